Context: an optimization exercise on an open-source flow, tuned for small area, a short achievable clock period and few clock cycles per item. The choices shown serve that exercise and are no tape-out recipe. At most, simulation tests tie the RTL to the original design; equivalence was not proved. Order is by start time. A run may have started before the one above it ended, and the first run may already hold edits. The series may have gaps, and a smaller design here may also do less where the tests do not look. The RTL of runs 1 and 3 was laid out without a check of its function. No activity file was given, so power comes from the tool's default toggle rates.

[design/flow/run.sh]
#!/bin/bash
# synth_recipe.tcl (not shown) runs the flow's synth.tcl, then flattens the netlist and writes it again
# the make line also repeats each setting of config.mk as NAME=value (left out here)
make -C /OpenROAD-flow-scripts/flow DESIGN_CONFIG=/design/flow/config.mk WORK_HOME=/design/flow/orfs CLKGATE_MAP_FILE= SYNTH_SCRIPT=/design/flow/synth_recipe.tcl finish
[design/flow/config.mk]
export PLATFORM = sky130hd
export DESIGN_NAME = redmule_mx_encoder
export DESIGN_NICKNAME = redmule_mx_encoder
export VERILOG_FILES = /design/flow/design.v
export SDC_FILE = /design/flow/constraint.sdc
export NUM_CORES = 4
export LEC_CHECK = 0
export CAP_MARGIN = 20
export CORE_MARGIN = 2
export CORE_UTILIZATION = 40
export PLACE_DENSITY = 0.6
export SLEW_MARGIN = 20
[design/flow/constraint.sdc]
create_clock -name core_clock -period 66.0 [get_ports {clk_i}]
set_input_delay 13.2000 -clock core_clock [delete_from_list [all_inputs] [get_ports {clk_i}]]
set_output_delay 13.2000 -clock core_clock [all_outputs]
set_load 0.01 [all_outputs]
[design/flow/design.v]
package redmule_pkg;
  typedef enum logic [2:0] {
    MX_FMT_E4M3 = 3'b000,
    MX_FMT_E5M2 = 3'b001,
    MX_FMT_E3M2 = 3'b010,
    MX_FMT_E2M3 = 3'b011,
    MX_FMT_E2M1 = 3'b100
  } mx_format_e;
endpackage
import redmule_pkg::*;
module redmule_mx_encoder
#(
    parameter int unsigned DATA_W = 256,
    parameter int unsigned BITW = 16,
    parameter int unsigned NUM_LANES = 32
)(
    input logic                    clk_i,
    input logic                   rst_ni,
    input logic [2:0]              mx_format_i,
    input logic                  fp16_valid_i,
    output logic                 fp16_ready_o,
    input logic [NUM_LANES*BITW-1:0]       fp16_data_i,
    output logic                         mx_val_valid_o,
    input  logic                         mx_val_ready_i,
    output logic [DATA_W-1:0]            mx_val_data_o,
    output logic                         mx_exp_valid_o,
    input  logic                         mx_exp_ready_i,
    output logic [7:0]                   mx_exp_data_o
);
localparam int unsigned ELEM_WIDTH = 8;
localparam int unsigned NUM_ELEMS = DATA_W / ELEM_WIDTH;
localparam int unsigned NUM_GROUPS = NUM_ELEMS / NUM_LANES;
localparam int BIAS_FP8_E4M3 = 7;
localparam int BIAS_FP8_E5M2 = 15;
localparam int BIAS_FP16     = 15;
logic [BITW-1:0]  fp16_lane [NUM_LANES];
logic [4:0]       e16_lane  [NUM_LANES];
genvar lane;
generate
  for (lane = 0; lane < NUM_LANES; lane++) begin : gen_lanes
    assign fp16_lane[lane] = fp16_data_i[BITW*lane +: BITW];
    assign e16_lane[lane]  = fp16_lane[lane][14:10];
  end
endgenerate
function automatic logic [7:0] compute_shared_exp(input logic [4:0] max_e16, input logic [2:0] fmt);
  int signed eM_unbiased;
  int signed scale_needed;
  int signed e8m0;
  int signed max_unbiased_e8;
  begin
    if (max_e16 == 5'd0) begin
      compute_shared_exp = 8'd127;
    end else begin
      case (fmt)
        MX_FMT_E5M2:  max_unbiased_e8 = 15;
        MX_FMT_E3M2:  max_unbiased_e8 = 3;
        MX_FMT_E2M3:  max_unbiased_e8 = 2;
        MX_FMT_E2M1:  max_unbiased_e8 = 2;
        default:       max_unbiased_e8 = 7;
      endcase
      eM_unbiased  = int'(max_e16) - BIAS_FP16;
      scale_needed = eM_unbiased - max_unbiased_e8;
      e8m0 = scale_needed + 127;
      if (e8m0 < 0)        compute_shared_exp = 8'd0;
      else if (e8m0 > 255) compute_shared_exp = 8'd255;
      else                 compute_shared_exp = e8m0[7:0];
    end
  end
endfunction
function automatic logic rne_round_up(
    input logic lsb, input logic round_bit, input logic sticky_bit
);
  logic [1:0] rs;
  begin
    rs = {round_bit, sticky_bit};
    unique case (rs)
      2'b00, 2'b01: rne_round_up = 1'b0;
      2'b10:        rne_round_up = lsb;
      2'b11:        rne_round_up = 1'b1;
      default:      rne_round_up = 1'b0;
    endcase
  end
endfunction
function automatic logic [ELEM_WIDTH-1:0] mx_max_finite(input logic s, input logic [2:0] fmt);
  case (fmt)
    MX_FMT_E5M2: mx_max_finite = {s, 5'b11110, 2'b11};
    MX_FMT_E3M2: mx_max_finite = {2'b0, s, 3'b110, 2'b11};
    MX_FMT_E2M3: mx_max_finite = {2'b0, s, 2'b11, 3'b111};
    MX_FMT_E2M1: mx_max_finite = {4'b0, s, 2'b11, 1'b1};
    default:      mx_max_finite = {s, 4'hE, 3'b111};
  endcase
endfunction
function automatic logic [ELEM_WIDTH-1:0] mx_inf(input logic s, input logic [2:0] fmt);
  case (fmt)
    MX_FMT_E5M2: mx_inf = {s, 5'b11111, 2'b00};
    MX_FMT_E3M2: mx_inf = {2'b0, s, 3'b111, 2'b00};
    MX_FMT_E2M3: mx_inf = {2'b0, s, 2'b11, 3'b111};
    MX_FMT_E2M1: mx_inf = {4'b0, s, 2'b11, 1'b1};
    default:      mx_inf = {s, 4'hF, 3'b000};
  endcase
endfunction
function automatic logic [ELEM_WIDTH-1:0] mx_nan(input logic s, input logic [2:0] fmt);
  case (fmt)
    MX_FMT_E5M2: mx_nan = {s, 5'b11111, 2'b01};
    MX_FMT_E3M2: mx_nan = {2'b0, s, 3'b111, 2'b01};
    MX_FMT_E2M3: mx_nan = {2'b0, s, 2'b11, 3'b111};
    MX_FMT_E2M1: mx_nan = {4'b0, s, 2'b11, 1'b1};
    default:      mx_nan = {s, 4'hF, 3'b001};
  endcase
endfunction
function automatic logic [ELEM_WIDTH-1:0] mx_normal_pack(
    input logic s,
    input logic signed [5:0] e8_biased,
    input logic [9:0] m16,
    input logic [2:0] fmt
);
  logic rbit, sbit, round_up;
  logic [4:0] e5_out; logic [1:0] m2_trunc, m2_round; logic c5;
  logic [2:0] e3_out; logic [1:0] m32_trunc, m32_round; logic c3;
  logic [1:0] e23_out; logic [2:0] m23_trunc, m23_round; logic c23;
  logic [1:0] e21_out; logic m21_trunc, m21_round; logic c21;
  logic [3:0] e4_out; logic [2:0] m43_trunc, m43_round; logic c4;
  begin
    mx_normal_pack = '0;
    rbit = 1'b0; sbit = 1'b0; round_up = 1'b0;
    case (fmt)
      MX_FMT_E5M2: begin
        e5_out = e8_biased[4:0]; m2_trunc = m16[9:8];
        rbit = m16[7]; sbit = |m16[6:0];
        round_up = rne_round_up(m2_trunc[0], rbit, sbit);
        {c5, m2_round} = {1'b0, m2_trunc} + round_up;
        if (c5) begin
          if (e5_out >= 5'b11110) begin e5_out = 5'b11110; m2_round = 2'b11; end
          else                    e5_out = e5_out + 5'd1;
        end
        mx_normal_pack = {s, e5_out, m2_round};
      end
      MX_FMT_E3M2: begin
        e3_out = e8_biased[2:0]; m32_trunc = m16[9:8];
        rbit = m16[7]; sbit = |m16[6:0];
        round_up = rne_round_up(m32_trunc[0], rbit, sbit);
        {c3, m32_round} = {1'b0, m32_trunc} + round_up;
        if (c3) begin
          if (e3_out >= 3'b110) begin e3_out = 3'b110; m32_round = 2'b11; end
          else                   e3_out = e3_out + 3'd1;
        end
        mx_normal_pack = {2'b0, s, e3_out, m32_round};
      end
      MX_FMT_E2M3: begin
        e23_out = e8_biased[1:0]; m23_trunc = m16[9:7];
        rbit = m16[6]; sbit = |m16[5:0];
        round_up = rne_round_up(m23_trunc[0], rbit, sbit);
        {c23, m23_round} = {1'b0, m23_trunc} + round_up;
        if (c23) begin
          if (e23_out >= 2'b11) begin e23_out = 2'b11; m23_round = 3'b111; end
          else                   e23_out = e23_out + 2'd1;
        end
        mx_normal_pack = {2'b0, s, e23_out, m23_round};
      end
      MX_FMT_E2M1: begin
        e21_out = e8_biased[1:0]; m21_trunc = m16[9];
        rbit = m16[8]; sbit = |m16[7:0];
        round_up = rne_round_up(m21_trunc, rbit, sbit);
        {c21, m21_round} = {1'b0, m21_trunc} + round_up;
        if (c21) begin
          if (e21_out >= 2'b11) begin e21_out = 2'b11; m21_round = 1'b1; end
          else                   e21_out = e21_out + 2'd1;
        end
        mx_normal_pack = {4'b0, s, e21_out, m21_round};
      end
      default: begin  
        e4_out = e8_biased[3:0]; m43_trunc = m16[9:7];
        rbit = m16[6]; sbit = |m16[5:0];
        round_up = rne_round_up(m43_trunc[0], rbit, sbit);
        {c4, m43_round} = {1'b0, m43_trunc} + round_up;
        if (c4) begin
          if (e4_out >= 4'hE) begin e4_out = 4'hE; m43_round = 3'b111; end
          else                 e4_out = e4_out + 4'd1;
        end
        mx_normal_pack = {s, e4_out, m43_round};
      end
    endcase
  end
endfunction
logic                   s1_v_q;
logic [BITW-1:0]        s1_buf_q   [NUM_LANES];
logic [4:0]             s1_e16_max_q;
logic                   s2_v_q;
logic [BITW-1:0]        s2_buf_q   [NUM_LANES];
logic [7:0]             s2_scale_q;
logic                   s3_v_q;
logic [7:0]             s3_scale_q;
logic                   s3_sign_q      [NUM_LANES];
logic [9:0]             s3_mant_q      [NUM_LANES];
logic [2:0]             s3_special_q   [NUM_LANES];
logic signed [5:0]      s3_e8_biased_q [NUM_LANES];
logic                   s4_v_q;
logic [DATA_W-1:0]      s4_val_q;
logic [7:0]             s4_scale_q;
logic [4:0] e16_max_in;
always_comb begin
  e16_max_in = 5'd0;
  for (int l = 0; l < NUM_LANES; l++) begin
    if (e16_lane[l] != 5'b0 && e16_lane[l] != 5'b11111)
      if (e16_lane[l] > e16_max_in)
        e16_max_in = e16_lane[l];
  end
end
logic [7:0] s2_scale_next;
assign s2_scale_next = compute_shared_exp(s1_e16_max_q, mx_format_i);
logic [2:0]             s3_special_next   [NUM_LANES];
logic signed [5:0]      s3_e8_biased_next [NUM_LANES];
logic                   s3_sign_next      [NUM_LANES];
logic [9:0]             s3_mant_next      [NUM_LANES];
always_comb begin
  for (int l = 0; l < NUM_LANES; l++) begin
    logic [BITW-1:0] fp16_val;
    logic        s_bit;
    logic [4:0]  e16;
    logic [9:0]  m16;
    int signed   delta, e8_unbiased, e8_biased_tmp;
    int signed   fp8_bias, max_unbiased;
    fp16_val = s2_buf_q[l];
    s_bit = fp16_val[15];
    e16   = fp16_val[14:10];
    m16   = fp16_val[9:0];
    case (mx_format_i)
      MX_FMT_E5M2: begin fp8_bias = BIAS_FP8_E5M2; max_unbiased = 15; end
      MX_FMT_E3M2: begin fp8_bias = 3;             max_unbiased = 3;  end
      MX_FMT_E2M3: begin fp8_bias = 1;             max_unbiased = 2;  end
      MX_FMT_E2M1: begin fp8_bias = 1;             max_unbiased = 2;  end
      default:      begin fp8_bias = BIAS_FP8_E4M3; max_unbiased = 7;  end
    endcase
    delta         = int'(s2_scale_q) - 127;
    e8_unbiased   = int'(e16) - BIAS_FP16 - delta;
    e8_biased_tmp = e8_unbiased + fp8_bias;
    s3_sign_next[l] = s_bit;
    s3_mant_next[l] = m16;
    if (e16 == 5'b0) begin
      s3_special_next[l]   = 3'd1;
      s3_e8_biased_next[l] = '0;
    end else if (e16 == 5'b11111) begin
      s3_special_next[l]   = (m16 == 0) ? 3'd2 : 3'd3;
      s3_e8_biased_next[l] = '0;
    end else if (e8_unbiased < -fp8_bias) begin
      s3_special_next[l]   = 3'd4;
      s3_e8_biased_next[l] = '0;
    end else if (e8_unbiased > max_unbiased) begin
      s3_special_next[l]   = 3'd5;
      s3_e8_biased_next[l] = '0;
    end else if (e8_biased_tmp <= 0) begin
      s3_special_next[l]   = 3'd4;
      s3_e8_biased_next[l] = '0;
    end else begin
      s3_special_next[l]   = 3'd0;
      s3_e8_biased_next[l] = 6'(e8_biased_tmp);
    end
  end
end
logic [DATA_W-1:0] s4_val_next;
always_comb begin
  s4_val_next = '0;
  for (int l = 0; l < NUM_LANES; l++) begin
    logic [ELEM_WIDTH-1:0] fp8_val;
    case (s3_special_q[l])
      3'd1:    fp8_val = {s3_sign_q[l], 7'b0};
      3'd2:    fp8_val = mx_inf(s3_sign_q[l], mx_format_i);
      3'd3:    fp8_val = mx_nan(s3_sign_q[l], mx_format_i);
      3'd4:    fp8_val = {s3_sign_q[l], 7'b0};
      3'd5:    fp8_val = mx_max_finite(s3_sign_q[l], mx_format_i);
      default: fp8_val = mx_normal_pack(s3_sign_q[l], s3_e8_biased_q[l], s3_mant_q[l], mx_format_i);
    endcase
    s4_val_next[ELEM_WIDTH*l +: ELEM_WIDTH] = fp8_val;
  end
end
logic out_handshake;
assign out_handshake = mx_val_valid_o && mx_val_ready_i && mx_exp_ready_i;
logic s4_ready, s3_ready, s2_ready, s1_ready;
assign s4_ready = !s4_v_q || out_handshake;
assign s3_ready = !s3_v_q || s4_ready;
assign s2_ready = !s2_v_q || s3_ready;
assign s1_ready = !s1_v_q || s2_ready;
assign fp16_ready_o = s1_ready;
logic s1_load, s2_advance, s3_advance, s4_advance;
assign s1_load    = fp16_valid_i && fp16_ready_o;
assign s2_advance = s1_v_q && s2_ready;
assign s3_advance = s2_v_q && s3_ready;
assign s4_advance = s3_v_q && s4_ready;
always_ff @(posedge clk_i or negedge rst_ni) begin
  if (!rst_ni) begin
    s1_v_q <= 1'b0;
    s2_v_q <= 1'b0;
    s3_v_q <= 1'b0;
    s4_v_q <= 1'b0;
    s1_e16_max_q <= 5'd0;
    s2_scale_q   <= 8'd0;
    s3_scale_q   <= 8'd0;
    s4_scale_q   <= 8'd0;
    s4_val_q     <= '0;
    for (int i = 0; i < NUM_LANES; i++) begin
      s1_buf_q[i]       <= '0;
      s2_buf_q[i]       <= '0;
      s3_sign_q[i]      <= 1'b0;
      s3_mant_q[i]      <= '0;
      s3_special_q[i]   <= '0;
      s3_e8_biased_q[i] <= '0;
    end
  end else begin
    if (s1_load) begin
      s1_v_q <= 1'b1;
      for (int l = 0; l < NUM_LANES; l++) s1_buf_q[l] <= fp16_lane[l];
      s1_e16_max_q <= e16_max_in;
    end else if (s2_advance) begin
      s1_v_q <= 1'b0;
    end
    if (s2_advance) begin
      s2_v_q <= 1'b1;
      for (int l = 0; l < NUM_LANES; l++) s2_buf_q[l] <= s1_buf_q[l];
      s2_scale_q <= s2_scale_next;
    end else if (s3_advance) begin
      s2_v_q <= 1'b0;
    end
    if (s3_advance) begin
      s3_v_q <= 1'b1;
      s3_scale_q <= s2_scale_q;
      for (int l = 0; l < NUM_LANES; l++) begin
        s3_sign_q[l]      <= s3_sign_next[l];
        s3_mant_q[l]      <= s3_mant_next[l];
        s3_special_q[l]   <= s3_special_next[l];
        s3_e8_biased_q[l] <= s3_e8_biased_next[l];
      end
    end else if (s4_advance) begin
      s3_v_q <= 1'b0;
    end
    if (s4_advance) begin
      s4_v_q <= 1'b1;
      s4_val_q   <= s4_val_next;
      s4_scale_q <= s3_scale_q;
    end else if (out_handshake) begin
      s4_v_q <= 1'b0;
    end
  end
end
assign mx_val_valid_o = s4_v_q;
assign mx_val_data_o  = s4_val_q;
assign mx_exp_valid_o = s4_v_q;
assign mx_exp_data_o  = s4_scale_q;
endmodule
==> impl_metrics.env, run 1 <==
export IMPL_status="no timing/DRC/antenna violations"
export IMPL_fin_nets=17400
export IMPL_setup_violations=0
export IMPL_slew_violations=0
export IMPL_crit_arrival_ns=63.16
export IMPL_synth_nets=16900
export IMPL_start_util_pct=40.3
export IMPL_die_area_sq_mm=0.313
export IMPL_wl_met3_mm=27.4
export IMPL_antenna_left=0
export IMPL_io_buffers=786
export IMPL_dp_cells=19700
export IMPL_clkSlewWorstSetupHoldPaths_ns=0.06
export IMPL_holdPathEnd="s3_mant_q[23][2]"
export IMPL_r2r_start="s2_scale_q[1]"
export IMPL_synthSimpleGateAreaFrac_pct=23.6
export IMPL_routed_wl_met2_mm=204
export IMPL_wire_per_inst_um=22.7
export IMPL_area_growth_pct=16.7
export IMPL_synth_compound_area_share_pct=17.5
export IMPL_finalNonFillerCells=20100
export IMPL_yosysSeqAreaShare_pct=38.9
export IMPL_drc_errors=0
export IMPL_cp_slowest_cell="clkdlybuf4s50_1"
export IMPL_synthFlopType="dfrtp_1"
export IMPL_min_path_cells=2
export IMPL_rrSetupSlack_ns=60.49
export IMPL_cts_sinks=1921
export IMPL_cp_required_ns=66.76
export IMPL_mostFrequentLayoutCell="nand2_1"
export IMPL_final_cell_mix="nand2_1 (4890), dfrtp_1 (1921), o21ai_0 (1020)"
export IMPL_path_common_cell="ha_1"
export IMPL_die_y_um=560
export IMPL_min_period_over_period_pct=94.5
export IMPL_avgSynthCellArea_sq_um=8.06
export IMPL_dpl_hpwl_mm=331
export IMPL_antenna_found_initial=52
export IMPL_rows=203
export IMPL_cp_max_fo=14
export IMPL_rr_worst_depth=17
export IMPL_routed_wl_mm=456
export IMPL_clock_latency_ns=0.93
export IMPL_num_vias=112000
export IMPL_ys_types=104
export IMPL_synth_top_family_by_area="simple AND/OR/NAND/NOR gates"
export IMPL_synth_edf_count=0
export IMPL_cap_violations=0
export IMPL_async_reset_ff_share_pct=100
export IMPL_coreArea_sq_mm=0.307
export IMPL_r2r_end="s3_e8_biased_q[11][1]"
export IMPL_gp_congestion=0.947
export IMPL_grt_use_total_pct=28.4
export IMPL_clk_path_buf_depth=4
export IMPL_max_clock_freq_ghz=0.0160
export IMPL_grt_remaining_overflow=0
export IMPL_period_needed_ns=62.40
export IMPL_grt_pass1_vias=107000
export IMPL_synth_cells=15300
export IMPL_min_from="s2_buf_q[23][2]"
export IMPL_htree_levels=4
export IMPL_ios=787
export IMPL_die_w_um=560
export IMPL_synth_seq_cells=1921
export IMPL_min_path_type="flop to flop"
export IMPL_wl_met1_mm=202
export IMPL_critPathKind="input pin to flop"
export IMPL_ys_warn_count=13
export IMPL_fill_cells=30400
export IMPL_via_per_inst=5.56
export IMPL_synth_xor_area_share_pct=3.61
export IMPL_cpPeakStageDelay_ns=0.49
export IMPL_worst_pin_slew_ns=1.38
export IMPL_fin_skew_ns=0.0758
export IMPL_first_iter_violations=10200
export IMPL_cts_tree="yes"
export IMPL_crit_path_start_kind="input pin"
export IMPL_syn_area_sq_mm=0.123
export IMPL_cts_inserted_buffers=226
export IMPL_multi_input_area_sq_mm=0.0707
export IMPL_drive_gt1_share_pct=4.99
export IMPL_final_hold_viol_count=0
export IMPL_synthMuxAreaShare_pct=1.25
export IMPL_critPathCaptureType="flop"
export IMPL_slew_headroom_pct=7.98
export IMPL_synth_fa_ha_area_share_pct=10.8
export IMPL_grt_max_degree=192
export IMPL_grt_pass1_wl_mm=688
export IMPL_routed_top_layer="met5"
export IMPL_cts_root_buf="clkbuf_16"
export IMPL_regArea_sq_mm=0.0481
export IMPL_first_pass_iters=7
## cell families (layout without fill, tap and decap cells)
kind of cell	Yosys count	after routing
compound gates	3375	3376
xor+xnor	509	509
fa+ha+maj	1030	1030
buf+inv	1408	2094
flops	1921	1921
mux	148	148
other cells	0	24
simple gates	6925	6925
## how the worst max path moves through the flow
stage / startpoint / endpoint / slack, ns / cells after the start
2_1_floorplan: fp16_data_i[14] / s1_e16_max_q[3] / 5.82 / 261
3_3_place_gp: fp16_data_i[11] / s1_e16_max_q[3] / -2.67 / 251
3_5_place_dp: fp16_data_i[11] / s1_e16_max_q[3] / -2.84 / 252
4_1_cts: fp16_data_i[11] / s1_e16_max_q[3] / 0.11 / 254
5_1_grt: fp16_data_i[11] / s1_e16_max_q[3] / -0.06 / 253
6_report: fp16_data_i[11] / s1_e16_max_q[3] / 3.60 / 252
## final cells by class
class / count / share of cell area [%]
multi-input cells: 12000 / 49.1
flip-flops and latches: 1921 / 33.4
repair buffers: 983 / 6.61
clock buffers: 294 / 4.37
well taps: 4100 / 3.56
inverters: 695 / 1.82
clock inverters: 122 / 1.15
diodes: 24 / 0.0417
## stage by stage
step	setup slack [ns]	area (sq um)	setup TNS (ns)	util, %	hold WS (ns)
2_1_floorplan	5.82	123000	0	-	0.437
3_3_place_gp	-2.67	136000	-12.76	44.2	0.447
3_5_place_dp	-2.84	136000	-13.73	44.2	0.448
4_1_cts	0.106	144000	0	46.8	0.436
5_1_grt	-0.0634	144000	-0.0634	47.0	0.466
6_report	3.60	144000	0	47.0	0.445
## registers in the layout, summed over array words and instances, names as in the netlist
| signal | count |
|---|---|
| s3_e8_biased_q | 160 |
| s4_scale_q | 8 |
| s2_buf_q | 512 |
| s1_e16_max_q | 5 |
| s2_scale_q | 8 |
| s4_val_q | 256 |
| s3_special_q | 96 |
| s2_v_q | 1 |
| s1_buf_q | 512 |
| s3_scale_q | 8 |
| s3_mant_q | 320 |
| s4_v_q | 1 |
| s3_sign_q | 32 |
| s1_v_q | 1 |
| s3_v_q | 1 |
## layer usage
layer,vias to the layer above,track usage (%)
li1,53700,-
met1,53700,38.6
met2,3677,44.8
met3,831,3.68
met4,8,13.4
met5,-,0
## what timing repair did
item / CTS / global route
hold buffers: 0 / 0
pin swaps: 4 / 12
resized for setup: 10 / 65
endpoints found under the setup margin: 5 / 5
buffers inserted: 7 / 15
gates cloned: 0 / 1
## synth_stat cells (all sizes together), types with 55 or more instances
library cell / count / area share, %
a211oi: 62 / 0.38
a21o: 129 / 0.78
a21oi: 792 / 3.2
a221oi: 89 / 0.63
a22o: 85 / 0.60
a311oi: 62 / 0.44
a31oi: 158 / 0.80
a32o: 75 / 0.61
a41oi: 75 / 0.53
and2: 96 / 0.49
and3: 106 / 0.54
clkbuf: 664 / 2.0
dfrtp: 1921 / 39
fa: 64 / 1.0
ha: 966 / 9.8
inv: 694 / 2.1
mux2i: 116 / 0.95
nand2: 4905 / 15
nand2b: 66 / 0.33
nand3: 239 / 0.97
nand4: 87 / 0.44
nor2: 729 / 2.2
nor2b: 138 / 0.70
nor3: 159 / 0.64
nor4: 100 / 0.51
o211ai: 61 / 0.39
o21a: 72 / 0.44
o21ai: 1062 / 4.3
o21bai: 101 / 0.61
o221ai: 57 / 0.41
o22ai: 97 / 0.49
or4: 55 / 0.33
xnor2: 321 / 2.3
xor2: 188 / 1.3
## critical path: cells and delay by family
kind	cells	cell delay, ns
AOI/OAI and AO/OA	131	25.01
buffers and inverters	17	3.00
muxes	6	1.55
and+or+nand+nor	67	11.38
adders and majority gates	31	8.92
Power of run 1 is left out: the tool's default activity adds up to more than one toggle a clock period on the data nets, which glitch-free logic cannot reach.
==> run 2: changes to the inputs <==
==> design/flow/design.v (replaced) <==
package redmule_pkg;
  typedef enum logic [2:0] {
    MX_FMT_E4M3 = 3'b000,
    MX_FMT_E5M2 = 3'b001,
    MX_FMT_E3M2 = 3'b010,
    MX_FMT_E2M3 = 3'b011,
    MX_FMT_E2M1 = 3'b100
  } mx_format_e;
endpackage
import redmule_pkg::*;
module redmule_mx_encoder
#(
    parameter int unsigned DATA_W = 256,
    parameter int unsigned BITW = 16,
    parameter int unsigned NUM_LANES = 32
)(
    input logic                    clk_i,
    input logic                   rst_ni,
    input logic [2:0]              mx_format_i,
    input logic                  fp16_valid_i,
    output logic                 fp16_ready_o,
    input logic [NUM_LANES*BITW-1:0]       fp16_data_i,
    output logic                         mx_val_valid_o,
    input  logic                         mx_val_ready_i,
    output logic [DATA_W-1:0]            mx_val_data_o,
    output logic                         mx_exp_valid_o,
    input  logic                         mx_exp_ready_i,
    output logic [7:0]                   mx_exp_data_o
);
localparam int unsigned ELEM_WIDTH = 8;
logic f_e5m2, f_e3m2, f_e2m3, f_e2m1, f_e4m3;
assign f_e5m2 = (mx_format_i == MX_FMT_E5M2);
assign f_e3m2 = (mx_format_i == MX_FMT_E3M2);
assign f_e2m3 = (mx_format_i == MX_FMT_E2M3);
assign f_e2m1 = (mx_format_i == MX_FMT_E2M1);
assign f_e4m3 = !(f_e5m2 || f_e3m2 || f_e2m3 || f_e2m1);
logic mb3, mb2, mb1;
assign mb3 = f_e4m3 | f_e2m3;
assign mb2 = f_e5m2 | f_e3m2;
assign mb1 = f_e2m1;
logic sp7, sp5, sp3;
assign sp7 = f_e4m3 | f_e5m2;
assign sp5 = f_e3m2 | f_e2m3;
assign sp3 = f_e2m1;
logic [4:0] elim;
logic [6:0] mc, ic, ovf;
always_comb begin
  unique case (1'b1)
    f_e5m2: begin elim = 5'd30; mc = 7'h7B; ic = 7'h7C; ovf = 7'h7C; end
    f_e3m2: begin elim = 5'd6;  mc = 7'h1B; ic = 7'h1C; ovf = 7'h1C; end
    f_e2m3: begin elim = 5'd3;  mc = 7'h1F; ic = 7'h1F; ovf = 7'h20; end
    f_e2m1: begin elim = 5'd3;  mc = 7'h07; ic = 7'h07; ovf = 7'h08; end
    default: begin elim = 5'd14; mc = 7'h77; ic = 7'h78; ovf = 7'h78; end
  endcase
end
logic [4:0] emax;
logic [NUM_LANES-1:0] cand [6];
always_comb begin
  for (int l = 0; l < NUM_LANES; l++)
    cand[5][l] = ~&fp16_data_i[BITW*l+10 +: 5];
  for (int b = 4; b >= 0; b--) begin
    logic [NUM_LANES-1:0] hit;
    for (int l = 0; l < NUM_LANES; l++)
      hit[l] = cand[b+1][l] & fp16_data_i[BITW*l+10+b];
    emax[b] = |hit;
    cand[b] = emax[b] ? hit : cand[b+1];
  end
end
logic [7:0] scale;
always_comb begin
  logic [7:0] off;
  unique case (1'b1)
    f_e5m2:         off = 8'd97;    
    f_e3m2:         off = 8'd109;   
    f_e2m3, f_e2m1: off = 8'd110;   
    default:        off = 8'd105;   
  endcase
  scale = (emax == 5'd0) ? 8'd127 : ({3'b0, emax} + off);
end
logic [6:0] kd, ks;
logic [4:0] thr;
assign kd  = {2'b0, elim} - {2'b0, emax};
assign ks  = mb3 ? {kd[3:0], 3'b0} : mb2 ? {kd[4:0], 2'b0} : {kd[5:0], 1'b0};
assign thr = (emax > elim) ? (emax - elim) : 5'd0;
logic [DATA_W-1:0] val_d;
always_comb begin
  for (int l = 0; l < NUM_LANES; l++) begin
    logic       s;
    logic [4:0] e;
    logic [9:0] m;
    logic [6:0] z, w, c;
    logic       rbit, sticky, ru, zero, big, sat;
    s = fp16_data_i[BITW*l+15];
    e = fp16_data_i[BITW*l+10 +: 5];
    m = fp16_data_i[BITW*l +: 10];
    unique case (1'b1)
      mb3:     begin z = {e[3:0], m[9:7]}; rbit = m[6]; sticky = |m[5:0]; end
      mb2:     begin z = {e, m[9:8]};      rbit = m[7]; sticky = |m[6:0]; end
      default: begin z = {1'b0, e, m[9]};  rbit = m[8]; sticky = |m[7:0]; end
    endcase
    ru = rbit & (sticky | z[0]);
    w  = z + ks + {6'b0, ru};
    big  = &e;
    zero = (e <= thr);
    sat  = ((w & ovf) == ovf);
    if (big)       c = ic | {6'b0, |m};
    else if (sat)  c = mc;
    else           c = w;
    if (zero && !big) val_d[ELEM_WIDTH*l +: ELEM_WIDTH] = {s, 7'b0};
    else val_d[ELEM_WIDTH*l +: ELEM_WIDTH] =
        {s & sp7, c[6], c[5] | (s & sp5), c[4], c[3] | (s & sp3), c[2:0]};
  end
end
logic              v_q;
logic [DATA_W-1:0] val_q;
logic [7:0]        scale_q;
logic              load;
assign fp16_ready_o = !v_q || (mx_val_ready_i && mx_exp_ready_i);
assign load         = fp16_valid_i && fp16_ready_o;
always_ff @(posedge clk_i or negedge rst_ni) begin
  if (!rst_ni) v_q <= 1'b0;
  else if (fp16_ready_o) v_q <= fp16_valid_i;
end
always_ff @(posedge clk_i) begin
  if (load) begin
    val_q   <= val_d;
    scale_q <= scale;
  end
end
assign mx_val_valid_o = v_q;
assign mx_exp_valid_o = v_q;
assign mx_val_data_o  = val_q;
assign mx_exp_data_o  = scale_q;
endmodule
--- a/design/flow/config.mk
+++ b/design/flow/config.mk
@@ -5,6 +5,7 @@
 export SDC_FILE = /design/flow/constraint.sdc
 export NUM_CORES = 4
 export LEC_CHECK = 0
+export ABC_AREA = 1
 export CAP_MARGIN = 20
 export CORE_MARGIN = 2
 export CORE_UTILIZATION = 40
==> run 2 against run 1 <==
Count of clock-buffer cells in the layout is 249 lower. Global-route usage up 5.2 points. First-iteration DRC count fell by 63%. Wire length decreased by 66%. Non-clock buffer count down 152. Utilization up 4.9 points. Still clean.
==> impl_metrics.env, run 2 <==
export IMPL_status="no timing/DRC/antenna violations"
export IMPL_synthMuxAreaShare_pct=0
export IMPL_io_buffers=786
export IMPL_synth_compound_area_share_pct=23.7
export IMPL_htree_levels=2
export IMPL_setup_violations=0
export IMPL_regArea_sq_mm=0.00795
export IMPL_wire_per_inst_um=22.6
export IMPL_power_density_mw_per_mm2=26.9
export IMPL_synthSimpleGateAreaFrac_pct=25.9
export IMPL_clk_path_buf_depth=3
export IMPL_cts_hold_buf=0
export IMPL_min_path_type="flop to flop"
export IMPL_synth_cells=5101
export IMPL_synth_fa_ha_area_share_pct=13.9
export IMPL_period_needed_ns=27.59
export IMPL_slew_headroom_pct=22.6
export IMPL_routed_wl_mm=157
export IMPL_grt_pass1_vias=36900
export IMPL_synth_edf_count=264
export IMPL_start_util_pct=40.2
export IMPL_yosys_top_cells_area="edfxtp_1 (23%), ha_1 (12%), a21oi_1 (10%), nand2_1 (10%), nand3_1 (7.1%)"
export IMPL_antenna_left=0
export IMPL_first_pass_iters=7
export IMPL_tns_ns=0
export IMPL_async_reset_ff_share_pct=0.377
export IMPL_crit_arrival_ns=14.39
export IMPL_mostFrequentLayoutCell="nand2_1"
export IMPL_ys_types=51
export IMPL_die_w_um=299
export IMPL_cts_root_buf="clkbuf_16"
export IMPL_rows=108
export IMPL_cap_violations=0
export IMPL_rr_worst_depth=3
export IMPL_synth_top_area_share_pct=22.8
export IMPL_ys_warn_count=2
export IMPL_drive_gt1_share_pct=3.79
export IMPL_r2r_end="val_q[144]"
export IMPL_synth_common_cells="nand2_1 (935), a21oi_1 (712), inv_1 (591), nand3_1 (495)"
export IMPL_synth_area_leader_cell="edfxtp_1"
export IMPL_via_per_inst=5.73
export IMPL_cp_required_ns=52.80
export IMPL_slew_violations=0
export IMPL_multi_input_area_sq_mm=0.0237
export IMPL_grt_max_degree=134
export IMPL_grt_remaining_overflow=0
export IMPL_top_regs="val_q (256), scale_q (8), v_q (1)"
export IMPL_cts_sinks=265
export IMPL_num_vias=39900
export IMPL_dpl_hpwl_mm=114
export IMPL_yosysSeqAreaShare_pct=22.9
export IMPL_clock_latency_ns=0.57
export IMPL_rsz0062_at_grt="no"
export IMPL_synth_nets=5988
export IMPL_max_clock_freq_ghz=0.0362
export IMPL_cts_tree="yes"
export IMPL_synth_xor_area_share_pct=4.23
export IMPL_rrSetupSlack_ns=63.40
export IMPL_fill_cells=8666
export IMPL_fin_nets=6645
export IMPL_area_growth_pct=29.1
export IMPL_max_flop_register="val_q"
export IMPL_grt_pass1_wl_mm=230
export IMPL_fin_skew_ns=0.0135
export IMPL_synth_top_family_by_area="simple AND/OR/NAND/NOR gates"
export IMPL_peakVddDrop_uv=17.5
export IMPL_first_iter_violations=3725
export IMPL_final_cell_mix="nand2_1 (930), clkdlybuf4s50_1 (786), a21oi_1 (711)"
export IMPL_worst_pin_slew_ns=1.16
export IMPL_ios=787
export IMPL_cts_resized=0
export IMPL_finalNonFillerCells=6972
export IMPL_final_hold_viol_count=0
export IMPL_cp_max_fo=2
export IMPL_gp_congestion=0.926
export IMPL_leakagePower_nw=20.6
export IMPL_min_from="v_q"
export IMPL_synthFlopType="edfxtp_1"
export IMPL_synth_seq_cells=265
export IMPL_yosysMostFrequentCell="nand2_1"
export IMPL_drc_errors=0
export IMPL_syn_area_sq_mm=0.0347
export IMPL_coreArea_sq_mm=0.0865
export IMPL_crit_path_start_kind="input pin"
export IMPL_dp_cells=6876
export IMPL_cts_inserted_buffers=35
export IMPL_antenna_found_initial=44
export IMPL_holdPathEnd="v_q"
export IMPL_critPathCaptureType="primary output"
export IMPL_grt_use_total_pct=33.6
export IMPL_avgSynthCellArea_sq_um=6.81
export IMPL_die_y_um=299
export IMPL_min_period_over_period_pct=41.8
export IMPL_critPathKind="input pin to primary output"
export IMPL_r2r_start="v_q"
export IMPL_largest_reg_flops=256
export IMPL_post_cts_buffers=0
export IMPL_die_area_sq_mm=0.0892
export IMPL_min_path_cells=2
export IMPL_clkSlewWorstSetupHoldPaths_ns=0.05
[run 2: cell count changes after synthesis, sizes merged, moves of 285 or more]
cell / previous run / this run
clkbuf: 664 / 135
nor2: 729 / 327
o21ai: 1062 / 388
ha: 966 / 334
xnor2: 321 / 36
nand2: 4905 / 987
dfrtp: 1921 / 1
[run 2: cells by family (layout without fill, tap and decap cells)]
| group | Yosys count | in the layout |
|---|---|---|
| simple gates | 2010 | 2010 |
| compound gates | 1476 | 1476 |
| buf+inv | 815 | 1492 |
| fa+ha+maj | 367 | 367 |
| flops | 265 | 265 |
| xor+xnor | 168 | 168 |
| other cells | 0 | 39 |
[run 2: worst max-delay path by stage]
stage	cells past startpoint	to	slack (ns)	start
after floorplan	2	scale_q[0]	39.11	mx_val_ready_i
after global placement	4	fp16_ready_o	38.43	mx_val_ready_i
after detailed placement	52	val_q[244]	38.27	fp16_data_i[268]
after CTS	4	fp16_ready_o	38.40	mx_val_ready_i
after global routing	52	val_q[244]	38.01	fp16_data_i[268]
final	4	fp16_ready_o	38.41	mx_val_ready_i
[run 2: final cells by class]
class	count	area share [%]
timing repair buffer	831	18.4
clock inverter	12	0.307
clock buffer	45	2.13
multi-input combinational	4021	52.9
tap	1155	3.22
sequential	265	17.7
antenna	39	0.218
inverter	604	5.10
[run 2: routing by layer]
| metal | vias to the layer above | global-route usage (%) | part of all wire (%) |
|---|---|---|---|
| met5 | - | 0 | 0.050 |
| met4 | 14 | 13.8 | 3.7 |
| met3 | 265 | 5.45 | 8.4 |
| met2 | 1892 | 55.9 | 47 |
| met1 | 18500 | 43.4 | 41 |
| li1 | 19200 | - | - |
[run 2: report_power, final]
part | internal, mW | switching, mW
combinational | 0.296 | 0.474
sequential | 0.234 | 0.00954
clock | 0.113 | 0.0804
[run 2: critical path, cell delays in order]
cell             delay (ns)
clkdlybuf4s50_1        0.45
nand2_1                0.09
nand2_1                0.10
clkdlybuf4s50_1        0.55
[run 2: per-stage QoR]
step | worst slack [ns] | area [sq um] | hold slack (ns) | utilization (%) | power [mW]
finish | 38.41 | 44800 | 0.623 | 51.9 | 1.21
CTS | 38.40 | 44700 | 0.634 | 51.7 | 1.20
floorplan | 39.11 | 34700 | 0.630 | - | 0.760
detailed placement | 38.27 | 43700 | 0.620 | 50.5 | 1.00
global placement | 38.43 | 43600 | 0.600 | 50.4 | 0.997
global route | 38.01 | 44800 | 0.666 | 51.8 | 1.31
Testbench counts for the RTL of run 2, summed over its fixed seeds: cycles 2,056, items 2,048.
==> run 3: changes to the inputs <==
--- a/design/flow/design.v
+++ b/design/flow/design.v
@@ -82,6 +82,14 @@
 assign kd  = {2'b0, elim} - {2'b0, emax};
 assign ks  = mb3 ? {kd[3:0], 3'b0} : mb2 ? {kd[4:0], 2'b0} : {kd[5:0], 1'b0};
 assign thr = (emax > elim) ? (emax - elim) : 5'd0;
+function automatic logic [6:0] add7(input logic [6:0] a, input logic [6:0] b, input logic cin);
+  logic c;
+  c = cin;
+  for (int i = 0; i < 7; i++) begin
+    add7[i] = a[i] ^ b[i] ^ c;
+    c = (a[i] & b[i]) | (c & (a[i] ^ b[i]));
+  end
+endfunction
 logic [DATA_W-1:0] val_d;
 always_comb begin
   for (int l = 0; l < NUM_LANES; l++) begin
@@ -99,7 +107,7 @@
       default: begin z = {1'b0, e, m[9]};  rbit = m[8]; sticky = |m[7:0]; end
     endcase
     ru = rbit & (sticky | z[0]);
-    w  = z + ks + {6'b0, ru};
+    w  = add7(z, ks, ru);
     big  = &e;
     zero = (e <= thr);
     sat  = ((w & ovf) == ovf);
==> design/flow/flow/run.sh (new file) <==
#!/bin/bash
# Own layout flow: the standard synthesis, then the combinational logic is
# re-mapped for area (flip-flops untouched), then the standard layout from
# that netlist. Each tool's output goes to a log file in this folder.
set -euo pipefail
HERE=$(pwd)
FLOWDIR=$HERE/flow
R=$HERE/orfs/results/$FLOW_PLATFORM/redmule_mx_encoder/base
P=$FLOW_HOME/platforms/$FLOW_PLATFORM
LIB=$P/lib/sky130_fd_sc_hd__tt_025C_1v80.lib

bash standard.sh synth > $HERE/log_1_standard_synth.log 2>&1

cp $R/1_2_yosys.v $HERE/standard_netlist.v
DONTUSE=$(grep -A60 "^export DONT_USE_CELLS" $P/config.mk | sed -n '1,/^$/p' | grep -o "sky130_fd_sc_hd__[a-z0-9_]*" | sed 's/^/-dont_use /' | tr '\n' ' ')
printf 'set_driving_cell sky130_fd_sc_hd__buf_1\nset_load 5\n' > $HERE/reopt.constr
sed -e "s#{LIB}#$LIB#g" -e "s#{IN}#$HERE/standard_netlist.v#" -e "s#{TOP}#$FLOW_TOP#g" \
    -e "s#{ABCSCRIPT}#$FLOWDIR/reopt.abc#" -e "s#{CONSTR}#$HERE/reopt.constr#" \
    -e "s#{DONTUSE}#$DONTUSE#" -e "s#{STAT}#$HERE/reopt_stat.txt#" -e "s#{OUT}#$HERE/reopt_netlist.v#" \
    $FLOWDIR/reopt.ys > $HERE/reopt_run.ys
yosys -s $HERE/reopt_run.ys > $HERE/log_2_reopt_yosys.log 2>&1
cp $HERE/reopt_netlist.v $R/1_2_yosys.v

bash standard.sh do-1_synth > $HERE/log_3_synth_odb.log 2>&1
export BUFFER_PORTS_ARGS="-buffer_cell sky130_fd_sc_hd__buf_1"
bash standard.sh finish > $HERE/log_4_layout.log 2>&1
==> design/flow/flow/reopt.abc (new file) <==
strash
dch -f
amap
strash
dch -f
amap
topo
==> design/flow/flow/reopt.ys (new file) <==
# Re-map the combinational logic of the standard synthesis for area.
# Flip-flops (and tie cells) stay the instances standard synthesis made,
# with their names and cell types; all other cells are flattened to their
# library functions and mapped again by ABC with an area-only script.
read_liberty -ignore_miss_func {LIB}
read_verilog {IN}
hierarchy -top {TOP}
setattr -mod -set keep_hierarchy 1 sky130_fd_sc_hd__*df* sky130_fd_sc_hd__conb*
flatten
opt -purge
select {TOP}
abc -script {ABCSCRIPT} -liberty {LIB} -constr {CONSTR} {DONTUSE}
opt_clean -purge
tee -o {STAT} stat -liberty {LIB}
write_verilog -noattr -noexpr -nohex -nodec -selected {OUT}
==> design/flow/standard.sh (new file) <==
#!/bin/bash
# synth_recipe.tcl (not shown) runs the flow's synth.tcl, then flattens the netlist and writes it again
# the make line also repeats each setting of config.mk as NAME=value (left out here)
make -C /OpenROAD-flow-scripts/flow DESIGN_CONFIG=/design/flow/config.mk WORK_HOME=/design/flow/orfs CLKGATE_MAP_FILE= SYNTH_SCRIPT=/design/flow/synth_recipe.tcl "${@:-finish}"
removed: design/flow/run.sh
==> run 3 against run 2 <==
Cell count fell by 19%. Hold slack improved by 0.027 ns. Setup slack got worse by 0.22 ns. Via count shrank 8.6%. Critical path depth increased by 44. Count of clock-buffer cells in the layout decreased by 4. Area after synthesis decreased by 23%. Die area decreased by 23%. Highest routed layer unchanged.
==> impl_metrics.env, run 3 <==
export IMPL_synth_cells=3818
export IMPL_antenna_left=0
export IMPL_grt_max_degree=126
export IMPL_die_w_um=262
export IMPL_crit_arrival_ns=28.09
export IMPL_cp_required_ns=66.28
export IMPL_use_met3_pct=9.34
export IMPL_peakVddDrop_uv=16.5
export IMPL_max_clock_freq_ghz=0.0360
export IMPL_grt_util_met1_pct=50.9
export IMPL_rsz0062_at_grt="no"
export IMPL_die_area_sq_mm=0.0687
export IMPL_dpl_hpwl_mm=104
export IMPL_gp_congestion=1.01
export IMPL_period_needed_ns=27.81
export IMPL_endpoint="val_q[171]"
export IMPL_mostFrequentLayoutCell="nor2_1"
export IMPL_place_area_sq_mm=0.0313
export IMPL_htree_levels=2
export IMPL_min_period_over_period_pct=42.1
export IMPL_dpl_worst_slack_ns=38.11
export IMPL_fin_util_pct=49.4
export IMPL_final_cell_mix="nor2_1 (877), buf_1 (786), o21ai_0 (444)"
export IMPL_rr_worst_depth=5
export IMPL_rows=94
export IMPL_top_regs="val_q (256), scale_q (8), v_q (1)"
export IMPL_cp_max_fo=40
export IMPL_slew_headroom_pct=21.0
export IMPL_syn_area_sq_mm=0.0267
export IMPL_cts_root_buf="clkbuf_16"
export IMPL_setup_slack_ns=38.19
export IMPL_tns_ns=0
export IMPL_largest_reg_flops=256
export IMPL_area_growth_pct=22.1
export IMPL_clock_latency_ns=0.58
export IMPL_first_pass_iters=10
export IMPL_crit_path_start_kind="input pin"
export IMPL_power_density_mw_per_mm2=27.2
export IMPL_top_usage_layer="met2"
export IMPL_worst_pin_slew_ns=1.18
export IMPL_crit_path_start="fp16_data_i[314]"
export IMPL_avgSynthCellArea_sq_um=6.98
export IMPL_grt_pass1_wl_mm=206
export IMPL_critPathCaptureType="flop"
export IMPL_grt_remaining_overflow=0
export IMPL_clkSlewWorstSetupHoldPaths_ns=0.06
export IMPL_cts_hold_buf=0
export IMPL_grt_pass1_vias=31800
export IMPL_antenna_found_initial=43
export IMPL_die_y_um=262
export IMPL_coreArea_sq_mm=0.0659
export IMPL_ys_warn_count=2
export IMPL_finalInstanceArea_sq_mm=0.0325
export IMPL_cp_slowest_cell="nor2_4"
export IMPL_drive_gt1_share_pct=2.82
export IMPL_first_iter_violations=5348
export IMPL_r2r_start="v_q"
export IMPL_finalNonFillerCells=5613
export IMPL_routed_wl_mm=146
export IMPL_use_met2_pct=63.4
export IMPL_drc_errors=0
export IMPL_cap_violations=0
export IMPL_ios=787
export IMPL_clk_path_buf_depth=3
export IMPL_wire_per_inst_um=26.1
export IMPL_grt_use_total_pct=40.2
export IMPL_start_util_pct=40.5
export IMPL_fin_skew_ns=0.0323
export IMPL_dp_cells=5518
export IMPL_rrSetupSlack_ns=62.91
export IMPL_max_flop_register="val_q"
export IMPL_critPathKind="input pin to flop"
export IMPL_via_per_inst=6.50
export IMPL_synth_nets=4338
export IMPL_slew_violations=0
export IMPL_hold_worst_slack_ns=0.650
export IMPL_cts_inserted_buffers=34
export IMPL_path_common_cell="nor2_1"
export IMPL_min_path_type="flop to flop"
export IMPL_final_hold_viol_count=0
export IMPL_cts_resized=0
export IMPL_leakagePower_nw=10.2
export IMPL_total_power_mw=0.885
export IMPL_io_buffers=786
export IMPL_cpPeakStageDelay_ns=0.82
export IMPL_setup_violations=0
export IMPL_status="no timing/DRC/antenna violations"
export IMPL_r2r_end="val_q[192]"
export IMPL_cts_tree="yes"
export IMPL_num_vias=36500
export IMPL_cts_sinks=265
export IMPL_post_cts_buffers=0
export IMPL_fin_nets=5210
run 3: critical path, delay by kind of cell:
kind / cells / cell delay [ns]
AO/OA/AOI/OAI: 19 / 5.57
buffers and inverters: 8 / 3.20
AND/OR/NAND/NOR: 21 / 5.98
run 3: layout make-up:
class	count	area, sq um
Sequential cell	265	7950
Fill cell	6804	33300
Antenna cell	35	87.6
Multi-Input combinational cell	3234	17700
Clock buffer	41	941
Tap cell	864	1080
Clock inverter	19	150
Timing Repair Buffer	837	3400
Inverter	318	1210
run 3: worst min path at each step:
stage / from / to / slack (ns) / cells after the start
floorplan: v_q / v_q / 0.76 / 3
global placement: v_q / v_q / 0.64 / 3
detailed placement: v_q / v_q / 0.64 / 3
CTS: v_q / v_q / 0.65 / 3
global route: v_q / v_q / 0.71 / 3
finish: v_q / v_q / 0.65 / 3
run 3: where the power goes:
group          total, mW  leakage, nW  switching, mW  internal, mW
clock network      0.191        0.530         0.0813         0.109
registers          0.226         2.52        0.00690         0.220
logic              0.468         7.19          0.321         0.147
run 3: layer usage:
metal,vias up,routed length [um]
met5,-,200
met1,16700,55300
met3,459,17100
met2,2500,65600
met4,30,8240
li1,16800,-
==> run 4: changes to the inputs <==
--- a/design/flow/design.v
+++ b/design/flow/design.v
@@ -77,46 +77,41 @@
   endcase
   scale = (emax == 5'd0) ? 8'd127 : ({3'b0, emax} + off);
 end
-logic [6:0] kd, ks;
-logic [4:0] thr;
-assign kd  = {2'b0, elim} - {2'b0, emax};
-assign ks  = mb3 ? {kd[3:0], 3'b0} : mb2 ? {kd[4:0], 2'b0} : {kd[5:0], 1'b0};
-assign thr = (emax > elim) ? (emax - elim) : 5'd0;
-function automatic logic [6:0] add7(input logic [6:0] a, input logic [6:0] b, input logic cin);
-  logic c;
-  c = cin;
-  for (int i = 0; i < 7; i++) begin
-    add7[i] = a[i] ^ b[i] ^ c;
-    c = (a[i] & b[i]) | (c & (a[i] ^ b[i]));
-  end
-endfunction
+logic [5:0] kd;
+assign kd = {1'b0, elim} - {1'b0, emax};
 logic [DATA_W-1:0] val_d;
 always_comb begin
   for (int l = 0; l < NUM_LANES; l++) begin
     logic       s;
     logic [4:0] e;
     logic [9:0] m;
-    logic [6:0] z, w, c;
-    logic       rbit, sticky, ru, zero, big, sat;
+    logic [2:0] mt, mo;
+    logic       rbit, sticky, ones, ru, cy, zero, big;
+    logic [5:0] ep;        
+    logic [6:0] c;         
     s = fp16_data_i[BITW*l+15];
     e = fp16_data_i[BITW*l+10 +: 5];
     m = fp16_data_i[BITW*l +: 10];
     unique case (1'b1)
-      mb3:     begin z = {e[3:0], m[9:7]}; rbit = m[6]; sticky = |m[5:0]; end
-      mb2:     begin z = {e, m[9:8]};      rbit = m[7]; sticky = |m[6:0]; end
-      default: begin z = {1'b0, e, m[9]};  rbit = m[8]; sticky = |m[7:0]; end
+      mb3:     begin mt = m[9:7];         rbit = m[6]; sticky = |m[5:0]; ones = &m[9:7]; end
+      mb2:     begin mt = {1'b0, m[9:8]}; rbit = m[7]; sticky = |m[6:0]; ones = &m[9:8]; end
+      default: begin mt = {2'b0, m[9]};   rbit = m[8]; sticky = |m[7:0]; ones = m[9];   end
     endcase
-    ru = rbit & (sticky | z[0]);
-    w  = add7(z, ks, ru);
+    ru = rbit & (sticky | mt[0]) & !(ones && cand[0][l]);
+    cy = ru & ones;
+    mo = mt + {2'b0, ru};
+    ep   = {1'b0, e} + kd + {5'b0, cy};
     big  = &e;
-    zero = (e <= thr);
-    sat  = ((w & ovf) == ovf);
-    if (big)       c = ic | {6'b0, |m};
-    else if (sat)  c = mc;
-    else           c = w;
+    zero = (e == 5'd0) || ep[5] || (ep[4:0] == 5'd0) || (cy && ep[4:0] == 5'd1);
+    unique case (1'b1)
+      mb3:     c = {ep[3:0], mo[2:0]};
+      mb2:     c = {ep[4:0], mo[1:0]};
+      default: c = {4'b0, ep[1:0], mo[0]};
+    endcase
+    if (big) c = ic | {6'b0, |m};
     if (zero && !big) val_d[ELEM_WIDTH*l +: ELEM_WIDTH] = {s, 7'b0};
     else val_d[ELEM_WIDTH*l +: ELEM_WIDTH] =
-        {s & sp7, c[6], c[5] | (s & sp5), c[4], c[3] | (s & sp3), c[2:0]};
+        {s & sp7, c[6] & sp7, c[5] | (s & sp5), c[4], c[3] | (s & sp3), c[2:0]};
   end
 end
 logic              v_q;
==> run 4 against run 3 <==
Utilization grew 0.21 points. First-iteration DRC count is 37% lower. Synthesized cell count is 5.2% lower. Critical endpoint is now val_q[72]. Largest cell class unchanged. Largest power group unchanged.
==> impl_metrics.env, run 4 <==
export IMPL_status="no timing/DRC/antenna violations"
export IMPL_routed_wl_mm=130
export IMPL_regArea_sq_mm=0.00795
export IMPL_cp_max_fo=36
export IMPL_setup_slack_ns=39.25
export IMPL_mostFrequentLayoutCell="buf_1"
export IMPL_critPathKind="input pin to flop"
export IMPL_wire_per_inst_um=24.2
export IMPL_cts_root_buf="clkbuf_16"
export IMPL_min_path_cells=3
export IMPL_leakagePower_nw=9.62
export IMPL_htree_levels=2
export IMPL_clock_latency_ns=0.56
export IMPL_slew_violations=0
export IMPL_start_util_pct=40.5
export IMPL_first_pass_iters=6
export IMPL_rrSetupSlack_ns=62.44
export IMPL_max_clock_freq_ghz=0.0374
export IMPL_cts_resized=0
export IMPL_final_cell_mix="buf_1 (786), nor2_1 (765), clkinv_1 (410)"
export IMPL_num_vias=33200
export IMPL_grt_remaining_overflow=0
export IMPL_syn_area_sq_mm=0.0250
export IMPL_rsz0062_at_grt="no"
export IMPL_min_period_over_period_pct=40.5
export IMPL_antenna_found_initial=41
export IMPL_grt_max_degree=76
export IMPL_rr_worst_depth=6
export IMPL_cp_slowest_cell="a2111oi_0"
export IMPL_grt_use_total_pct=38.2
export IMPL_r2r_start="v_q"
export IMPL_post_cts_buffers=0
export IMPL_die_area_sq_mm=0.0646
export IMPL_power_density_mw_per_mm2=25.1
export IMPL_multi_input_area_sq_mm=0.0157
export IMPL_grt_pass1_wl_mm=184
export IMPL_first_iter_violations=3359
export IMPL_cpPeakStageDelay_ns=0.80
export IMPL_holdPathEnd="v_q"
export IMPL_final_hold_viol_count=0
export IMPL_cap_violations=0
export IMPL_fill_cells=6501
export IMPL_largest_reg_flops=256
export IMPL_die_w_um=254
export IMPL_tns_ns=0
export IMPL_drive_gt1_share_pct=2.64
export IMPL_cts_hold_buf=0
export IMPL_cts_inserted_buffers=34
export IMPL_rows=91
export IMPL_avgSynthCellArea_sq_um=6.91
export IMPL_crit_arrival_ns=27.14
export IMPL_r2r_end="val_q[120]"
export IMPL_finalInstanceArea_sq_mm=0.0307
export IMPL_io_buffers=786
export IMPL_cp_required_ns=66.39
export IMPL_clkSlewWorstSetupHoldPaths_ns=0.06
export IMPL_crit_path_start_kind="input pin"
export IMPL_grt_pass1_vias=28800
export IMPL_area_growth_pct=22.6
export IMPL_gp_congestion=0.955
export IMPL_fin_util_pct=49.6
export IMPL_coreArea_sq_mm=0.0618
export IMPL_place_area_sq_mm=0.0295
export IMPL_top_regs="val_q (256), scale_q (8), v_q (1)"
export IMPL_max_flop_register="val_q"
export IMPL_ys_warn_count=2
export IMPL_cts_sinks=265
export IMPL_total_power_mw=0.770
export IMPL_worst_pin_slew_ns=1.17
export IMPL_antenna_left=0
export IMPL_drc_errors=0
export IMPL_setup_violations=0
export IMPL_fin_skew_ns=0.0146
export IMPL_synth_cells=3621
export IMPL_fin_nets=5007
export IMPL_min_path_type="flop to flop"
export IMPL_ios=787
export IMPL_dpl_hpwl_mm=94.4
export IMPL_slew_headroom_pct=21.2
export IMPL_synth_nets=4141
export IMPL_clk_path_buf_depth=3
export IMPL_min_from="v_q"
export IMPL_critPathCaptureType="flop"
export IMPL_period_needed_ns=26.75
export IMPL_peakVddDrop_uv=15.4
export IMPL_dpl_worst_slack_ns=38.83
export IMPL_cts_tree="yes"
export IMPL_via_per_inst=6.16
export IMPL_die_y_um=254
[run 4: worst max-delay path by stage]
stage | startpoint | end
floorplan | mx_format_i[0] | val_q[28]
global placement | fp16_data_i[317] | val_q[119]
detailed placement | fp16_data_i[317] | val_q[72]
CTS | mx_exp_ready_i | fp16_ready_o
global route | fp16_data_i[315] | val_q[112]
finish | fp16_data_i[317] | val_q[72]
[run 4: layout make-up]
type / instances / area share [%]
Multi-Input combinational cell: 2942 / 51.1
Clock buffer: 42 / 3.08
Sequential cell: 265 / 25.9
Antenna cell: 31 / 0.253
Tap cell: 837 / 3.41
Clock inverter: 19 / 0.408
Timing Repair Buffer: 831 / 10.7
Inverter: 413 / 5.10
[run 4: per-layer routing]
metal / track usage [%] / part of all wire [%] / wire length [um] / vias up
met5: 0 / 0.13 / 172 / -
met4: 20.0 / 5.3 / 6930 / 28
met3: 8.71 / 10 / 13600 / 350
met2: 60.7 / 45 / 58500 / 1892
met1: 48.4 / 39 / 50800 / 15200
li1: - / - / - / 15700
[run 4: report_power, final]
part | switching [mW] | internal [mW]
Clock | 0.0804 | 0.106
Combinational | 0.257 | 0.110
Sequential | 0.00606 | 0.211
Total | 0.343 | 0.427
[run 4: metrics by stage]
| step | hold WS, ns | std cells |
|---|---|---|
| finish | 0.650 | 5380 |
| floorplan | 0.764 | 3621 |
| global placement | 0.644 | 5287 |
| detailed placement | 0.641 | 5287 |
| global route | 0.731 | 5372 |
| CTS | 0.659 | 5348 |
[run 4: worst max-delay path, delay by kind of cell]
kind	cells	cell delay, ns
buffers and inverters	10	3.85
AND/OR/NAND/NOR	15	4.61
AO/OA/AOI/OAI	17	5.35
Testbench counts for the RTL of run 4, summed over its fixed seeds: cycles 2,056, items 2,048.
==> run 5: changes to the inputs <==
--- a/design/flow/design.v
+++ b/design/flow/design.v
@@ -54,18 +54,23 @@
   endcase
 end
 logic [4:0] emax;
-logic [NUM_LANES-1:0] cand [6];
+logic [NUM_LANES-1:0] cand0;
+logic [NUM_LANES-1:0] eb [5];
+logic [NUM_LANES-1:0] c0, c1, c2;
 always_comb begin
-  for (int l = 0; l < NUM_LANES; l++)
-    cand[5][l] = ~&fp16_data_i[BITW*l+10 +: 5];
-  for (int b = 4; b >= 0; b--) begin
-    logic [NUM_LANES-1:0] hit;
+  for (int b = 0; b < 5; b++)
     for (int l = 0; l < NUM_LANES; l++)
-      hit[l] = cand[b+1][l] & fp16_data_i[BITW*l+10+b];
-    emax[b] = |hit;
-    cand[b] = emax[b] ? hit : cand[b+1];
-  end
+      eb[b][l] = fp16_data_i[BITW*l+10+b];
 end
+assign c0 = ~(eb[4] & eb[3] & eb[2] & eb[1] & eb[0]);
+assign emax[4] = |(c0 & eb[4]);
+assign emax[3] = emax[4] ? |(c0 & eb[4] & eb[3]) : |(c0 & eb[3]);
+assign c1 = c0 & ~(eb[4] ^ {NUM_LANES{emax[4]}}) & ~(eb[3] ^ {NUM_LANES{emax[3]}});
+assign emax[2] = |(c1 & eb[2]);
+assign emax[1] = emax[2] ? |(c1 & eb[2] & eb[1]) : |(c1 & eb[1]);
+assign c2 = c1 & ~(eb[2] ^ {NUM_LANES{emax[2]}}) & ~(eb[1] ^ {NUM_LANES{emax[1]}});
+assign emax[0] = |(c2 & eb[0]);
+assign cand0   = emax[0] ? (c2 & eb[0]) : c2;
 logic [7:0] scale;
 always_comb begin
   logic [7:0] off;
@@ -97,7 +102,7 @@
       mb2:     begin mt = {1'b0, m[9:8]}; rbit = m[7]; sticky = |m[6:0]; ones = &m[9:8]; end
       default: begin mt = {2'b0, m[9]};   rbit = m[8]; sticky = |m[7:0]; ones = m[9];   end
     endcase
-    ru = rbit & (sticky | mt[0]) & !(ones && cand[0][l]);
+    ru = rbit & (sticky | mt[0]) & !(ones && cand0[l]);
     cy = ru & ones;
     mo = mt + {2'b0, ru};
     ep   = {1'b0, e} + kd + {5'b0, cy};
--- a/design/flow/flow/run.sh
+++ b/design/flow/flow/run.sh
@@ -1,6 +1,6 @@
 #!/bin/bash
 # Own layout flow: the standard synthesis, then the combinational logic is
-# re-mapped for area (flip-flops untouched), then the standard layout from
+# re-mapped for area by ABC (flow/reopt.abc; flip-flops untouched), then the standard layout from
 # that netlist. Each tool's output goes to a log file in this folder.
 set -euo pipefail
 HERE=$(pwd)
@@ -19,6 +19,10 @@
     -e "s#{DONTUSE}#$DONTUSE#" -e "s#{STAT}#$HERE/reopt_stat.txt#" -e "s#{OUT}#$HERE/reopt_netlist.v#" \
     $FLOWDIR/reopt.ys > $HERE/reopt_run.ys
 yosys -s $HERE/reopt_run.ys > $HERE/log_2_reopt_yosys.log 2>&1
+
+grep -oE "sky130_fd_sc_hd__[a-z0-9_]*df[a-z0-9_]* +[^ ]+" $HERE/standard_netlist.v | sort > $HERE/regs_standard.txt
+grep -oE "sky130_fd_sc_hd__[a-z0-9_]*df[a-z0-9_]* +[^ ]+" $HERE/reopt_netlist.v | sort > $HERE/regs_reopt.txt
+cmp $HERE/regs_standard.txt $HERE/regs_reopt.txt
 cp $HERE/reopt_netlist.v $R/1_2_yosys.v
 
 bash standard.sh do-1_synth > $HERE/log_3_synth_odb.log 2>&1
==> design/flow/flow/reopt.abc (replaced) <==
strash
&get -n
&deepsyn -T 240
&put
dch -f
amap
topo
--- a/design/flow/config.mk
+++ b/design/flow/config.mk
@@ -9,5 +9,7 @@
 export CAP_MARGIN = 20
 export CORE_MARGIN = 2
 export CORE_UTILIZATION = 40
+export CTS_CLUSTER_DIAMETER = 100
+export CTS_CLUSTER_SIZE = 20
 export PLACE_DENSITY = 0.6
 export SLEW_MARGIN = 20
==> run 5 against run 4 <==
Synthesized cell count down 6.0%. Setup slack got worse by 1.1 ns. Cell count shrank 5.3%. Register-to-register slack improved by 0.42 ns. Hold slack gained 0.037 ns. Final area is 3.1% lower. Global-route usage grew 3.3 points. Sequential power about the same. First-iteration DRC count increased by 21%. Still clean. Non-clock buffer count is 14 higher.
==> impl_metrics.env, run 5 <==
export IMPL_status="no timing/DRC/antenna violations"
export IMPL_worst_pin_slew_ns=1.09
export IMPL_dpl_hpwl_mm=106
export IMPL_cts_hold_buf=0
export IMPL_pwr_share_comb_pct=52.1
export IMPL_grt_pass1_vias=29900
export IMPL_cts_tree="yes"
export IMPL_finalInstanceArea_sq_mm=0.0297
export IMPL_period_needed_ns=27.90
export IMPL_switching_share_pct=46.1
export IMPL_start_util_pct=40.5
export IMPL_clk_path_buf_depth=3
export IMPL_cts_root_buf="clkbuf_16"
export IMPL_final_cell_mix="buf_1 (786), nor2_1 (531), clkinv_1 (423)"
export IMPL_wire_per_inst_um=27.1
export IMPL_antenna_left=0
export IMPL_grt_use_total_pct=41.5
export IMPL_first_pass_iters=6
export IMPL_crit_family="simple AND/OR/NAND/NOR gates"
export IMPL_cts_sinks=265
export IMPL_io_buffers=786
export IMPL_final_hold_viol_count=0
export IMPL_power_density_mw_per_mm2=23.8
export IMPL_coreArea_sq_mm=0.0605
export IMPL_fin_skew_ns=0.0306
export IMPL_antenna_found_initial=48
export IMPL_critPathCaptureType="flop"
export IMPL_min_period_over_period_pct=42.3
export IMPL_rows=90
export IMPL_mostFrequentLayoutCell="buf_1"
export IMPL_cap_violations=0
export IMPL_gp_congestion=1.03
export IMPL_max_flop_register="val_q"
export IMPL_ys_warn_count=2
export IMPL_rr_worst_depth=5
export IMPL_cp_required_ns=66.41
export IMPL_min_path_type="flop to flop"
export IMPL_tns_ns=0
export IMPL_post_cts_buffers=0
export IMPL_rsz0062_at_grt="no"
export IMPL_top_regs="val_q (256), scale_q (8), v_q (1)"
export IMPL_p_clk_share_pct=17.2
export IMPL_drc_errors=0
export IMPL_setup_slack_ns=38.10
export IMPL_ios=787
export IMPL_power_frac_seq_pct=30.8
export IMPL_synth_cells=3402
export IMPL_fill_cells=6393
export IMPL_crit_arrival_ns=28.32
export IMPL_die_y_um=252
export IMPL_cp_depth=51
export IMPL_grt_remaining_overflow=0
export IMPL_drive_gt1_share_pct=2.43
export IMPL_min_path_cells=3
export IMPL_syn_area_sq_mm=0.0245
export IMPL_power_internal_mw=0.382
export IMPL_grt_max_degree=91
export IMPL_switching_power_mw=0.327
export IMPL_clkSlewWorstSetupHoldPaths_ns=0.08
export IMPL_critPathKind="input pin to flop"
export IMPL_num_vias=32900
export IMPL_synth_nets=3922
export IMPL_slew_violations=0
export IMPL_die_area_sq_mm=0.0633
export IMPL_cts_resized=0
export IMPL_largest_reg_flops=256
export IMPL_max_clock_freq_ghz=0.0358
export IMPL_first_iter_violations=4070
export IMPL_cpPeakStageDelay_ns=0.93
export IMPL_regArea_sq_mm=0.00795
export IMPL_cp_slowest_cell="a221oi_1"
export IMPL_fin_nets=4786
export IMPL_place_area_sq_mm=0.0291
export IMPL_cp_max_fo=33
export IMPL_area_growth_pct=21.2
export IMPL_leakagePower_nw=9.41
export IMPL_via_per_inst=6.45
export IMPL_grt_pass1_wl_mm=196
export IMPL_slew_headroom_pct=25.3
export IMPL_path_common_cell="nor2_1"
export IMPL_htree_levels=1
export IMPL_die_w_um=252
export IMPL_setup_violations=0
export IMPL_avgSynthCellArea_sq_um=7.21
export IMPL_routed_wl_mm=138
export IMPL_clock_latency_ns=0.58
export IMPL_peakVddDrop_uv=14.9
export IMPL_dpl_worst_slack_ns=38.89
export IMPL_crit_path_start_kind="input pin"
export IMPL_multi_input_area_sq_mm=0.0151
export IMPL_path_buf_inv=14
export IMPL_cts_inserted_buffers=18
[run 5: cell types whose count changed in the layout (fill, tap and decap cells not counted), moves of 34 or more]
cell and delta:
nand3_1 +46, a22oi_1 +100, nor4_1 -34, o21a_1 +61, nand2_1 +148, nor2_1 -234, o21ai_0 -45, o221ai_1 +52
a21oi_1 -190, o22ai_1 -194
[run 5: cell type report]
type	count	area share [%]
Clock inverter	6	0.265
Sequential cell	265	26.8
Antenna cell	36	0.303
Tap cell	782	3.29
Inverter	427	5.41
Multi-Input combinational cell	2709	50.8
Clock buffer	24	1.62
Timing Repair Buffer	845	11.5
[run 5: worst reg2reg max path, stage by stage (launching register included)]
cell and delay [ns]:
dfrtp_1 0.40, nand2_1 0.10, clkinv_1 0.12, nor2b_4 0.44
buf_4 0.70, buf_4 0.91
[run 5: routing by layer]
metal,wire [um],vias to the layer above,GRT usage (%)
li1,-,14900,-
met1,52100,15300,52.3
met2,62300,2206,65.9
met3,16800,406,11.1
met4,6800,26,20.2
met5,172,-,0
[run 5: power by group through the flow]
stage                     Clock (mW)  Sequential [mW]  Combinational, mW
after floorplan                    0            0.233              0.220
after global placement             0            0.222              0.356
after detailed placement           0            0.222              0.356
after CTS                      0.123            0.218              0.358
after global routing           0.128            0.219              0.399
final                          0.122            0.218              0.369
[run 5: stage by stage]
stage	total power [mW]	util [%]	hold slack (ns)	instances
2_1_floorplan	0.452	-	0.764	3402
3_3_place_gp	0.578	48.0	0.655	5027
3_5_place_dp	0.578	48.1	0.659	5028
4_1_cts	0.699	49.0	0.681	5058
5_1_grt	0.746	49.1	0.778	5086
6_report	0.709	49.1	0.686	5094
[run 5: path summary, 6_finish.rpt]
path | slack [ns] | from | to
setup / recovery | 38.10 | fp16_data_i[43] | val_q[233]
hold / removal | 0.69 | v_q | v_q
setup reg to reg | 62.86 | v_q | val_q[230]
hold reg to reg | 0.69 | v_q | v_q
max in group asynchronous | 53.53 | rst_ni | v_q
min in group asynchronous | 12.37 | rst_ni | v_q
Testbench counts for the RTL of run 5, summed over its fixed seeds: cycles 2,056, items 2,048.
==> run 6: changes to the inputs <==
--- a/design/flow/design.v
+++ b/design/flow/design.v
@@ -54,23 +54,18 @@
   endcase
 end
 logic [4:0] emax;
-logic [NUM_LANES-1:0] cand0;
-logic [NUM_LANES-1:0] eb [5];
-logic [NUM_LANES-1:0] c0, c1, c2;
+logic [NUM_LANES-1:0] cand [6];
 always_comb begin
-  for (int b = 0; b < 5; b++)
+  for (int l = 0; l < NUM_LANES; l++)
+    cand[5][l] = ~&fp16_data_i[BITW*l+10 +: 5];
+  for (int b = 4; b >= 0; b--) begin
+    logic [NUM_LANES-1:0] hit;
     for (int l = 0; l < NUM_LANES; l++)
-      eb[b][l] = fp16_data_i[BITW*l+10+b];
+      hit[l] = cand[b+1][l] & fp16_data_i[BITW*l+10+b];
+    emax[b] = |hit;
+    cand[b] = emax[b] ? hit : cand[b+1];
+  end
 end
-assign c0 = ~(eb[4] & eb[3] & eb[2] & eb[1] & eb[0]);
-assign emax[4] = |(c0 & eb[4]);
-assign emax[3] = emax[4] ? |(c0 & eb[4] & eb[3]) : |(c0 & eb[3]);
-assign c1 = c0 & ~(eb[4] ^ {NUM_LANES{emax[4]}}) & ~(eb[3] ^ {NUM_LANES{emax[3]}});
-assign emax[2] = |(c1 & eb[2]);
-assign emax[1] = emax[2] ? |(c1 & eb[2] & eb[1]) : |(c1 & eb[1]);
-assign c2 = c1 & ~(eb[2] ^ {NUM_LANES{emax[2]}}) & ~(eb[1] ^ {NUM_LANES{emax[1]}});
-assign emax[0] = |(c2 & eb[0]);
-assign cand0   = emax[0] ? (c2 & eb[0]) : c2;
 logic [7:0] scale;
 always_comb begin
   logic [7:0] off;
@@ -102,7 +97,7 @@
       mb2:     begin mt = {1'b0, m[9:8]}; rbit = m[7]; sticky = |m[6:0]; ones = &m[9:8]; end
       default: begin mt = {2'b0, m[9]};   rbit = m[8]; sticky = |m[7:0]; ones = m[9];   end
     endcase
-    ru = rbit & (sticky | mt[0]) & !(ones && cand0[l]);
+    ru = rbit & (sticky | mt[0]) & !(ones && cand[0][l]);
     cy = ru & ones;
     mo = mt + {2'b0, ru};
     ep   = {1'b0, e} + kd + {5'b0, cy};
--- a/design/flow/flow/run.sh
+++ b/design/flow/flow/run.sh
@@ -1,6 +1,6 @@
 #!/bin/bash
 # Own layout flow: the standard synthesis, then the combinational logic is
-# re-mapped for area by ABC (flow/reopt.abc; flip-flops untouched), then the standard layout from
+# re-mapped for area (flip-flops untouched), then the standard layout from
 # that netlist. Each tool's output goes to a log file in this folder.
 set -euo pipefail
 HERE=$(pwd)
@@ -19,10 +19,6 @@
     -e "s#{DONTUSE}#$DONTUSE#" -e "s#{STAT}#$HERE/reopt_stat.txt#" -e "s#{OUT}#$HERE/reopt_netlist.v#" \
     $FLOWDIR/reopt.ys > $HERE/reopt_run.ys
 yosys -s $HERE/reopt_run.ys > $HERE/log_2_reopt_yosys.log 2>&1
-
-grep -oE "sky130_fd_sc_hd__[a-z0-9_]*df[a-z0-9_]* +[^ ]+" $HERE/standard_netlist.v | sort > $HERE/regs_standard.txt
-grep -oE "sky130_fd_sc_hd__[a-z0-9_]*df[a-z0-9_]* +[^ ]+" $HERE/reopt_netlist.v | sort > $HERE/regs_reopt.txt
-cmp $HERE/regs_standard.txt $HERE/regs_reopt.txt
 cp $HERE/reopt_netlist.v $R/1_2_yosys.v
 
 bash standard.sh do-1_synth > $HERE/log_3_synth_odb.log 2>&1
==> design/flow/flow/reopt.abc (replaced) <==
strash
dch -f
amap
strash
dch -f
amap
topo
==> run 6 against run 5 <==
Still clean. Synthesized cell count up 6.4%. Critical path depth down 47. Combinational power about the same. Register-to-register slack worse by 0.39 ns. Cell count up 5.0%. Area after synthesis up 2.1%. Clock power up 5%. Critical path type is now input pin to primary output. Largest cell class unchanged.
==> impl_metrics.env, run 6 <==
export IMPL_status="no timing/DRC/antenna violations"
export IMPL_critPathCaptureType="primary output"
export IMPL_finalInstanceArea_sq_mm=0.0302
export IMPL_power_internal_mw=0.379
export IMPL_setup_violations=0
export IMPL_period_needed_ns=26.74
export IMPL_final_hold_viol_count=0
export IMPL_slew_violations=0
export IMPL_die_w_um=254
export IMPL_min_period_over_period_pct=40.5
export IMPL_wire_per_inst_um=24.3
export IMPL_finalNonFillerCells=5347
export IMPL_synth_cells=3621
export IMPL_area_growth_pct=20.6
export IMPL_clkSlewWorstSetupHoldPaths_ns=0.08
export IMPL_rsz0062_at_grt="no"
export IMPL_use_met3_pct=7.17
export IMPL_grt_pass1_vias=28800
export IMPL_ios=787
export IMPL_largest_reg_flops=256
export IMPL_io_buffers=786
export IMPL_fin_nets=4992
export IMPL_cts_sinks=265
export IMPL_final_cell_mix="buf_1 (786), nor2_1 (765), clkinv_1 (402)"
export IMPL_gp_congestion=0.955
export IMPL_avgSynthCellArea_sq_um=6.91
export IMPL_drive_gt1_share_pct=2.21
export IMPL_fin_skew_ns=0.0142
export IMPL_peakVddDrop_uv=19.1
export IMPL_coreArea_sq_mm=0.0618
export IMPL_max_clock_freq_ghz=0.0374
export IMPL_syn_area_sq_mm=0.0250
export IMPL_cts_resized=0
export IMPL_clk_path_buf_depth=3
export IMPL_htree_levels=1
export IMPL_crit_path_start_kind="input pin"
export IMPL_dp_cells=5287
export IMPL_rows=91
export IMPL_antenna_left=0
export IMPL_clock_latency_ns=0.58
export IMPL_grt_max_degree=76
export IMPL_power_density_mw_per_mm2=23.6
export IMPL_switching_share_pct=46.7
export IMPL_top_regs="val_q (256), scale_q (8), v_q (1)"
export IMPL_hold_worst_slack_ns=0.655
export IMPL_first_iter_violations=3369
export IMPL_cts_tree="yes"
export IMPL_cts_root_buf="clkbuf_16"
export IMPL_cp_required_ns=52.80
export IMPL_die_y_um=254
export IMPL_crit_arrival_ns=13.54
export IMPL_start_util_pct=40.5
export IMPL_via_per_inst=6.18
export IMPL_cts_inserted_buffers=19
export IMPL_grt_remaining_overflow=0
export IMPL_min_path_type="flop to flop"
export IMPL_post_cts_buffers=0
export IMPL_use_met2_pct=61.3
export IMPL_pwr_share_comb_pct=51.6
export IMPL_critPathKind="input pin to primary output"
export IMPL_dpl_worst_slack_ns=38.83
export IMPL_min_from="v_q"
export IMPL_cts_hold_buf=0
export IMPL_place_area_sq_mm=0.0295
export IMPL_grt_use_total_pct=38.0
export IMPL_grt_util_met1_pct=49.2
export IMPL_die_area_sq_mm=0.0646
export IMPL_tns_ns=0
export IMPL_drc_errors=0
export IMPL_num_vias=33000
export IMPL_setup_slack_ns=39.26
export IMPL_worst_pin_slew_ns=1.14
export IMPL_routed_wl_mm=130
export IMPL_cp_max_fo=2
export IMPL_top_usage_layer="met2"
export IMPL_dpl_hpwl_mm=94.4
export IMPL_r2r_start="v_q"
export IMPL_slew_headroom_pct=23.6
export IMPL_first_pass_iters=9
export IMPL_power_frac_seq_pct=30.4
export IMPL_synth_nets=4141
export IMPL_antenna_found_initial=36
export IMPL_ys_warn_count=2
export IMPL_p_clk_share_pct=18.0
export IMPL_mostFrequentLayoutCell="buf_1"
export IMPL_cap_violations=0
export IMPL_grt_pass1_wl_mm=184
export IMPL_crit_path_start="mx_exp_ready_i"
export IMPL_leakagePower_nw=9.38
export IMPL_max_flop_register="val_q"
export IMPL_switching_power_mw=0.333
-- run 6: cell type report --
class                           instances  area, sq um
Antenna cell                           28         70.1
Clock buffer                           22          487
Clock inverter                          9          101
Fill cell                            6550        31600
Inverter                              413         1570
Multi-Input combinational cell       2942        15700
Sequential cell                       265         7950
Tap cell                              837         1050
Timing Repair Buffer                  831         3300
-- run 6: per-layer routing --
layer / wire [um] / vias up
met5: 144 / -
met4: 5810 / 24
met3: 13700 / 298
met2: 59000 / 1833
met1: 51100 / 15300
li1: - / 15600
-- run 6: stage by stage --
stage	total power, mW	util (%)
after floorplan	0.458	-
after global placement	0.575	47.7
after detailed placement	0.576	47.7
after CTS	0.704	48.7
after global routing	0.754	48.8
final	0.712	48.8
-- run 6: power by group through the flow --
stage | Combinational [mW] | Sequential (mW) | Clock [mW]
after detailed placement | 0.356 | 0.220 | 0
after floorplan | 0.229 | 0.229 | 0
after global placement | 0.355 | 0.220 | 0
after CTS | 0.358 | 0.216 | 0.130
final | 0.367 | 0.216 | 0.128
after global routing | 0.402 | 0.217 | 0.135
-- run 6: worst paths after layout --
path	to	slack, ns	cells after the start
worst max register to register	val_q[117]	62.47	6
worst max-delay path	fp16_ready_o	39.26	4
max in group asynchronous	v_q	53.53	1
min in group asynchronous	v_q	12.38	1
worst min-delay path	v_q	0.66	3
worst min register to register	v_q	0.66	3
-- run 6: critical path, cell delays in order --
cell	delay (ns)
buf_1	0.07
nand2_1	0.05
nand2_1	0.08
buf_1	0.15
Testbench counts for the RTL of run 6, summed over its fixed seeds: cycles 2,056, items 2,048.
==> run 7: changes to the inputs <==
--- a/design/flow/config.mk
+++ b/design/flow/config.mk
@@ -8,8 +8,8 @@
 export ABC_AREA = 1
 export CAP_MARGIN = 20
 export CORE_MARGIN = 2
-export CORE_UTILIZATION = 40
+export CORE_UTILIZATION = 55
 export CTS_CLUSTER_DIAMETER = 100
 export CTS_CLUSTER_SIZE = 20
-export PLACE_DENSITY = 0.6
+export PLACE_DENSITY = 0.7
 export SLEW_MARGIN = 20
==> run 7 against run 6 <==
The run now fails in 3_2_place_iop. Synthesized cell count unchanged. Area after synthesis unchanged.
==> impl_metrics.env, run 7 <==
export IMPL_status="did not finish"
export IMPL_stop_stage="3_2_place_iop"
export IMPL_error="[ERROR PPL-0024] Number of IO pins (787) exceeds maximum number of available positions (780). Increase the die perimeter from 869.18um to 1070.32um."
export IMPL_avgSynthCellArea_sq_um=6.91
export IMPL_ys_warn_count=2
export IMPL_start_util_pct=55.4
export IMPL_synth_cells=3621
export IMPL_die_w_um=217
export IMPL_synth_nets=4141
export IMPL_die_y_um=217
export IMPL_syn_area_sq_mm=0.0250
export IMPL_rows=78
==> run 8: changes to the inputs <==
--- a/design/flow/config.mk
+++ b/design/flow/config.mk
@@ -6,10 +6,10 @@
 export NUM_CORES = 4
 export LEC_CHECK = 0
 export ABC_AREA = 1
-export CAP_MARGIN = 20
+export CAP_MARGIN = 10
 export CORE_MARGIN = 2
-export CORE_UTILIZATION = 55
+export CORE_UTILIZATION = 40
 export CTS_CLUSTER_DIAMETER = 100
 export CTS_CLUSTER_SIZE = 20
-export PLACE_DENSITY = 0.7
-export SLEW_MARGIN = 20
+export PLACE_DENSITY = 0.6
+export SLEW_MARGIN = 10
==> run 8 against run 7 <==
Now clean on timing, DRC and antenna. Area after synthesis is the same. Synthesized cell count is the same.
==> impl_metrics.env, run 8 <==
export IMPL_dpl_worst_slack_ns=38.83
export IMPL_die_area_sq_mm=0.0646
export IMPL_cts_sinks=265
export IMPL_clkSlewWorstSetupHoldPaths_ns=0.08
export IMPL_crit_path_start_kind="input pin"
export IMPL_clk_path_buf_depth=3
export IMPL_wire_per_inst_um=24.2
export IMPL_switching_share_pct=46.7
export IMPL_max_clock_freq_ghz=0.0370
export IMPL_first_pass_iters=6
export IMPL_cp_required_ns=66.38
export IMPL_fill_cells=6551
export IMPL_synth_nets=4141
export IMPL_crit_family="compound AO/OA/AOI/OAI gates"
export IMPL_synth_cells=3621
export IMPL_power_frac_seq_pct=30.4
export IMPL_switching_power_mw=0.332
export IMPL_crit_arrival_ns=27.37
export IMPL_largest_reg_flops=256
export IMPL_rrSetupSlack_ns=62.43
export IMPL_min_period_over_period_pct=40.9
export IMPL_cts_hold_buf=0
export IMPL_rows=91
export IMPL_cp_max_fo=36
export IMPL_cts_root_buf="clkbuf_16"
export IMPL_p_clk_share_pct=18.0
export IMPL_cp_slowest_cell="a2111oi_0"
export IMPL_avgSynthCellArea_sq_um=6.91
export IMPL_area_growth_pct=20.6
export IMPL_ys_warn_count=2
export IMPL_max_flop_register="val_q"
export IMPL_dpl_hpwl_mm=94.4
export IMPL_start_util_pct=40.5
export IMPL_grt_use_total_pct=38.0
export IMPL_setup_slack_ns=39.00
export IMPL_min_path_type="flop to flop"
export IMPL_grt_remaining_overflow=0
export IMPL_fin_skew_ns=0.0183
export IMPL_mostFrequentLayoutCell="buf_1"
export IMPL_antenna_found_initial=36
export IMPL_gp_congestion=0.955
export IMPL_coreArea_sq_mm=0.0618
export IMPL_syn_area_sq_mm=0.0250
export IMPL_top_regs="val_q (256), scale_q (8), v_q (1)"
export IMPL_antenna_left=0
export IMPL_slew_violations=0
export IMPL_die_w_um=254
export IMPL_final_hold_viol_count=0
export IMPL_setup_violations=0
export IMPL_cp_depth=42
export IMPL_htree_levels=1
export IMPL_die_y_um=254
export IMPL_cts_tree="yes"
export IMPL_slew_headroom_pct=24.7
export IMPL_r2r_end="val_q[117]"
export IMPL_fin_nets=4991
export IMPL_status="no timing/DRC/antenna violations"
export IMPL_routed_wl_mm=130
export IMPL_drive_gt1_share_pct=2.19
export IMPL_via_per_inst=6.17
export IMPL_endpoint="val_q[72]"
export IMPL_rr_worst_depth=6
export IMPL_final_cell_mix="buf_1 (786), nor2_1 (765), clkinv_1 (402)"
export IMPL_leakagePower_nw=9.38
export IMPL_critPathCaptureType="flop"
export IMPL_drc_errors=0
export IMPL_peakVddDrop_uv=19.5
export IMPL_place_area_sq_mm=0.0295
export IMPL_first_iter_violations=3223
export IMPL_grt_pass1_vias=28800
export IMPL_io_buffers=786
export IMPL_grt_max_degree=76
export IMPL_period_needed_ns=27.00
export IMPL_r2r_start="v_q"
export IMPL_cts_resized=0
export IMPL_path_buf_inv=10
export IMPL_cpPeakStageDelay_ns=0.82
export IMPL_cap_violations=0
export IMPL_crit_path_start="fp16_data_i[317]"
export IMPL_power_density_mw_per_mm2=23.6
export IMPL_power_internal_mw=0.379
export IMPL_num_vias=33000
export IMPL_critPathKind="input pin to flop"
export IMPL_post_cts_buffers=0
export IMPL_grt_pass1_wl_mm=184
export IMPL_rsz0062_at_grt="no"
export IMPL_cts_inserted_buffers=19
export IMPL_tns_ns=0
export IMPL_worst_pin_slew_ns=1.12
export IMPL_clock_latency_ns=0.57
export IMPL_pwr_share_comb_pct=51.6
export IMPL_finalInstanceArea_sq_mm=0.0302
export IMPL_ios=787
run 8: worst min-delay path by stage:
stage | start | to | slack (ns) | depth (start not counted)
5_1_grt | v_q | v_q | 0.74 | 3
3_5_place_dp | v_q | v_q | 0.64 | 3
3_3_place_gp | v_q | v_q | 0.64 | 3
4_1_cts | v_q | v_q | 0.66 | 3
2_1_floorplan | v_q | v_q | 0.76 | 3
6_report | v_q | v_q | 0.66 | 3
run 8: area by class of cell:
class | instances | area [sq um] | share of cell area, %
inverter | 413 | 1570 | 5.19
multi-input combinational | 2942 | 15700 | 51.9
sequential | 265 | 7950 | 26.4
timing repair buffer | 830 | 3280 | 10.9
clock inverter | 9 | 101 | 0.336
antenna | 28 | 70.1 | 0.232
tap | 837 | 1050 | 3.47
clock buffer | 22 | 487 | 1.61
run 8: worst min-delay path, cell delays in order, from the launching register on:
cell and delay, ns:
dfrtp_1 0.36, nand2_1 0.07, clkinv_1 0.08, or2_0 0.11
run 8: per-stage QoR:
stage               power (mW)  util, %  hold WS [ns]  instances
floorplan                0.458        -         0.764       3621
global placement         0.575     47.7         0.644       5287
detailed placement       0.576     47.7         0.641       5287
CTS                      0.704     48.7         0.664       5318
global route             0.754     48.8         0.736       5339
finish                   0.712     48.8         0.656       5346
run 8: power by group through the flow:
stage	sequential, mW	combinational, mW	clock (mW)
6_report	0.216	0.367	0.128
2_1_floorplan	0.229	0.229	0
3_3_place_gp	0.220	0.355	0
5_1_grt	0.217	0.402	0.135
3_5_place_dp	0.220	0.356	0
4_1_cts	0.216	0.358	0.130
run 8: routing by layer:
metal / track usage (%) / part of all wire [%] / vias up
li1: - / - / 15600
met2: 61.3 / 45 / 1831
met3: 7.17 / 11 / 305
met5: 0 / 0.12 / -
met1: 49.2 / 39 / 15200
met4: 17.2 / 4.5 / 24

## port drivers added, routing unchanged
No port has a modelled driver above. Below, the same layouts with a new extraction and two added sets of constraints. Step 1, drivers: a clkbuf_16 drives clk_i and a buf_2 each remaining input, both assumed. Step 2, shift: input delay + t, output delay - t, t = (earliest + latest rising clock arrival at the registers) / 2. This alone moves slack from input paths to output paths. Three values: no drivers, after step 1, after step 2; two values: the first two.
run	shift t [ns]	slack for setup (ns)	worst hold slack (ns)	worst setup path at the end	pins driven straight from the clock port
run 1	0.996	3.598 / 3.674 / 2.678	0.445 / 0.445 / 0.445	input to register	1
run 2	0.634	38.411 / 38.386 / 38.057	0.623 / 0.623 / 0.623	input to register	1
run 3	0.630	38.189 / 38.203 / 37.573	0.650 / 0.650 / 0.650	input to register	1
run 4	0.626	39.246 / 39.232 / 38.644	0.650 / 0.650 / 0.650	input to register	1
run 5	0.636	38.098 / 38.083 / 37.448	0.686 / 0.686 / 0.686	input to register	1
run 6	0.633	39.255 / 39.233 / 38.668	0.655 / 0.655 / 0.655	input to register	1
run 8	0.633	39.004 / 39.033 / 38.400	0.656 / 0.656 / 0.656	input to register	1
After both steps every run listed still meets setup and hold. For run 1, which loses most, drivers alone change the setup slack by +0.076 ns; drivers and shift together by -0.920 ns.
